From an optimization exercise on the open Yosys and OpenROAD flow, aimed at a short achievable clock period and few clock cycles; shortcuts taken in it are not production practice. In this exercise RTL edits were held to simulation tests only and were not proved equivalent to the original. Runs are listed by start time; runs that overlapped did not see each other's results, and the first one shown may already differ from the original design. Not every run is shown, and edits may drop behaviour that the tests do not exercise. Power and IR drop assume default switching activity.

==> flow/design.v <==
module ControlUnit(
  input [5:0] opcode,
  input [5:0] funct,
  output reg [1:0] RegDst,
  output reg Branch,
  output reg MemRead,
  output reg [1:0] MemtoReg,
  output reg [1:0] ALUOp,
  output reg MemWrite,
  output reg ALUSrc,
  output reg RegWrite, 
  output reg Jump,
  output reg Jal,
  output reg print,
  output reg in, 
  output reg [1:0] bits_16_26,
  output reg pause
);
  always @(*)
    case (opcode)
      6'b000000:  
			begin
				RegDst    <= 2'b01;
				Branch    <= 0;
				MemRead   <= 0;
				MemtoReg  <= 2'b00;
				ALUOp     <= 2'b00;  
				MemWrite  <= 0;
				ALUSrc    <= 0;
				RegWrite  <= 1;
				Jump      <= 0;
				Jal       <= 0;
				print     <= 0;
				in		    <= 0;
				bits_16_26<= 0;
				pause	  <= 0;
			end
		6'b001000:  
			begin
				RegDst    <= 2'b00;
				Branch    <= 0;
				MemRead   <= 0;
				MemtoReg  <= 2'b00;
				ALUOp     <= 2'b00;  
				MemWrite  <= 0;
				ALUSrc    <= 1;
				RegWrite  <= 1;
				Jump      <= 0;
				Jal       <= 0;
				print     <= 0;
			   in		    <= 0;
				bits_16_26<= 2'b11;
				pause	  <= 0;
			end
		6'b000010:  
			begin
				RegDst    <= 2'b00; 
				Branch    <= 0;
				MemRead   <= 0;
				MemtoReg  <= 2'b00; 
				ALUOp     <= 2'b00;  
				MemWrite  <= 0;
				ALUSrc    <= 0;
				RegWrite  <= 0;
				Jump      <= 1;
				Jal       <= 0;
				print     <= 0;
				in		    <= 0;
				bits_16_26<= 2'b00;
				pause	  <= 0;
			end
		6'b000011:  
			begin
				RegDst    <= 2'b00; 
				Branch    <= 0;
				MemRead   <= 0;
				MemtoReg  <= 2'b00; 
				ALUOp     <= 2'b01;  
				MemWrite  <= 0;
				ALUSrc    <= 1;
				RegWrite  <= 0;
				Jump      <= 0;
				Jal       <= 1;
				print     <= 0;
				in		    <= 0;
				bits_16_26<= 2'b00;
				pause	  <= 0;
			end
      6'b100011:
        begin
          RegDst    <= 2'b00;
          Branch    <= 0;
          MemRead   <= 1;
          MemtoReg  <= 2'b01;  
          ALUOp     <= 2'b11;  
          MemWrite  <= 0;
          ALUSrc    <= 1;
          RegWrite  <= 1;
			 Jump      <= 0;
			 Jal       <= 0;
			 print     <= 0;
			 in		  <= 0;
			 bits_16_26<= 2'b11;
			 pause	  <= 0;
        end
      6'b101011:
        begin
          RegDst    <= 2'b00;  
          Branch    <= 0;
          MemRead   <= 0;
          MemtoReg  <= 2'b00;  
          ALUOp     <= 2'b11;
          MemWrite  <= 1;
          ALUSrc    <= 1;
          RegWrite  <= 0;
			 Jump      <= 0;
			 Jal       <= 0;
			 print     <= 0;
			 in		  <= 0;
			 bits_16_26<= 2'b11;
			 pause	  <= 0;
        end
		6'b000100:
		  begin
			 RegDst    <= 2'b00;  
			 Branch    <= 1;
			 MemRead   <= 0;
			 MemtoReg  <= 2'b00;  
			 ALUOp     <= 2'b10;  
			 MemWrite  <= 0;
			 ALUSrc    <= 0;
			 RegWrite  <= 0;
			 Jump      <= 0;
			 Jal       <= 0;
			 print     <= 0;
			 in		  <= 0;
			 bits_16_26<= 2'b11;
			 pause	  <= 0;
		  end
      6'b000101: 
		  begin
			 RegDst    <= 2'b00;  
			 Branch    <= 1;
			 MemRead   <= 0;
			 MemtoReg  <= 2'b00;  
			 ALUOp     <= 2'b00;  
			 MemWrite  <= 0;
			 ALUSrc    <= 0;
			 RegWrite  <= 0;
			 Jump      <= 0;
			 Jal       <= 0;
			 print     <= 0;
			 in        <= 0;
			 bits_16_26<= 2'b11;
			 pause	  <= 0;
		  end
		6'b001111:
		  begin
			  RegDst    <= 2'b00;  
			  Branch    <= 0;	 
			  MemRead   <= 0;	
			  MemtoReg  <= 2'b10;
			  ALUOp     <= 2'b00;
			  MemWrite  <= 0;
			  ALUSrc    <= 0;  
			  RegWrite  <= 1;
			  Jump      <= 0;
			  Jal       <= 0;
			  print     <= 0;
			  in		   <= 0;
			  bits_16_26<= 2'b11;
			  pause	  <= 0;
		  end
		6'b111111:
        begin
          RegDst    <= 2'b00;
          Branch    <= 0;
          MemRead   <= 0;
          MemtoReg  <= 2'b00;
          ALUOp     <= 2'b00;
          MemWrite  <= 0;
          ALUSrc    <= 0;
          RegWrite  <= 0;
			 Jump      <= 0;
			 Jal       <= 0;
			 print     <= 1;
			 in		  <= 0;
			 bits_16_26<= 2'b00;
			 pause	  <= 0;
        end
		6'b111000:
        begin
          RegDst    <= 2'b10;
          Branch    <= 0;
          MemRead   <= 0;
          MemtoReg  <= 2'b10;
          ALUOp     <= 2'b00;
          MemWrite  <= 0;
          ALUSrc    <= 0;
          RegWrite  <= 1;
			 Jump      <= 0;
			 Jal       <= 0;
			 print     <= 0;
			 in		  <= 1;
			 bits_16_26<= 2'b01;
			 pause	  <= 0;
        end
		6'b000111:
		 begin
          RegDst    <= 2'b00;
          Branch    <= 0;
          MemRead   <= 0;
          MemtoReg  <= 2'b00;
          ALUOp     <= 2'b00;
          MemWrite  <= 0;
          ALUSrc    <= 0;
          RegWrite  <= 0;
			 Jump      <= 0;
			 Jal       <= 0;
			 print     <= 0;
			 in		  <= 0;
			 bits_16_26<= 2'b00;
			 pause	  <= 1;
			end
      default:
        begin
          RegDst    <= 2'b00;
          Branch    <= 0;
          MemRead   <= 0;
          MemtoReg  <= 2'b00;
          ALUOp     <= 2'b00;
          MemWrite  <= 0;
          ALUSrc    <= 0;
          RegWrite  <= 0;
			 Jump      <= 0;
			 Jal       <= 0;
			 print     <= 0;
			 in		  <= 0;
			 bits_16_26<= 2'b00;
			 pause	  <= 0;
        end
    endcase
endmodule
module ALUControl(
  input[5:0] opcode,
  input [5:0] funct,
  input [4:0] shamt,
  output reg [3:0] ALUCtrl
);
always @(*) begin
	case (opcode)
		6'b001000:  
			ALUCtrl <= 4'b0010;
		6'b101011, 6'b100011:  
			ALUCtrl <= 4'b1010;
		6'b000011: 	 
			ALUCtrl <= 4'b1110;
		6'b000100:  
			ALUCtrl <= 4'b1100;
		 6'b000101:  
			ALUCtrl <= 4'b0100;
		6'b000000:  
			case (funct)
				6'b100000:  
					ALUCtrl <= 4'b0010;
				6'b100100:  
					ALUCtrl <= 4'b1011;
				6'b100111: 
					ALUCtrl <= 4'b1001;
				6'b000000:  
					ALUCtrl <= 4'b0101;
				6'b000010:  
					ALUCtrl <= 4'b1000;
				6'b100010:  
					ALUCtrl <= 4'b0110;
				6'b100101:  
					ALUCtrl <= 4'b0001;
				6'b101010:  
					ALUCtrl <= 4'b0111;
				6'b011000:  
					ALUCtrl <= 4'b1111;
				6'b011010:  
					ALUCtrl <= 4'b0011;
				6'b001000:  
					ALUCtrl <= 4'b0000;
				default:
					ALUCtrl <= 4'b0000;
			endcase
		default:
			ALUCtrl <= 4'b1111;
	endcase
end
endmodule
module signExtend
( input [1:0] bits_16_26,
  input [26:0] sign_to_extend_1,
  input [3:0] sign_to_extend_2,
  input [4:0] input_register,
  output [31:0] signal_extended
);
	assign signal_extended = (bits_16_26==0) ? {6'b0, sign_to_extend_1[25:0]}: ((bits_16_26 == 1) ? {28'b0, sign_to_extend_2[3:0]} : {16'b0, sign_to_extend_1[15:0]});
endmodule
module Mux_N #(parameter N=31, parameter M=0)
 (input [N:0] input_1, input [N:0] input_2, input [N:0] input_3, input [M:0] flag, output [N:0] mux_output);
	assign mux_output = (flag == 0) ? input_1 : ((flag == 1) ? input_2 : input_3);
endmodule
module Mux_Y #(parameter N=31, parameter M=0)
(input [M:0] flag, input [N:0] input_1, input [N:0] input_2, output [N:0] mux_output);
	  assign mux_output = (flag == 0) ? input_1 : input_2;
endmodule
module BankRegister
(
input clk, input reset, input RegWrite, input Jal,
input [4:0]source, input [4:0] target, input [4:0]target_or_destination,  input [4:0] print_adress,
output [31:0] read_register_1, output [31:0]read_register_2, output [31:0] print_register, input[31:0] write_data, input[31:0] pc
);
	integer i;
	reg [31:0]registers [31:0];
	assign read_register_1 = registers[source];
	assign read_register_2 = registers[target];
	assign print_register = registers[print_adress];
	always @(posedge clk)
	begin
		if (reset == 1)
		begin
			for (i = 0; i < 32; i=i+1)
			begin
				registers[i] <= 32'b0;
			end
		end
		else if (RegWrite) registers[target_or_destination] <= write_data;
		else if (Jal == 1) registers[31] <= pc + 1;
	end
endmodule
module ArithmeticLogicUnit
	(
	input [31:0] read_data_1,
	input [31:0] read_data_2,
	input [3:0] ALUCtrl,
	input [4:0] shamt,
	input [31:0] signal_extended,
	output reg [31:0] ALU_result
);
	always @(*)
	begin
		case (ALUCtrl)
			4'b0010: ALU_result = read_data_1 + read_data_2;
			4'b1010: ALU_result = read_data_1 + read_data_2;
			4'b0110: ALU_result = read_data_1 - read_data_2;
			4'b0001: ALU_result = read_data_1 | read_data_2;
			4'b1011: ALU_result = read_data_1 & read_data_2;
			4'b0111: ALU_result = (read_data_1 < read_data_2) ? 32'd1 : 32'd0;
			4'b0101: ALU_result = read_data_1 << shamt;
			4'b1000: ALU_result = read_data_1 >> shamt;
			4'b1001: ALU_result = ~read_data_1;
			4'b1111: ALU_result = read_data_1 * read_data_2;
			4'b0011:
				begin
					if (read_data_2 != 0)
						ALU_result = read_data_1 / read_data_2;
					else ALU_result = 32'd1;
				end
			4'b1100:  
				begin
					if (read_data_1 == read_data_2)
						ALU_result = signal_extended;
					else ALU_result = 32'hffffffff;
				end
			4'b0100:  
				begin
					if (read_data_1 != read_data_2)
						ALU_result = signal_extended;
					else ALU_result = 32'hffffffff;
				end
			default:
				ALU_result = 32'd0;
		endcase
	end
endmodule
module DataMemory
(
	input [31:0] write_data_ram,
	input [31:0] address,
	input MemWrite, reset, clk,
	output [31:0] read_data
);
	integer i;
	reg [31:0] ram[31:0];
	always @ (posedge clk)
	begin
		if (reset)
		begin
			for (i = 0; i < 32; i=i+1)
				ram[i] <= 32'b0;
		end
		else if (MemWrite)
			ram[address[4:0]] <= write_data_ram;
	end
	assign read_data = ram[address[4:0]];
endmodule
module mips_core
(
	input clk,
	input reset,
	output [31:0] imem_addr,
	input [31:0] imem_data,
	input [3:0] input_register,
	output retire,
	output [31:0] retire_pc,
	output wb_en,
	output [4:0] wb_addr,
	output [31:0] wb_data,
	output mem_we,
	output [4:0] mem_addr,
	output [31:0] mem_wdata,
	output print,
	output [31:0] print_a, print_b, print_c,
	output halted
);
	integer i;
	reg        rst_q;
	reg [31:0] pc_f;
	reg [31:0] regs [0:31];
	reg [31:0] dmem [0:31];
	reg [63:0] bp_v, bp_t;
	reg        x_valid;
	reg [31:0] x_ir, x_pc, x_pnext;
	reg        d_act;
	reg [2:0]  d_cnt;
	reg [31:0] d_rem, d_q;
	reg        h;
	reg        t_retire, t_wb_en, t_mem_we, t_print;
	reg [31:0] t_pc, t_wb_data, t_mem_wdata, t_pa, t_pb, t_pcc;
	reg [4:0]  t_wb_addr, t_mem_addr;
	wire [5:0]  x_op    = x_ir[31:26];
	wire [4:0]  x_rs    = x_ir[25:21];
	wire [4:0]  x_rt    = x_ir[20:16];
	wire [4:0]  x_rd    = x_ir[15:11];
	wire [4:0]  x_sh    = x_ir[10:6];
	wire [5:0]  x_fn    = x_ir[5:0];
	wire [31:0] x_imm   = {16'b0, x_ir[15:0]};
	wire [31:0] x_tgt   = {6'b0, x_ir[25:0]};
	wire x_rtype = x_op == 6'b000000;
	wire x_addi  = x_op == 6'b001000;
	wire x_li    = x_op == 6'b001111;
	wire x_lw    = x_op == 6'b100011;
	wire x_sw    = x_op == 6'b101011;
	wire x_beq   = x_op == 6'b000100;
	wire x_bne   = x_op == 6'b000101;
	wire x_j     = x_op == 6'b000010;
	wire x_jal   = x_op == 6'b000011;
	wire x_prn   = x_op == 6'b111111;
	wire x_in    = x_op == 6'b111000;
	wire x_jr    = x_rtype && x_fn == 6'b001000;
	wire x_div   = x_rtype && x_fn == 6'b011010;
	wire [31:0] a = regs[x_rs];
	wire [31:0] b = regs[x_rt];
	wire [31:0] c = regs[x_rd];
	localparam DK = 4;
	localparam DN = 32 / DK;
	wire [DK-1:0] dv_bits = a >> (32 - DK - DK * d_cnt);
	reg  [31:0]   dv_r;
	reg  [32:0]   dv_t;
	reg  [DK-1:0] dv_q;
	integer k;
	always @(*) begin
		dv_r = d_act ? d_rem : 32'b0;
		for (k = DK - 1; k >= 0; k = k - 1) begin
			dv_t = {dv_r, dv_bits[k]};
			if (dv_t >= {1'b0, b}) begin
				dv_t = dv_t - {1'b0, b};
				dv_q[k] = 1'b1;
			end else
				dv_q[k] = 1'b0;
			dv_r = dv_t[31:0];
		end
	end
	wire        dv_zero  = b == 32'b0;
	wire        dv_fast  = !d_act && (dv_zero || a < b);
	wire        dv_last  = d_act && d_cnt == DN - 1;
	wire        dv_done  = dv_fast || dv_last;
	wire [31:0] dv_res   = dv_fast ? {31'b0, dv_zero} : {d_q[31-DK:0], dv_q};
	reg [31:0] alu;
	always @(*) begin
		case (x_fn)
			6'b100000: alu = a + b;
			6'b100010: alu = a - b;
			6'b100100: alu = a & b;
			6'b100101: alu = a | b;
			6'b100111: alu = ~a;
			6'b000000: alu = a << x_sh;
			6'b000010: alu = a >> x_sh;
			6'b101010: alu = {31'b0, a < b};
			6'b011000: alu = a * b;
			6'b011010: alu = dv_res;
			default:   alu = 32'b0;
		endcase
	end
	wire [4:0]  maddr = a[4:0] + x_ir[4:0];
	wire [31:0] mrd   = dmem[maddr];
	wire        wen   = (x_rtype && !x_jr) || x_addi || x_li || x_lw || x_jal || x_in;
	wire [4:0]  waddr = x_rtype ? x_rd : x_jal ? 5'd31 : x_in ? x_rs : x_rt;
	wire [31:0] pc1   = x_pc + 32'd1;
	wire [31:0] wdata = x_rtype ? alu :
	                    x_addi  ? a + x_imm :
	                    x_li    ? x_imm :
	                    x_lw    ? mrd :
	                    x_jal   ? pc1 :
	                    {28'b0, input_register};
	wire        eq     = a == b;
	wire        taken  = (x_beq && eq) || (x_bne && !eq);
	wire [31:0] x_next = (x_j || x_jal) ? x_tgt : x_jr ? a : taken ? x_imm : pc1;
	wire x_busy = x_valid && !h;
	wire x_go   = x_busy && (!x_div || dv_done);
	wire stall  = x_busy && x_div && !dv_done;
	wire redir  = x_go && (x_next != x_pnext);
	wire x_wr   = x_go && wen;
	wire [5:0]  f_op    = imem_data[31:26];
	wire        f_j     = f_op[5:1] == 5'b00001;
	wire        f_br    = f_op[5:1] == 5'b00010;
	wire        f_jr    = f_op == 6'b000000 && imem_data[5:0] == 6'b001000;
	wire        f_pause = f_op == 6'b000111;
	wire        bpv     = bp_v[pc_f[5:0]] && !rst_q;
	wire        f_bt    = bpv ? bp_t[pc_f[5:0]] : f_op[0];
	wire [31:0] r31     = rst_q ? 32'b0 : (x_wr && waddr == 5'd31) ? wdata : regs[31];
	wire [31:0] f_seq   = pc_f + 32'd1;
	wire [31:0] f_pred  = f_j ? {6'b0, imem_data[25:0]} :
	                      (f_br && f_bt) ? {16'b0, imem_data[15:0]} :
	                      f_jr ? r31 : f_seq;
	wire        f_enter = !redir && !stall && !h;
	always @(posedge clk) begin
		rst_q <= reset;
		if (reset) begin
			pc_f    <= 32'b0;
			x_valid <= 1'b0;
			h       <= 1'b0;
			d_act   <= 1'b0;
			d_cnt   <= 3'b0;
		end else begin
			if (redir) begin
				pc_f    <= x_next;
				x_valid <= 1'b0;
			end else if (f_enter) begin
				pc_f    <= f_pred;
				x_valid <= 1'b1;
				h       <= f_pause;
			end else if (x_go) begin
				x_valid <= 1'b0;
			end
			d_act <= stall;
			d_cnt <= stall ? d_cnt + 3'd1 : 3'd0;
		end
		if (f_enter) begin
			x_ir    <= imem_data;
			x_pc    <= pc_f;
			x_pnext <= f_pred;
		end
		if (stall) begin
			d_rem <= dv_r;
			d_q   <= {d_q[31-DK:0], dv_q};
		end
	end
	always @(posedge clk) begin
		if (rst_q) begin
			for (i = 0; i < 32; i = i + 1)
				regs[i] <= 32'b0;
		end else if (x_wr)
			regs[waddr] <= wdata;
	end
	always @(posedge clk) begin
		if (rst_q) begin
			for (i = 0; i < 32; i = i + 1)
				dmem[i] <= 32'b0;
		end else if (x_go && x_sw)
			dmem[maddr] <= b;
	end
	always @(posedge clk) begin
		if (rst_q) begin
			bp_v <= 64'b0;
			bp_t <= 64'b0;
		end else if (x_go && (x_beq || x_bne)) begin
			bp_v[x_pc[5:0]] <= 1'b1;
			bp_t[x_pc[5:0]] <= taken;
		end
	end
	always @(posedge clk) begin
		t_retire <= !reset && x_go;
		t_wb_en  <= x_go && wen;
		t_mem_we <= x_go && x_sw;
		t_print  <= x_go && x_prn;
		t_pc        <= x_pc;
		t_wb_addr   <= waddr;
		t_wb_data   <= wdata;
		t_mem_addr  <= maddr;
		t_mem_wdata <= b;
		t_pa        <= a;
		t_pb        <= b;
		t_pcc       <= c;
	end
	assign imem_addr = pc_f;
	assign retire    = t_retire;
	assign retire_pc = t_pc;
	assign wb_en     = t_wb_en;
	assign wb_addr   = t_wb_addr;
	assign wb_data   = t_wb_data;
	assign mem_we    = t_mem_we;
	assign mem_addr  = t_mem_addr;
	assign mem_wdata = t_mem_wdata;
	assign print     = t_print;
	assign print_a   = t_pa;
	assign print_b   = t_pb;
	assign print_c   = t_pcc;
	assign halted    = h;
endmodule
==> flow/flow/run.sh <==
#!/bin/bash
set -euo pipefail
MARGIN=$(cat flow/margin.txt)
bash standard.sh SETUP_SLACK_MARGIN=$MARGIN finish > flow_make.log 2>&1
==> flow/flow/margin.txt <==
118.8
==> flow/standard.sh <==
#!/bin/bash
# synth_recipe.tcl (not shown) runs the flow's synth.tcl, then flattens the netlist and writes it again
# the make line also repeats each setting of config.mk as NAME=value (left out here)
make -C /OpenROAD-flow-scripts/flow DESIGN_CONFIG=/design/flow/config.mk WORK_HOME=/design/flow/orfs CLKGATE_MAP_FILE= SYNTH_SCRIPT=/design/flow/synth_recipe.tcl "${@:-finish}"
==> flow/config.mk <==
export PLATFORM = sky130hd
export DESIGN_NAME = mips_core
export DESIGN_NICKNAME = mips_core
export VERILOG_FILES = /design/flow/design.v
export SDC_FILE = /design/flow/constraint.sdc
export NUM_CORES = 4
export LEC_CHECK = 0
export ABC_CLOCK_PERIOD_IN_PS = 28000
export CAP_MARGIN = 20
export CORE_MARGIN = 2
export CORE_UTILIZATION = 40
export PLACE_DENSITY = 0.6
export SLEW_MARGIN = 20
==> flow/constraint.sdc <==
create_clock -name core_clock -period 150.0 [get_ports {clk}]
set_input_delay 30.0000 -clock core_clock [delete_from_list [all_inputs] [get_ports {clk}]]
set_output_delay 30.0000 -clock core_clock [all_outputs]
set_load 0.01 [all_outputs]
==> summary.md, run 1 <==
| Metric | Value |
|---|---|
| Vias in the first global route | 121000 |
| Period utilization | 21.1% |
| Row cnt | 231 |
| Post-synth top cells | nor2_1, edfxtp_1, mux4_2, nand2_1, clkbuf_1 |
| Clock latency on the worst-skew pair | 1010 ps |
| Distinct cells, synth | 103 |
| Synthesis-to-layout area growth | 12.9% |
| Syn_nets | 14300 |
| Initial detailed-routing violation count | 22900 |
| Outcome | finished clean |
| Area share of the largest cell type after synthesis | 41.8% |
| Final antenna-violating net count | 0 |
| DRT Pass-1 Iters | 9 |
| Cell taking the most area after synthesis | edfxtp_1 |
| Post-Syn Area per Cell | 11.7 um2 |
| Initial Util | 40.1% |
| Most common cell in the netlist | nor2_1 |
| Synth Instances | 13500 |
| Worst Hold Class | reg2reg |
| Setup TNS Final | 0 ps |
| Crit path launch type | register |
| Yosys warnings | 1 |
| Clk_skew | 78.8 ps |
| Bufs on Longest Clock Path | 4 |
| Final std cells w/o fill | 19100 |
| Global route overflow | 0 |
| Worst Setup End Kind | primary output |
| CTS Hold Bufs | 0 |
| Routed WL per cell | 39.4 um |
| Nets | 14400 |
| CTS tree | yes |
| # port buffers | 276 |
| Max incr delay on CP | 350 ps |
| Post-synth EDFFs | 2204 |
| Synth area leaders | edfxtp_1, mux4_2, nor2_1, fa_1, dfxtp_1 |
| Slew margin rel. | 6.89% |
| Die Span Y | 633 um |
| Die outline area | 0.401 mm2 |
| Clock buffer count from CTS | 297 |
| CP Data Arrival Time | 1590 ps |
| Via count | 128000 |
| CP Cell Sequence | buf_12 > buf_6 |
| Gp weighted congestion | 1.08 |
| CP top delay family | flip-flops |
| First-pass GRT wire length | 1020000 um |
| H-tree lvl count | 5 |
| Fin. Hold Viols | 0 |
| Register area share after synthesis | 46.3% |
| DP HPWL | 498000 um |
| CP bufs+invs | 2 |
| Max_cap viols | 0 |
| Placement Cell Area | 0.168 mm2 |
| Worst path slowest cell | dfxtp_4 |
| Clock transition at path regs | 60 ps |
| Finished Cell Area | 0.179 mm2 |
| CORE AREA | 0.395 mm2 |
| Largest net degree at the start of global routing | 97 |
| Detailed Route WL | 752000 um |
| Slew Limit Fails | 0 |
| Fin crit period | 31590 ps |
| Dpl cells | 18400 |
| Slew @ Worst Pin | 1380 ps |
| Initial antenna violation count | 94 |
| Avg Vias per Cell | 6.70 |
| Crit Path Max Fanout | 2 |
| Setup violations, final | 0 |
| Total GRT Usage | 36.9% |
| Drc violations | 0 |
| Kind of critical path | reg2out |
| Synth Flop Type | edfxtp_1 |
| RSZ-0062 raised after global routing | yes |
| Sink Count | 2555 |
| Clk root buf | clkbuf_16 |
| Post-synthesis async set-or-reset flop share | 0% |
| Hold_ws | 455 ps |
| Post-Syn Area | 0.158 mm2 |
| Max frequency | 31.7 MHz |
| Layout cells sized above 1 | 21.6% |
| Die Wd | 633 um |
| Ports | 277 |
| FF+latch count, synth | 2555 |
| CP required | 120000 ps |
-- sequential cells by signal, indices dropped and copies added, names as in the netlist, 3 cells and up, named ones only --
signal / count
bp_v: 64
bp_t: 64
x_ir: 32
d_rem: 32
t_pc: 32
t_wb_addr: 5
x_pc: 32
t_pb: 32
t_pcc: 32
d_q: 28
t_mem_addr: 5
regs: 1024
d_cnt: 3
pc_f: 32
t_wb_data: 32
t_pa: 32
x_pnext: 32
dmem: 1024
-- final timing paths --
path            start           end  slack [ps]  cells after the start
max           pc_f[1]  imem_addr[1]      118410                      2
min            d_q[0]        d_q[4]         460                      0
max reg2reg  register   regs[14][0]      127570                     65
min reg2reg    d_q[0]        d_q[4]         460                      0
-- logic make-up (layout without fill, tap and decap cells) --
group / Yosys count / in the layout / share of synthesized area, %
AND/OR/NAND/NOR: 4574 / 4575 / 12.0
flip-flops: 2555 / 2555 / 46.3
buffers and inverters: 1884 / 2168 / 4.86
AO/OA/AOI/OAI: 1725 / 1727 / 7.37
multiplexers: 1667 / 1667 / 19.6
adder cells (fa/ha/maj): 786 / 786 / 8.18
XOR/XNOR: 310 / 310 / 1.76
other: 0 / 78 / 0
-- stage by stage --
step           utilization, %  setup WS, ps
5_1_grt                  45.2        118420
3_5_place_dp             42.5        116910
6_report                 45.3        118410
3_3_place_gp             42.5        116900
2_1_floorplan               -        118430
4_1_cts                  45.0        118410
-- cell type report --
cell class | instances | area (um2)
fill | 36300 | 216000
sequential | 2555 | 73500
inverter | 745 | 2810
multi-input combinational | 9065 | 78600
tap | 5242 | 6560
clock buffer | 376 | 7990
clock inverter | 163 | 1730
antenna | 78 | 195
timing repair buffer | 884 | 7370
-- repair_timing --
item | in CTS | in global routing
pin swaps | 8 | 14
setup endpoints to repair | 399 | 301
cloned | 6 | 1
gates resized for setup | 1250 | 119
buffers inserted | 52 | 6
-- routing by layer --
metal  up-vias  wire length [um]  track usage [%]
met3      2774            118000             15.2
met2     11600            307000             51.2
met5         -               749            0.725
li1      49400                 -                -
met4        50             72200             28.2
met1     64200            255000             45.3
-- cell usage in the layout, fill, tap and decap left out, types with 48 or more instances in the layout --
master	synthesis	layout
o22ai_1	54	53
fa_1	415	414
dfxtp_2	0	86
o21a_1	59	58
clkbuf_16	0	307
ha_1	371	370
buf_4	69	576
nor4_1	57	48
edfxtp_1	2204	2204
nor2b_1	56	48
xnor2_1	215	212
and3_1	60	57
diode_2	0	78
nand3_1	181	175
inv_1	718	712
a31oi_1	97	95
mux4_2	1132	1131
nand2_1	1093	1023
xor2_1	90	90
mux2i_1	392	376
nand4_1	56	56
nor2_1	2694	2678
clkbuf_1	766	63
nand2b_1	49	48
nand2_2	0	66
clkinv_1	12	64
mux2_2	142	141
buf_2	151	94
o21ai_0	276	262
and2_1	76	74
a22oi_1	178	177
a21o_1	123	123
a21oi_1	414	412
buf_6	17	150
nor3_1	116	108
dfxtp_1	351	225
Testbench counts, summed over its fixed seeds: cycles 37,369.
Power of run 1 is not shown: the default activity estimate is doubtful for this run.
==> run 2: changes to the inputs <==
--- a/flow/design.v
+++ b/flow/design.v
@@ -425,5 +425,6 @@
 	reg [63:0] bp_v, bp_t;
 	reg        x_valid;
-	reg [31:0] x_ir, x_pc, x_pnext;
+	reg [31:0] x_ir, x_pc;
+	reg        x_bpv, x_bpt;
 	reg        d_act;
 	reg [2:0]  d_cnt;
@@ -510,9 +511,11 @@
 	wire        eq     = a == b;
 	wire        taken  = (x_beq && eq) || (x_bne && !eq);
-	wire [31:0] x_next = (x_j || x_jal) ? x_tgt : x_jr ? a : taken ? x_imm : pc1;
+	wire        x_pt   = x_bpv ? x_bpt : x_op[0];    
+	wire [31:0] x_next = x_jr ? a : taken ? x_imm : pc1;
+	wire        x_miss = ((x_beq || x_bne) && taken != x_pt) || (x_jr && a != regs[31]);
 	wire x_busy = x_valid && !h;
 	wire x_go   = x_busy && (!x_div || dv_done);
 	wire stall  = x_busy && x_div && !dv_done;
-	wire redir  = x_go && (x_next != x_pnext);
+	wire redir  = x_go && x_miss;
 	wire x_wr   = x_go && wen;
 	wire [5:0]  f_op    = imem_data[31:26];
@@ -525,8 +528,9 @@
 	wire [31:0] r31     = rst_q ? 32'b0 : (x_wr && waddr == 5'd31) ? wdata : regs[31];
 	wire [31:0] f_seq   = pc_f + 32'd1;
-	wire [31:0] f_pred  = f_j ? {6'b0, imem_data[25:0]} :
-	                      (f_br && f_bt) ? {16'b0, imem_data[15:0]} :
-	                      f_jr ? r31 : f_seq;
 	wire        f_enter = !redir && !stall && !h;
+	wire [31:0] f_early = redir ? x_next : f_enter ? f_seq : pc_f;
+	wire        f_tk    = f_enter && (f_j || (f_br && f_bt));
+	wire        f_rt    = f_enter && f_jr;
+	wire [31:0] f_tgt   = {6'b0, imem_data[25:16] & {10{!f_op[2]}}, imem_data[15:0]};
 	always @(posedge clk) begin
 		rst_q <= reset;
@@ -538,9 +542,8 @@
 			d_cnt   <= 3'b0;
 		end else begin
+			pc_f <= f_tk ? f_tgt : f_rt ? r31 : f_early;
 			if (redir) begin
-				pc_f    <= x_next;
 				x_valid <= 1'b0;
 			end else if (f_enter) begin
-				pc_f    <= f_pred;
 				x_valid <= 1'b1;
 				h       <= f_pause;
@@ -554,5 +557,6 @@
 			x_ir    <= imem_data;
 			x_pc    <= pc_f;
-			x_pnext <= f_pred;
+			x_bpv   <= bpv;
+			x_bpt   <= bp_t[pc_f[5:0]];
 		end
 		if (stall) begin
==> flow/flow/run.sh (replaced) <==
#!/bin/bash
# Standard ORFS layout (standard.sh, unchanged synthesis) with these
# changes to how the layout is made:
#  - port buffers are buf_4 cells rather than the default delay-type buffer;
#  - repair may resize cells to other footprints.
# The whole make output goes to flow_make.log here; ORFS keeps each step's own
# log under orfs/logs/.
set -euo pipefail
bash standard.sh \
  SETUP_SLACK_MARGIN=118.8 \
  "BUFFER_PORTS_ARGS=-buffer_cell sky130_fd_sc_hd__buf_4" \
  MATCH_CELL_FOOTPRINT=0 \
  finish > flow_make.log 2>&1
removed: flow/flow/margin.txt
==> run 2 against run 1 <==
Against the previous run:
- setup slack better by 63 ps
- die area fell by 1.3%
- register-to-register slack better by 1400 ps
- maximum frequency rose by 0.20%
- sequential cell count decreased by 30
- routed wire length decreased by 7.6%
==> summary.md, run 2 <==
| Metric | Value |
|---|---|
| PwrDens | 19.3 mW/mm2 |
| Bufs on Longest Clock Path | 4 (unchanged) |
| Dpl cells | 18400 (-0.011%) |
| Die Wd | 629 um (-0.65%) |
| Worst Hold Class | reg2reg |
| Clk_skew | 77.4 ps (-1.32 ps) |
| Design Power | 3.40 mW |
| Slew @ Worst Pin | 1370 ps (-18.4 ps) |
| Initial antenna violation count | 83 (-12%) |
| Slew Limit Fails | 0 (unchanged) |
| CTS tree | yes |
| Synth area leaders | edfxtp_1, mux4_2, nor2_1, fa_1, dfxtp_1 |
| Post-synth top cells | nor2_1, edfxtp_1, nand2_1, mux4_2, clkbuf_1 |
| Final antenna-violating net count | 0 (unchanged) |
| Post-synthesis async set-or-reset flop share | 0% (unchanged) |
| Avg Vias per Cell | 6.53 (-2.6%) |
| Most common cell after layout, fill and taps aside | nor2_1 |
| DRT Pass-1 Iters | 7 (-2) |
| Nets | 14400 (+0.18%) |
| H-tree lvl count | 5 (unchanged) |
| Crit Path Max Fanout | 2 (unchanged) |
| Global route overflow | 0 (unchanged) |
| Fin. Hold Viols | 0 (unchanged) |
| First-pass GRT wire length | 956000 um (-6.1%) |
| Sink Count | 2525 (-1.2%) |
| Worst Setup End Kind | primary output |
| FF+latch count, synth | 2525 (-1.2%) |
| Drc violations | 0 (unchanged) |
| Pleak | 66.1 nW |
| CP required | 120000 ps (about the same) |
| Cell taking the most area after synthesis | edfxtp_1 |
| Crit path launch type | register |
| Register area share after synthesis | 46.3% (about the same) |
| Layout cells sized above 1 | 20.2% (-1.4 points) |
| Via count | 124000 (-2.8%) |
| Detailed Route WL | 695000 um (-7.6%) |
| Area share of the largest cell type after synthesis | 41.8% (about the same) |
| Initial Util | 40.2% (+0.088 points) |
| Worst VDD drop | 0.0000838 V |
| Largest net degree at the start of global routing | 128 (+32%) |
| Yosys warnings | 1 (unchanged) |
| Setup TNS Final | 0 ps (unchanged) |
| CP Data Arrival Time | 1530 ps (-60 ps) |
| Gp weighted congestion | 1.04 (-3.3%) |
| Core Util, Final | 45.2% (about the same) |
| Syn_nets | 14500 (+1.3%) |
| Max frequency | 31.7 MHz (+0.20%) |
| Initial detailed-routing violation count | 19600 (-14%) |
| Outcome | finished clean |
| Row cnt | 229 (-0.87%) |
| Max_cap viols | 0 (unchanged) |
| Synthesis-to-layout area growth | 12.5% |
| Clock latency on the worst-skew pair | 990 ps (-20 ps) |
| Post-Syn Area | 0.156 mm2 (-1.3%) |
| Kind of critical path | reg2out |
| Final std cells w/o fill | 19100 (-0.24%) |
| Synth Flop Type | edfxtp_1 |
| DP HPWL | 450000 um (-9.7%) |
| # port buffers | 276 (unchanged) |
| Clock buffer count from CTS | 294 (-1.0%) |
| CORE AREA | 0.389 mm2 (-1.5%) |
| Most frequent cells in the layout | nor2_1, edfxtp_1, nand2_1, mux4_2, inv_1 |
| Post-synth EDFFs | 2174 (-1.4%) |
| Clk root buf | clkbuf_16 |
| Fin crit period | 31530 ps (-63.0 ps) |
| Min-Delay Startpoint | d_q[12] |
| CTS Hold Bufs | 0 (unchanged) |
| Setup violations, final | 0 (unchanged) |
| Ports | 277 (unchanged) |
| Distinct cells, synth | 109 (+5.8%) |
| Synth Instances | 13700 (+1.4%) |
| Largest regs | dmem x1024, regs x1024 |
| Post-Syn Area per Cell | 11.4 um2 (-2.6%) |
| Most common cell in the netlist | nor2_1 |
| Worst setup path start | pc_f[1] |
| Slew margin rel. | 8.00% (+1.1 points) |
| Total GRT Usage | 34.4% (-2.5 points) |
| Die Span Y | 629 um (-0.65%) |
| Routed WL per cell | 36.5 um (-7.4%) |
| Clock transition at path regs | 70 ps (about the same) |
| RSZ-0062 raised after global routing | yes |
| Die outline area | 0.396 mm2 (-1.3%) |
| Vias in the first global route | 119000 (-1.7%) |
| Period utilization | 21.0% (-0.042 points) |
-- run 2: worst paths after layout --
kind	slack (ps)	cells after the start	endpoint
max	118470	2	imem_addr[1]
min	440	0	d_q[16]
max reg2reg	128940	64	regs[18][0]
min reg2reg	440	0	d_q[16]
-- run 2: metal layers --
layer / wire, um / global-route usage (%)
met1: 241000 / 42.1
met5: 566 / 0.362
met2: 300000 / 51.2
met3: 93000 / 11.2
met4: 60700 / 24.4
-- run 2: timing repair --
item | in CTS | in global routing
gates resized for setup | 439 | 58
setup endpoints to repair | 265 | 292
hold endpoints to repair | 0 | 0
pin swaps | 3 | 8
gates cloned | 4 | 0
setup buffers | 47 | 2
-- run 2: cell families after synthesis --
group	count (synthesis)	synth area share (%)
buffers and inverters	1939	4.96
adder cells (fa/ha/maj)	786	8.29
multiplexers	1632	18.2
flip-flops	2525	46.3
AND/OR/NAND/NOR	4642	12.5
AO/OA/AOI/OAI	1851	8.02
XOR/XNOR	312	1.76
-- run 2: power breakdown --
part | switching (mW) | internal (mW)
logic | 1.27 | 0.599
registers | 0.0181 | 0.788
clock network | 0.309 | 0.409
-- run 2: cell type report --
| class | count | area, um2 |
|---|---|---|
| Fill cell | 35700 | 213000 |
| Multi-Input combinational cell | 9224 | 77200 |
| Sequential cell | 2525 | 72700 |
| Clock buffer | 389 | 8030 |
| Timing Repair Buffer | 807 | 7190 |
| Tap cell | 5197 | 6500 |
| Inverter | 722 | 2720 |
| Clock inverter | 142 | 1350 |
| Antenna cell | 57 | 143 |
-- run 2: worst max-delay path: stages (launching register included) --
cell and delay, ps:
dfxtp_4 350, buf_12 130, buf_6 110
-- run 2: metrics by stage --
| stage | hold WS [ps] | instance area (um2) | setup slack, ps |
|---|---|---|---|
| after floorplan | 346 | 156000 | 118140 |
| after global placement | 428 | 164000 | 117140 |
| after detailed placement | 436 | 164000 | 117110 |
| after CTS | 440 | 175000 | 118450 |
| after global routing | 447 | 176000 | 118450 |
| final | 439 | 176000 | 118470 |
Testbench counts for the RTL of run 2, summed over its fixed seeds: cycles 37,371.
==> run 3: changes to the inputs <==
--- a/flow/design.v
+++ b/flow/design.v
@@ -420,4 +420,5 @@
 	integer i;
 	reg        rst_q;
+	reg [3:0]  in_q;    
 	reg [31:0] pc_f;
 	reg [31:0] regs [0:31];
@@ -460,5 +461,15 @@
 	localparam DK = 4;
 	localparam DN = 32 / DK;
-	wire [DK-1:0] dv_bits = a >> (32 - DK - DK * d_cnt);
+	reg  [2:0]    dv_c0;
+	integer ci;
+	always @(*) begin
+		dv_c0 = DN - 1;
+		for (ci = DN - 1; ci >= 0; ci = ci - 1)
+			if ((a >> (32 - DK - DK * ci)) >= b)
+				dv_c0 = ci;
+	end
+	wire [2:0]    dv_cur  = d_act ? d_cnt : dv_c0;
+	wire [DK-1:0] dv_bits = a >> (32 - DK - DK * dv_cur);
+	wire [31:0]   dv_qin  = d_act ? d_q : 32'b0;
 	reg  [31:0]   dv_r;
 	reg  [32:0]   dv_t;
@@ -466,5 +477,5 @@
 	integer k;
 	always @(*) begin
-		dv_r = d_act ? d_rem : 32'b0;
+		dv_r = d_act ? d_rem : (a >> (32 - DK * dv_c0));
 		for (k = DK - 1; k >= 0; k = k - 1) begin
 			dv_t = {dv_r, dv_bits[k]};
@@ -479,7 +490,6 @@
 	wire        dv_zero  = b == 32'b0;
 	wire        dv_fast  = !d_act && (dv_zero || a < b);
-	wire        dv_last  = d_act && d_cnt == DN - 1;
-	wire        dv_done  = dv_fast || dv_last;
-	wire [31:0] dv_res   = dv_fast ? {31'b0, dv_zero} : {d_q[31-DK:0], dv_q};
+	wire        dv_done  = dv_fast || dv_cur == DN - 1;
+	wire [31:0] dv_res   = dv_fast ? {31'b0, dv_zero} : {dv_qin[31-DK:0], dv_q};
 	reg [31:0] alu;
 	always @(*) begin
@@ -508,5 +518,5 @@
 	                    x_lw    ? mrd :
 	                    x_jal   ? pc1 :
-	                    {28'b0, input_register};
+	                    {28'b0, in_q};
 	wire        eq     = a == b;
 	wire        taken  = (x_beq && eq) || (x_bne && !eq);
@@ -535,4 +545,5 @@
 	always @(posedge clk) begin
 		rst_q <= reset;
+		in_q  <= input_register;
 		if (reset) begin
 			pc_f    <= 32'b0;
@@ -552,5 +563,5 @@
 			end
 			d_act <= stall;
-			d_cnt <= stall ? d_cnt + 3'd1 : 3'd0;
+			d_cnt <= stall ? dv_cur + 3'd1 : 3'd0;
 		end
 		if (f_enter) begin
@@ -562,5 +573,5 @@
 		if (stall) begin
 			d_rem <= dv_r;
-			d_q   <= {d_q[31-DK:0], dv_q};
+			d_q   <= {dv_qin[31-DK:0], dv_q};
 		end
 	end
==> run 3 against run 2 <==
Against the previous run:
- clock power increased by 3.5%
- sequential cell count increased by 4
- critical path type unchanged
- critical path depth unchanged
- cell count up 2.3%
- total power increased by 24%
- still clean
- synthesized cell count rose by 2.4%
- core utilization is essentially flat
- combinational power is 41% higher
- global-route usage decreased by 0.26 points
- critical endpoint is now imem_addr[19]
- die area rose by 3.2%
==> summary.md, run 3 <==
| Metric | Value |
|---|---|
| DP HPWL | 455000 um (+1.2%) |
| Nets | 14900 (+3.6%) |
| Dpl ws | 116630 ps (-475 ps) |
| Max incr delay on CP | 350 ps (about the same) |
| CORE AREA | 0.402 mm2 (+3.4%) |
| Die Span Y | 639 um (+1.6%) |
| Detailed Route WL | 712000 um (+2.5%) |
| CTS Hold Bufs | 0 (unchanged) |
| Sink Count | 2529 (+0.16%) |
| Gp weighted congestion | 1.02 (-2.0%) |
| Yosys warnings | 1 (unchanged) |
| Post-synth EDFFs | 2174 (unchanged) |
| Area share of the largest cell type after synthesis | 40.5% (-1.3 points) |
| Period utilization | 21.1% (+0.041 points) |
| Post-synthesis adder-cell area fraction | 9.34% (+1.1 points) |
| Drc violations | 0 (unchanged) |
| Synthesis-to-layout area growth | 12.7% |
| Post-synthesis async set-or-reset flop share | 0% (unchanged) |
| Slew @ Worst Pin | 1290 ps (-71.2 ps) |
| Routed WL per cell | 36.5 um (+0.19%) |
| Global route overflow | 0 (unchanged) |
| Clock transition at path regs | 60 ps (about the same) |
| Largest net degree at the start of global routing | 157 (+23%) |
| Final std cells w/o fill | 19500 (+2.3%) |
| Worst path slowest cell | dfxtp_2 |
| Cell taking the most area after synthesis | edfxtp_1 |
| Slew margin rel. | 13.7% (+5.7 points) |
| Distinct cells, synth | 111 (+1.8%) |
| Most common cell after layout, fill and taps aside | nor2_1 |
| Worst Setup End Kind | primary output |
| Worst Hold Class | reg2reg |
| First-pass GRT wire length | 976000 um (+2.1%) |
| Most common cell in the netlist | nor2_1 |
| Final worst setup slack | 118410 ps (-61.0 ps) |
| Main combinational cell family by area after synthesis | multiplexers |
| Bufs on Longest Clock Path | 4 (unchanged) |
| CP Cell Sequence | buf_8 > buf_6 |
| GR Util met2 | 48.9% (-2.3 points) |
| Post-synthesis mux area share | 19.2% (+1.0 points) |
| Clock buffer count from CTS | 293 (-0.34%) |
| Via count | 128000 (+3.1%) |
| Die Wd | 639 um (+1.6%) |
| RSZ-0062 raised after global routing | yes |
| PwrDens | 23.2 mW/mm2 (+20%) |
| Routing usage on met1 | 42.5% (+0.35 points) |
| Slew Limit Fails | 0 (unchanged) |
| Worst VDD drop | 0.0000799 V (-4.7%) |
| Syn_nets | 15000 (+3.4%) |
| Initial Util | 40.1% (-0.076 points) |
| Post-synth top cells | nor2_1, edfxtp_1, mux4_2, nand2_1, clkbuf_1 |
| Crit Path Max Fanout | 2 (unchanged) |
| Ports | 277 (unchanged) |
| Synth Flop Type | edfxtp_1 |
| Register area share after synthesis | 44.9% (-1.4 points) |
| Synth Instances | 14000 (+2.4%) |
| Die outline area | 0.408 mm2 (+3.2%) |
| Most frequent cells in the layout | nor2_1, edfxtp_1, mux4_2, nand2_1, inv_1 |
| Setup violations, final | 0 (unchanged) |
| FF+latch count, synth | 2529 (+0.16%) |
| Synth Area in XOR/XNOR | 1.72% (-0.041 points) |
| Fillers | 36600 (+2.3%) |
| Setup TNS Final | 0 ps (unchanged) |
| Compound-gate portion of the synthesized area | 7.89% (-0.12 points) |
| Post-Syn Area | 0.161 mm2 (+3.2%) |
| CP Data Arrival Time | 1590 ps (+60 ps) |
| Kind of critical path | reg2out |
| H-tree lvl count | 5 (unchanged) |
| Max_cap viols | 0 (unchanged) |
| Outcome | finished clean |
| Total GRT Usage | 34.1% (-0.26 points) |
| CP required | 120000 ps (about the same) |
| Dpl cells | 18800 (+2.3%) |
| CTS tree | yes |
| Post-Syn Area per Cell | 11.5 um2 (+0.81%) |
| Clk root buf | clkbuf_16 |
| Crit path launch type | register |
| Simple-gate share of the synthesized area | 12.1% (-0.43 points) |
| Pleak | 68.2 nW (+3.3%) |
| Final antenna-violating net count | 0 (unchanged) |
| Largest regs | dmem x1024, regs x1024 |
| Row cnt | 233 (+1.7%) |
| Vias in the first global route | 122000 (+2.5%) |
| Clk_skew | 115 ps (+37.2 ps) |
| GRT Max-Usage Layer | met2 |
| Met3 Usage GRT | 11.6% (+0.42 points) |
| Avg Vias per Cell | 6.58 (+0.78%) |
| Max frequency | 31.7 MHz (-0.19%) |
| Fin. Hold Viols | 0 (unchanged) |
| Synth area leaders | edfxtp_1, mux4_2, nor2_1, fa_1, dfxtp_1 |
| Initial detailed-routing violation count | 21200 (+7.9%) |
| Fin crit period | 31590 ps (+61.0 ps) |
| Design Power | 4.22 mW (+24%) |
| DRT Pass-1 Iters | 7 (unchanged) |
| Layout cells sized above 1 | 20.8% (+0.59 points) |
| Initial antenna violation count | 68 (-18%) |
| Clock latency on the worst-skew pair | 1000 ps (about the same) |
| # port buffers | 276 (unchanged) |
-- run 3: final timing paths --
check	from	to	slack [ps]	cells past startpoint
max reg2reg	register	d_rem[6]	120880	84
min reg2reg	bp_v[14]	bp_v[14]	450	2
min	bp_v[14]	bp_v[14]	450	2
max	pc_f[19]	imem_addr[19]	118410	2
-- run 3: report_power, final --
| part | internal, mW | switching (mW) | leakage (nW) |
|---|---|---|---|
| Clock | 0.421 | 0.322 | 4.72 |
| Sequential | 0.821 | 0.0225 | 25.4 |
| Combinational | 0.996 | 1.63 | 38.1 |
-- run 3: cell type report --
cell class                 instances  area [um2]  share of cell area (%)
antenna                           52         130                  0.0716
clock buffer                     356        7790                    4.29
clock inverter                   177        1940                    1.07
inverter                         788        2970                    1.63
multi-input combinational       9513       82200                    45.3
sequential                      2529       72700                    40.0
tap                             5287        6620                    3.64
timing repair buffer             793        7250                    3.99
-- run 3: metrics by stage --
step	instance area (um2)	hold WS (ps)	utilization (%)
after detailed placement	170000	440	42.2
after global routing	182000	475	45.2
after floorplan	161000	346	-
after CTS	181000	450	45.0
final	182000	449	45.2
after global placement	170000	431	42.2
-- run 3: what timing repair did --
| item | CTS | global route |
|---|---|---|
| resized for setup | 461 | 81 |
| gates cloned | 1 | 0 |
| setup buffers | 35 | 28 |
| pin swaps | 1 | 6 |
| setup endpoints to repair | 271 | 259 |
-- run 3: logic make-up (layout without fill, tap and decap cells) --
kind of cell	after synthesis	in the layout
multiplexers	1699	1699
AND/OR/NAND/NOR	4621	4622
adder cells (fa/ha/maj)	955	955
buffers and inverters	1971	2114
flip-flops	2529	2529
other	0	52
AO/OA/AOI/OAI	1924	1924
XOR/XNOR	313	313
-- run 3: per-layer routing --
metal	vias up	wire, um	part of all wire (%)
li1	50800	-	-
met1	64600	247000	35
met2	10200	298000	42
met3	2521	101000	14
met4	36	65700	9.2
met5	-	412	0.058
-- run 3: critical path: cells and delay by family (launching register included) --
| kind | cells | cell delay (ps) |
|---|---|---|
| flip-flops | 1 | 350 |
| buffers and inverters | 2 | 280 |
Testbench counts for the RTL of run 3, summed over its fixed seeds: cycles 37,245.
==> run 4: changes to the inputs <==
--- a/flow/design.v
+++ b/flow/design.v
@@ -421,5 +421,7 @@
 	reg        rst_q;
 	reg [3:0]  in_q;    
-	reg [31:0] pc_f;
+	reg [31:0] fa;        
+	reg [31:0] pr_e;
+	reg        pr_tk, pr_rt;
 	reg [31:0] regs [0:31];
 	reg [31:0] dmem [0:31];
@@ -524,5 +526,6 @@
 	wire [31:0] x_next = x_jr ? a : taken ? x_imm : pc1;
 	wire        x_miss = ((x_beq || x_bne) && taken != x_pt) || (x_jr && a != regs[31]);
-	wire x_busy = x_valid && !h;
+	wire x_halt = x_valid && x_op == 6'b000111;    
+	wire x_busy = x_valid && !x_halt;
 	wire x_go   = x_busy && (!x_div || dv_done);
 	wire stall  = x_busy && x_div && !dv_done;
@@ -534,18 +537,25 @@
 	wire        f_jr    = f_op == 6'b000000 && imem_data[5:0] == 6'b001000;
 	wire        f_pause = f_op == 6'b000111;
+	wire [31:0] pc_f    = rst_q ? 32'b0 :
+	                      pr_tk ? {6'b0, x_ir[25:16] & {10{!x_ir[28]}}, x_ir[15:0]} :
+	                      pr_rt ? regs[31] : pr_e;
 	wire        bpv     = bp_v[pc_f[5:0]] && !rst_q;
 	wire        f_bt    = bpv ? bp_t[pc_f[5:0]] : f_op[0];
 	wire [31:0] r31     = rst_q ? 32'b0 : (x_wr && waddr == 5'd31) ? wdata : regs[31];
 	wire [31:0] f_seq   = pc_f + 32'd1;
-	wire        f_enter = !redir && !stall && !h;
+	wire        f_enter = !redir && !stall && !x_halt;
 	wire [31:0] f_early = redir ? x_next : f_enter ? f_seq : pc_f;
 	wire        f_tk    = f_enter && (f_j || (f_br && f_bt));
 	wire        f_rt    = f_enter && f_jr;
 	wire [31:0] f_tgt   = {6'b0, imem_data[25:16] & {10{!f_op[2]}}, imem_data[15:0]};
+	wire [31:0] f_next  = f_tk ? f_tgt : f_rt ? r31 : f_early;
 	always @(posedge clk) begin
 		rst_q <= reset;
 		in_q  <= input_register;
+		pr_e  <= f_early;
+		pr_tk <= f_tk;
+		pr_rt <= f_rt;
 		if (reset) begin
-			pc_f    <= 32'b0;
+			fa      <= 32'b0;
 			x_valid <= 1'b0;
 			h       <= 1'b0;
@@ -553,5 +563,5 @@
 			d_cnt   <= 3'b0;
 		end else begin
-			pc_f <= f_tk ? f_tgt : f_rt ? r31 : f_early;
+			fa <= f_next;
 			if (redir) begin
 				x_valid <= 1'b0;
@@ -613,5 +623,5 @@
 		t_pcc       <= c;
 	end
-	assign imem_addr = pc_f;
+	assign imem_addr = fa;
 	assign retire    = t_retire;
 	assign retire_pc = t_pc;
--- a/flow/config.mk
+++ b/flow/config.mk
@@ -9,5 +9,5 @@
 export CAP_MARGIN = 20
 export CORE_MARGIN = 2
-export CORE_UTILIZATION = 40
-export PLACE_DENSITY = 0.6
+export CORE_UTILIZATION = 60
+export PLACE_DENSITY = 0.72
 export SLEW_MARGIN = 20
==> run 4 against run 3 <==
Against the previous run:
- total power down 3.9%
- register-to-register slack better by 420 ps
- critical endpoint is now imem_addr[0]
- global-route usage up 21 points
==> summary.md, run 4 <==
| Metric | Value |
|---|---|
| Max incr delay on CP | 490 ps (+140 ps) |
| CTS tree | yes |
| Placement Cell Area | 0.170 mm2 (+0.45%) |
| Synth area leaders | edfxtp_1, mux4_2, nor2_1, fa_1, dfxtp_1 |
| Slew Limit Fails | 0 (unchanged) |
| Crit path launch type | register |
| Slew margin rel. | 9.84% (-3.9 points) |
| DRT Pass-1 Iters | 10 (+3) |
| Die outline area | 0.277 mm2 (-32%) |
| Nets | 15300 (+2.9%) |
| CP bufs+invs | 1 (-1) |
| Die Wd | 526 um (-18%) |
| CP top delay family | flip-flops |
| Synth Flop Type | edfxtp_1 |
| Outcome | finished clean |
| Detailed Route WL | 772000 um (+8.4%) |
| Worst path slowest cell | dfxtp_4 |
| Largest net degree at the start of global routing | 145 (-7.6%) |
| Area share of the largest cell type after synthesis | 39.9% (-0.55 points) |
| Post-synthesis adder-cell area fraction | 9.22% (-0.13 points) |
| Max_cap viols | 0 (unchanged) |
| Clock transition at path regs | 60 ps (about the same) |
| Synth Instances | 14400 (+2.9%) |
| CP Cell Sequence | buf_6 |
| Synth Area in XOR/XNOR | 1.71% (-0.0094 points) |
| Period utilization | 21.1% (about the same) |
| Max frequency | 31.7 MHz (about the same) |
| Main combinational cell family by area after synthesis | multiplexers |
| Sink Count | 2563 (+1.3%) |
| Most common cell in the netlist | nor2_1 |
| CP required | 120000 ps (about the same) |
| Synthesis-to-layout area growth | 11.2% |
| Initial antenna violation count | 106 (+56%) |
| Clock buffer count from CTS | 285 (-2.7%) |
| Simple-gate share of the synthesized area | 12.4% (+0.32 points) |
| Compound-gate portion of the synthesized area | 8.57% (+0.68 points) |
| Fin. Hold Viols | 0 (unchanged) |
| Kind of critical path | reg2out |
| Fillers | 19500 (-47%) |
| Post-Syn Area | 0.163 mm2 (+1.4%) |
| Global route overflow | 0 (unchanged) |
| PwrDens | 22.3 mW/mm2 (-3.9%) |
| DP HPWL | 508000 um (+12%) |
| Layout cells sized above 1 | 20.6% (-0.17 points) |
| First-pass GRT wire length | 1050000 um (+7.8%) |
| Register area share after synthesis | 44.7% (-0.19 points) |
| Critical Path Stages | 1 (-1) |
| Crit Path Max Fanout | 1 (-1) |
| Yosys warnings | 1 (unchanged) |
| Avg Vias per Cell | 7.65 (+16%) |
| Worst setup path start | fa[0] |
| Worst Setup End Kind | primary output |
| Clk_skew | 85.5 ps (-29.1 ps) |
| Routed WL per cell | 42.3 um (+16%) |
| Drc violations | 0 (unchanged) |
| Row cnt | 191 (-18%) |
| Worst VDD drop | 0.0000603 V (-24%) |
| FF+latch count, synth | 2563 (+1.3%) |
| CP endpoint | imem_addr[0] |
| Most common cell after layout, fill and taps aside | nor2_1 |
| CP Data Arrival Time | 1580 ps (about the same) |
| Initial Util | 60.4% (+20 points) |
| Distinct cells, synth | 109 (-1.8%) |
| Pleak | 68.8 nW (+0.90%) |
| Bufs on Longest Clock Path | 4 (unchanged) |
| Vias in the first global route | 133000 (+9.3%) |
| Setup violations, final | 0 (unchanged) |
| Fin crit period | 31580 ps (-10.0 ps) |
| Post-Syn Area per Cell | 11.3 um2 (-1.5%) |
| H-tree lvl count | 5 (unchanged) |
| Gp weighted congestion | 1.08 (+5.7%) |
| Die Span Y | 526 um (-18%) |
| Largest regs | dmem x1024, regs x1024 |
| Final antenna-violating net count | 0 (unchanged) |
| Worst Hold Class | reg2reg |
| Setup TNS Final | 0 ps (unchanged) |
| FF-to-FF path depth | 79 (-6.0%) |
| Clk root buf | clkbuf_16 |
| Cell taking the most area after synthesis | edfxtp_1 |
| Ports | 277 (unchanged) |
| Hold Path Depth | 2 (unchanged) |
| Total GRT Usage | 55.0% (+21 points) |
| Slew @ Worst Pin | 1350 ps (+53.1 ps) |
| # port buffers | 276 (unchanged) |
| Most frequent cells in the layout | nor2_1, edfxtp_1, mux4_2, nand2_1, inv_1 |
| Worst reg-to-reg setup slack | 121300 ps (+420 ps) |
| CORE AREA | 0.271 mm2 (-33%) |
| Finished Cell Area | 0.182 mm2 (about the same) |
| Post-synthesis async set-or-reset flop share | 0% (unchanged) |
| Via count | 140000 (+8.8%) |
| RSZ-0062 raised after global routing | yes |
| Clock latency on the worst-skew pair | 960 ps (-40 ps) |
| Post-synthesis mux area share | 18.5% (-0.68 points) |
| RR Endpoint | d_rem[11] |
| Initial detailed-routing violation count | 26400 (+25%) |
| Post-synth EDFFs | 2174 (unchanged) |
| Syn_nets | 15400 (+2.7%) |
| Post-synth top cells | nor2_1, edfxtp_1, nand2_1, mux4_2, clkbuf_1 |
==> run 4: cell count changes in the layout (fill, tap and decap cells not counted), sizes merged, moves of 47 or more <==
cell / before / now
nor2: 2713 / 2852
nand2: 987 / 1109
o21ai: 316 / 374
nor3: 145 / 197
a21oi: 536 / 470
nand3: 190 / 143
nand2b: 129 / 76
mux2i: 481 / 405
diode: 52 / 99
a22oi: 190 / 110
a211oi: 78 / 180
mux2: 123 / 203
==> run 4: power by group <==
group	internal (mW)	switching, mW
combinational	0.895	1.57
sequential	0.828	0.0226
clock	0.423	0.315
total	2.15	1.91
==> run 4: per-stage QoR <==
stage          util, %  cells  hold slack [ps]  total power, mW  setup slack, ps
3_3_place_gp      62.9  17600              442             3.14           117460
5_1_grt           67.0  18200              489             4.19           118460
4_1_cts           66.9  18100              468             3.92           118450
3_5_place_dp      62.9  17600              454             3.17           117420
2_1_floorplan        -  14400              360             2.40           118220
6_report          67.1  18200              468             4.05           118420
==> run 4: how the worst min path moves through the flow <==
stage	from	endpoint	slack [ps]
after global routing	bp_t[9]	bp_t[9]	490
final	bp_v[29]	bp_v[29]	470
after CTS	bp_v[29]	bp_v[29]	470
after global placement	bp_v[30]	bp_v[30]	440
after floorplan	x_pc[2]	t_pc[2]	360
after detailed placement	bp_v[34]	bp_v[34]	450
==> run 4: cells by family (layout without fill, tap and decap cells) <==
kind of cell,after synthesis,count (layout)
adders and majority gates,955,955
other,0,99
xor gates and xnor gates,314,314
AOI/OAI and AO/OA,2083,2083
and+or+nand+nor,4851,4851
DFF,2563,2563
muxes,1668,1668
buffers and inverters,1981,2142
==> run 4: layer usage <==
| metal | share of wire (%) | wire, um | up-vias | GRT usage (%) |
|---|---|---|---|---|
| met1 | 30 | 233000 | 67700 | 64.1 |
| met2 | 40 | 310000 | 15200 | 74.7 |
| li1 | - | - | 52500 | - |
| met5 | 0.11 | 864 | - | 0.329 |
| met3 | 18 | 140000 | 4183 | 26.6 |
| met4 | 11 | 88200 | 92 | 49.2 |
==> run 4: worst register-to-register path: cells and delay by family, from the launching register on <==
| family | cells | cell delay (ps) |
|---|---|---|
| AOI/OAI and AO/OA | 44 | 13900 |
| adders and majority gates | 6 | 2860 |
| buffers and inverters | 13 | 6410 |
| DFF | 1 | 680 |
| muxes | 4 | 2030 |
| and+or+nand+nor | 12 | 2610 |
==> run 4: final cells by class <==
type	count	area, um2	area share [%]
clock buffer	375	7980	4.39
tap	3570	4470	2.46
timing repair buffer	812	7240	3.99
sequential	2563	73400	40.4
antenna	99	248	0.136
multi-input combinational	9871	83800	46.1
clock inverter	144	1590	0.876
inverter	811	3050	1.68
==> run 4: repair_timing <==
action / in CTS / in global routing
hold buffers: 0 / 0
cloned: 1 / 1
gates resized for setup: 426 / 65
buffers inserted: 5 / 2
endpoints found under the setup margin: 265 / 265
pin swaps: 2 / 9
Testbench counts for the RTL of run 4, summed over its fixed seeds: cycles 37,245.
==> run 5: changes to the inputs <==
--- a/flow/flow/run.sh
+++ b/flow/flow/run.sh
@@ -3,8 +3,13 @@
 # changes to how the layout is made:
 #  - port buffers are buf_4 cells rather than the default delay-type buffer;
-#  - repair may resize cells to other footprints.
+#  - repair may resize cells to other footprints;
+#  - the program-memory pins are kept together on one edge (io_pins.tcl);
+#  - before detailed placement, flip-flops that drive only output buffers are
+#    moved next to those buffers (pull_out_flops.tcl).
 # The whole make output goes to flow_make.log here; ORFS keeps each step's own
 # log under orfs/logs/.
 set -euo pipefail
+export PRE_IO_PLACEMENT_TCL="$(pwd)/flow/io_pins.tcl"
+export PRE_DETAIL_PLACE_TCL="$(pwd)/flow/pull_out_flops.tcl"
 bash standard.sh \
   SETUP_SLACK_MARGIN=118.8 \
==> flow/flow/io_pins.tcl (new file) <==
# Keep the program-memory interface (imem_addr, imem_data) and reset together
# on the top edge: the fetch address register sits between the returning
# instruction word and the address it drives.
set names {reset}
for {set i 0} {$i < 32} {incr i} {
  lappend names "imem_addr\[$i\]" "imem_data\[$i\]"
}
set_io_pin_constraint -pin_names $names -region top:*
==> flow/flow/pull_out_flops.tcl (new file) <==
# Output paths: move each flip-flop whose output feeds nothing but output-port
# buffers onto the middle of those buffers; the detailed placement that
# follows makes the placement legal again.
set block [ord::get_db_block]
set moved 0
foreach bterm [$block getBTerms] {
  if {[$bterm getIoType] != "OUTPUT"} { continue }
  set net [$bterm getNet]
  if {$net == "NULL"} { continue }
  set drv ""
  foreach it [$net getITerms] { if {[$it isOutputSignal]} { set drv $it } }
  if {$drv == ""} { continue }
  set buf [$drv getInst]
  set n2 ""
  foreach it [$buf getITerms] { if {[$it isInputSignal]} { set n2 [$it getNet] } }
  if {$n2 == "" || $n2 == "NULL"} { continue }
  set fdrv ""
  set only_bufs 1
  set xs 0
  set ys 0
  set nb 0
  foreach it [$n2 getITerms] {
    if {[$it isOutputSignal]} { set fdrv $it; continue }
    set ld [$it getInst]
    # a load that is not an output-port buffer: leave this flip-flop alone
    set onet ""
    foreach o [$ld getITerms] { if {[$o isOutputSignal]} { set onet [$o getNet] } }
    if {$onet == "" || $onet == "NULL" || [llength [$onet getBTerms]] == 0} { set only_bufs 0; break }
    set l [$ld getLocation]
    set xs [expr {$xs + [lindex $l 0]}]
    set ys [expr {$ys + [lindex $l 1]}]
    incr nb
  }
  if {$fdrv == "" || !$only_bufs || $nb == 0} { continue }
  if {[llength [$n2 getBTerms]] != 0} { continue }
  set ff [$fdrv getInst]
  if {![[$ff getMaster] isSequential]} { continue }
  if {[info exists done([$ff getName])]} { continue }
  set done([$ff getName]) 1
  $ff setLocation [expr {$xs / $nb}] [expr {$ys / $nb}]
  incr moved
}
puts "pull_out_flops: moved $moved flip-flops next to their output buffers"
==> run 5 against run 4 <==
Against the previous run:
- via count fell by 2.0%
- clock skew rose by 8.9 ps
- sequential cell count did not move
- worst hold slack got worse by 7.3 ps
- clock power fell by 3%
- cell area fell by 0.44%
- cell count fell by 0.26%
- routed wire length fell by 3.3%
- critical path depth did not move
- setup slack improved by 50 ps
- sequential power barely moved
- first-iteration DRC count fell by 5.4%
- critical path type unchanged
- largest cell class unchanged
==> summary.md, run 5 <==
| Metric | Value |
|---|---|
| CP required | 120000 ps (about the same) |
| Gp weighted congestion | 1.08 (-0.22%) |
| Worst path slowest cell | dfxtp_4 |
| Ports | 277 (unchanged) |
| Yosys warnings | 1 (unchanged) |
| CP bufs+invs | 1 (unchanged) |
| FF+latch count, synth | 2563 (unchanged) |
| Clk root buf | clkbuf_16 |
| Sink Count | 2563 (unchanged) |
| Most common cell after layout, fill and taps aside | nor2_1 |
| Layout cells sized above 1 | 20.3% (-0.31 points) |
| Worst VDD drop | 0.0000857 V (+42%) |
| Max frequency | 31.7 MHz (+0.16%) |
| Largest regs | dmem x1024, regs x1024 |
| Kind of critical path | reg2out |
| Fin crit period | 31530 ps (-50.0 ps) |
| Slew Limit Fails | 0 (unchanged) |
| Clock buffer count from CTS | 281 (-1.4%) |
| Final antenna-violating net count | 0 (unchanged) |
| Distinct cells, synth | 109 (unchanged) |
| CP Data Arrival Time | 1530 ps (-50 ps) |
| Setup TNS Final | 0 ps (unchanged) |
| First-pass GRT wire length | 1020000 um (-2.7%) |
| Global route overflow | 0 (unchanged) |
| Setup violations, final | 0 (unchanged) |
| Switching pwr | 1.89 mW (-1.1%) |
| Vias in the first global route | 132000 (-1.2%) |
| Fillers | 19800 (+1.7%) |
| Synthesis-to-layout area growth | 10.7% |
| Pleak | 68.5 nW (-0.52%) |
| Row cnt | 191 (unchanged) |
| Power share of the clock group | 17.9% (-0.3 points) |
| Register area share after synthesis | 44.7% (unchanged) |
| Synth area leaders | edfxtp_1, mux4_2, nor2_1, fa_1, dfxtp_1 |
| Bufs on Longest Clock Path | 4 (unchanged) |
| CP Cell Sequence | buf_8 |
| Fin. Hold Viols | 0 (unchanged) |
| Pint | 2.12 mW (-1.0%) |
| Nets | 15300 (-0.24%) |
| CP top delay family | flip-flops |
| Detailed Route WL | 746000 um (-3.3%) |
| Initial Util | 60.4% (unchanged) |
| Max incr delay on CP | 410 ps (-80 ps) |
| RSZ-0062 raised after global routing | yes |
| Initial antenna violation count | 98 (-7.5%) |
| Total GRT Usage | 53.2% (-1.8 points) |
| Clock transition at path regs | 60 ps (about the same) |
| Most frequent cells in the layout | nor2_1, edfxtp_1, mux4_2, nand2_1, inv_1 |
| Die outline area | 0.277 mm2 (unchanged) |
| Synth Flop Type | edfxtp_1 |
| Largest net degree at the start of global routing | 140 (-3.4%) |
| Routed WL per cell | 41.0 um (-3.1%) |
| Crit Path Max Fanout | 2 (+1) |
| Area share of the largest cell type after synthesis | 39.9% (unchanged) |
| Post-Syn Area per Cell | 11.3 um2 (unchanged) |
| Crit path launch type | register |
| Post-Syn Area | 0.163 mm2 (unchanged) |
| Synth Instances | 14400 (unchanged) |
| Max_cap viols | 0 (unchanged) |
| Period utilization | 21.0% (-0.033 points) |
| Clock latency on the worst-skew pair | 1000 ps (+40 ps) |
| DP HPWL | 487000 um (-4.1%) |
| # port buffers | 276 (unchanged) |
| Via count | 137000 (-2.0%) |
| Post-synth top cells | nor2_1, edfxtp_1, nand2_1, mux4_2, clkbuf_1 |
| Post-synthesis async set-or-reset flop share | 0% (unchanged) |
| Drc violations | 0 (unchanged) |
| Clk_skew | 94.4 ps (+8.86 ps) |
| Avg Vias per Cell | 7.52 (-1.7%) |
| CTS tree | yes |
| Slew margin rel. | 10.8% (+0.97 points) |
| Logic pwr share | 60.9% (about the same) |
| Sw frac | 47.1% (about the same) |
| Slew @ Worst Pin | 1330 ps (-17.6 ps) |
| Sequential power share | 21.2% (+0.2 points) |
| CORE AREA | 0.271 mm2 (unchanged) |
| Outcome | finished clean |
| Worst Hold Class | reg2reg |
| Die Span Y | 526 um (unchanged) |
| PwrDens | 22.2 mW/mm2 (-0.63%) |
| Worst Setup End Kind | primary output |
| Cell taking the most area after synthesis | edfxtp_1 |
| Core Util, Final | 66.8% (-0.29 points) |
| Post-synth EDFFs | 2174 (unchanged) |
| H-tree lvl count | 5 (unchanged) |
| Syn_nets | 15400 (unchanged) |
| DRT Pass-1 Iters | 8 (-2) |
| Most common cell in the netlist | nor2_1 |
| Initial detailed-routing violation count | 25000 (-5.4%) |
| Die Wd | 526 um (unchanged) |
-- run 5: metrics by stage --
step / power (mW) / cell area, um2 / hold slack [ps] / cells / worst slack [ps]
global placement: 3.13 / 170000 / 443 / 17600 / 117280
detailed placement: 3.18 / 170000 / 447 / 17600 / 117210
finish: 4.01 / 181000 / 460 / 18200 / 118470
floorplan: 2.40 / 163000 / 360 / 14400 / 118220
global route: 4.16 / 181000 / 485 / 18100 / 118480
CTS: 3.90 / 181000 / 463 / 18100 / 118490
-- run 5: power by group through the flow --
stage / Combinational [mW] / Sequential, mW / Clock, mW
floorplan: 1.55 / 0.854 / 0
global placement: 2.27 / 0.859 / 0
detailed placement: 2.32 / 0.861 / 0
CTS: 2.34 / 0.848 / 0.712
global route: 2.57 / 0.851 / 0.740
finish: 2.44 / 0.851 / 0.719
-- run 5: final cells by class --
class,instances,area [um2],area share (%)
Clock inverter,144,1510,0.834
Clock buffer,367,7740,4.28
Timing Repair Buffer,779,6860,3.79
Tap cell,3570,4470,2.47
Multi-Input combinational cell,9871,83700,46.3
Antenna cell,92,230,0.127
Sequential cell,2563,73400,40.5
Inverter,811,3050,1.68
-- run 5: final timing paths --
path,startpoint,endpoint,slack [ps],cells after the start
setup / recovery,h,halted,118470,1
hold / removal,bp_v[14],bp_v[14],460,2
setup reg to reg,register,d_rem[28],121540,79
hold reg to reg,bp_v[14],bp_v[14],460,2
-- run 5: kinds of logic after synthesis --
family | synth area share (%)
XOR/XNOR | 1.71
adder cells (fa/ha/maj) | 9.22
flip-flops | 44.7
multiplexers | 18.5
AO/OA/AOI/OAI | 8.57
buffers and inverters | 4.88
AND/OR/NAND/NOR | 12.4
-- run 5: what timing repair did --
action / in CTS / in global routing
buffers inserted: 4 / 1
cloned: 0 / 0
hold buffers: 0 / 0
pin swaps: 1 / 2
resized for setup: 398 / 62
endpoints found under the setup margin: 266 / 267
-- run 5: metal layers --
metal,vias to the layer above,global-route usage [%],part of all wire (%)
met5,-,0.641,0.15
met4,91,46.9,11
met3,3955,24.4,17
met2,13900,73.3,41
met1,66500,62.3,31
li1,52400,-,-
==> run 6: changes to the inputs <==
--- a/flow/design.v
+++ b/flow/design.v
@@ -568,8 +568,8 @@
 			end else if (f_enter) begin
 				x_valid <= 1'b1;
-				h       <= f_pause;
 			end else if (x_go) begin
 				x_valid <= 1'b0;
 			end
+			h     <= f_enter ? f_pause : x_halt;
 			d_act <= stall;
 			d_cnt <= stall ? dv_cur + 3'd1 : 3'd0;
==> flow/flow/io_pins.tcl (replaced) <==
# Keep the program-memory interface (imem_addr, imem_data), reset and halted
# together on the top edge: the fetch address register and the halted register
# sit between the returning instruction word and the pins they drive.
set names {reset halted}
for {set i 0} {$i < 32} {incr i} {
  lappend names "imem_addr\[$i\]" "imem_data\[$i\]"
}
set_io_pin_constraint -pin_names $names -region top:*
# print_b and mem_wdata carry the same register value: keep each pair together.
for {set i 0} {$i < 32} {incr i} {
  set_io_pin_constraint -group -order -pin_names [list "mem_wdata\[$i\]" "print_b\[$i\]"]
}
--- a/flow/config.mk
+++ b/flow/config.mk
@@ -9,5 +9,5 @@
 export CAP_MARGIN = 20
 export CORE_MARGIN = 2
-export CORE_UTILIZATION = 60
-export PLACE_DENSITY = 0.72
+export CORE_UTILIZATION = 45
+export PLACE_DENSITY = 0.62
 export SLEW_MARGIN = 20
==> run 6 against run 5 <==
Against the previous run:
- still clean on timing, DRC and antenna
- core utilization down 17 points
- cell area up 0.53%
- sequential cell count stayed put
- non-clock buffer count down 29
- routed wire length is 5.3% lower
- register-to-register slack gained 2200 ps
- via count shrank 4.7%
- first-iteration DRC count decreased by 17%
- synthesized area is 0.13% lower
- clock skew fell by 22 ps
- sequential share of layout area shrank 0.22 points
==> summary.md, run 6 <==
| Metric | Value |
|---|---|
| Final antenna-violating net count | 0 (unchanged) |
| CTS tree | yes |
| DP HPWL | 463000 um (-5.0%) |
| Seq. cell area | 0.0734 mm2 (about the same) |
| RSZ-0062 raised after global routing | yes |
| Cell taking the most area after synthesis | edfxtp_1 |
| H-tree lvl count | 5 (unchanged) |
| Period utilization | 20.9% (-0.081 points) |
| CORE AREA | 0.362 mm2 (+34%) |
| Synth Flop Type | edfxtp_1 |
| Fin. Hold Viols | 0 (unchanged) |
| Crit path launch type | register |
| CP bufs+invs | 1 (unchanged) |
| Nets | 15100 (-1.4%) |
| Worst reg-to-reg setup slack | 123710 ps (+2170 ps) |
| Clock latency on the worst-skew pair | 980 ps (-20 ps) |
| CP top delay family | flip-flops |
| CP Data Arrival Time | 1410 ps (-120 ps) |
| Initial detailed-routing violation count | 20800 (-17%) |
| Worst Hold Class | reg2reg |
| Crit Path Max Fanout | 2 (unchanged) |
| First-pass GRT wire length | 980000 um (-4.3%) |
| Multi-input logic area | 0.0831 mm2 (-0.69%) |
| Core Util, Final | 50.3% (-17 points) |
| Post-synth top cells | nor2_1, edfxtp_1, mux4_2, nand2_1, clkbuf_1 |
| Largest regs | dmem x1024, regs x1024 |
| Area share of the largest cell type after synthesis | 40.0% (+0.053 points) |
| Avg Vias per Cell | 6.80 (-9.7%) |
| DRT Pass-1 Iters | 14 (+6) |
| Bufs on Longest Clock Path | 4 (unchanged) |
| Post-Syn Area per Cell | 11.5 um2 (+1.1%) |
| Most frequent cells in the layout | nor2_1, edfxtp_1, mux4_2, nand2_1, inv_1 |
| Max frequency | 31.8 MHz (+0.39%) |
| Post-synthesis async set-or-reset flop share | 0% (unchanged) |
| Layout cells sized above 1 | 20.3% (+0.031 points) |
| Max_cap viols | 0 (unchanged) |
| Post-Syn Area | 0.163 mm2 (-0.13%) |
| Synth area leaders | edfxtp_1, mux4_2, nor2_1, fa_1, dfxtp_1 |
| Clk_skew | 72.7 ps (-21.6 ps) |
| Via count | 130000 (-4.7%) |
| Syn_nets | 15200 (-1.1%) |
| Distinct cells, synth | 112 (+2.8%) |
| Die Span Y | 606 um (+15%) |
| Gp weighted congestion | 1.02 (-5.1%) |
| Post-synth EDFFs | 2174 (unchanged) |
| # port buffers | 276 (unchanged) |
| Synthesis-to-layout area growth | 11.4% |
| Kind of critical path | reg2out |
| Finished Cell Area | 0.182 mm2 (+0.53%) |
| Outcome | finished clean |
| CTS Hold Bufs | 0 (unchanged) |
| CP Cell Sequence | buf_6 |
| Vias in the first global route | 125000 (-4.8%) |
| Clock buffer count from CTS | 292 (+3.9%) |
| Placement Cell Area | 0.171 mm2 (+0.48%) |
| Slew @ Worst Pin | 1310 ps (-24.5 ps) |
| Fin crit period | 31410 ps (-121 ps) |
| Largest net degree at the start of global routing | 130 (-7.1%) |
| Routed WL per cell | 36.8 um (-10%) |
| Most common cell after layout, fill and taps aside | nor2_1 |
| Total GRT Usage | 38.0% (-15 points) |
| Setup TNS Final | 0 ps (unchanged) |
| Max incr delay on CP | 340 ps (-70 ps) |
| Yosys warnings | 1 (unchanged) |
| Global route overflow | 0 (unchanged) |
| Initial antenna violation count | 86 (-12%) |
| Clk root buf | clkbuf_16 |
| Worst Setup End Kind | primary output |
| Slew Limit Fails | 0 (unchanged) |
| Register area share after synthesis | 44.8% (+0.059 points) |
| Detailed Route WL | 707000 um (-5.3%) |
| CP required | 120000 ps (about the same) |
| Worst path slowest cell | dfxtp_2 |
| FF+latch count, synth | 2563 (unchanged) |
| Die outline area | 0.368 mm2 (+33%) |
| Initial Util | 45.1% (-15 points) |
| Most common cell in the netlist | nor2_1 |
| Fillers | 31700 (+60%) |
| Sink Count | 2563 (unchanged) |
| Ports | 277 (unchanged) |
| Setup violations, final | 0 (unchanged) |
| Clock transition at path regs | 60 ps (about the same) |
| Slew margin rel. | 13.0% (+2.2 points) |
| Die Wd | 606 um (+15%) |
| Hold_ws | 451 ps (-8.75 ps) |
| Drc violations | 0 (unchanged) |
| Synth Instances | 14200 (-1.2%) |
| Row cnt | 221 (+16%) |
## run 6: layer usage
layer | vias to the layer above | track usage [%] | share of wire (%)
met3 | 2988 | 13.4 | 14
met4 | 74 | 29.6 | 9.6
li1 | 51700 | - | -
met1 | 64800 | 46.0 | 34
met2 | 10900 | 55.2 | 42
met5 | - | 0.379 | 0.10
## run 6: cell type report
type / count / share of cell area, %
antenna: 58 / 0.0798
clock buffer: 377 / 4.38
clock inverter: 153 / 0.871
inverter: 808 / 1.67
multi-input combinational: 9685 / 45.7
sequential: 2563 / 40.3
tap: 4794 / 3.30
timing repair buffer: 750 / 3.66
## run 6: kinds of logic (layout without fill, tap and decap cells)
logic type               count (synthesis)  in the layout  share of synthesized area [%]
AO/OA/AOI/OAI                         1915           1915                           7.96
XOR/XNOR                               321            321                           1.73
adder cells (fa/ha/maj)                955            955                           9.23
buffers and inverters                 1991           2088                           4.95
flip-flops                            2563           2563                           44.8
multiplexers                          1681           1681                           18.8
other                                    0             58                              0
AND/OR/NAND/NOR                       4812           4813                           12.5
## run 6: worst paths after layout
kind,from,endpoint,cells past startpoint
max,t_pb[27],print_b[27],1
min,bp_t[36],bp_t[36],2
max reg2reg,register,d_rem[19],80
min reg2reg,bp_t[36],bp_t[36],2
## run 6: repair_timing
| action | CTS | global route |
|---|---|---|
| pin swaps | 0 | 1 |
| buffers inserted | 3 | 3 |
| gates cloned | 1 | 0 |
| resized for setup | 390 | 47 |
| setup endpoints to repair | 271 | 258 |
## run 6: metrics by stage
stage                     setup slack [ps]  std cells
after detailed placement            117390      18600
after global placement              117490      18600
final                               118590      19200
after CTS                           118530      19100
after floorplan                     118350      14200
after global routing                118560      19100
Testbench counts for the RTL of run 6, summed over its fixed seeds: cycles 37,245.
Power of run 6 is not shown: the default activity estimate is doubtful for this run.
==> run 7: changes to the inputs <==
--- a/flow/design.v
+++ b/flow/design.v
@@ -472,6 +472,8 @@
 	end
 	wire [2:0]    dv_cur  = d_act ? d_cnt : dv_c0;
-	wire [DK-1:0] dv_bits = a >> (32 - DK - DK * dv_cur);
 	wire [31:0]   dv_qin  = d_act ? d_q : 32'b0;
+	wire [31:0]   dv_rin  = d_act ? d_rem : (a >> (32 - DK * dv_c0));
+	wire          dv_nar  = b[31:8] == 24'b0;
+	wire [DK-1:0] dv_bits = a >> (32 - DK - DK * dv_cur);
 	reg  [31:0]   dv_r;
 	reg  [32:0]   dv_t;
@@ -479,5 +481,5 @@
 	integer k;
 	always @(*) begin
-		dv_r = d_act ? d_rem : (a >> (32 - DK * dv_c0));
+		dv_r = dv_rin;
 		for (k = DK - 1; k >= 0; k = k - 1) begin
 			dv_t = {dv_r, dv_bits[k]};
@@ -490,8 +492,30 @@
 		end
 	end
+	wire [35:0]     dv_ax   = {a, {DK{1'b0}}};
+	wire [2*DK-1:0] dvn_bits = dv_ax >> (32 - DK - DK * dv_cur);
+	reg  [7:0]      dvn_r;
+	reg  [8:0]      dvn_t;
+	reg  [2*DK-1:0] dvn_q;
+	integer kn;
+	always @(*) begin
+		dvn_r = dv_rin[7:0];
+		for (kn = 2 * DK - 1; kn >= 0; kn = kn - 1) begin
+			dvn_t = {dvn_r, dvn_bits[kn]};
+			if (dvn_t >= {1'b0, b[7:0]}) begin
+				dvn_t = dvn_t - {1'b0, b[7:0]};
+				dvn_q[kn] = 1'b1;
+			end else
+				dvn_q[kn] = 1'b0;
+			dvn_r = dvn_t[7:0];
+		end
+	end
 	wire        dv_zero  = b == 32'b0;
 	wire        dv_fast  = !d_act && (dv_zero || a < b);
-	wire        dv_done  = dv_fast || dv_cur == DN - 1;
-	wire [31:0] dv_res   = dv_fast ? {31'b0, dv_zero} : {dv_qin[31-DK:0], dv_q};
+	wire        dv_done  = dv_fast || dv_cur == DN - 1 || (dv_nar && dv_cur == DN - 2);
+	wire [31:0] dv_rnext = dv_nar ? {24'b0, dvn_r} : dv_r;
+	wire [31:0] dv_qnext = dv_nar ? {dv_qin[31-2*DK:0], dvn_q} : {dv_qin[31-DK:0], dv_q};
+	wire [31:0] dv_res   = dv_fast ? {31'b0, dv_zero} :
+	                       (dv_nar && dv_cur == DN - 1) ? {dv_qin[31-DK:0], dvn_q[2*DK-1:DK]} :
+	                       dv_qnext;
 	reg [31:0] alu;
 	always @(*) begin
@@ -573,5 +597,5 @@
 			h     <= f_enter ? f_pause : x_halt;
 			d_act <= stall;
-			d_cnt <= stall ? dv_cur + 3'd1 : 3'd0;
+			d_cnt <= stall ? dv_cur + (dv_nar ? 3'd2 : 3'd1) : 3'd0;
 		end
 		if (f_enter) begin
@@ -582,6 +606,6 @@
 		end
 		if (stall) begin
-			d_rem <= dv_r;
-			d_q   <= {dv_qin[31-DK:0], dv_q};
+			d_rem <= dv_rnext;
+			d_q   <= dv_qnext;
 		end
 	end
==> run 7 against run 6 <==
Against the previous run:
- register-to-register slack worse by 3200 ps
- critical path depth unchanged
- maximum frequency about the same
- global-route usage down 0.94 points
- sequential cell count unchanged
- clock-buffer cell count up 15
- clock skew up 3.9 ps
- via count up 1.8%
- synthesized cell count up 3.0%
- still clean
- synthesized area up 1.3%
==> summary.md, run 7 <==
| Metric | Value |
|---|---|
| Outcome | finished clean |
| Min-Delay Startpoint | bp_v[56] |
| Synth Flop Type | edfxtp_1 |
| Detailed Route WL | 715000 um (+1.2%) |
| Period utilization | 21.0% (about the same) |
| Post-synth top cells | nor2_1, edfxtp_1, mux4_2, nand2_1, clkbuf_1 |
| RR Endpoint | regs[18][0] |
| Worst Hold Class | reg2reg |
| Setup TNS Final | 0 ps (unchanged) |
| Max_cap viols | 0 (unchanged) |
| Setup violations, final | 0 (unchanged) |
| Crit Path Max Fanout | 2 (unchanged) |
| CP Data Arrival Time | 1430 ps (+20 ps) |
| Total GRT Usage | 37.0% (-0.94 points) |
| DRT Pass-1 Iters | 7 (-7) |
| Clk_skew | 76.6 ps (+3.93 ps) |
| Hold Path Depth | 2 (unchanged) |
| Gp weighted congestion | 1.03 (+0.94%) |
| Post-synthesis async set-or-reset flop share | 0% (unchanged) |
| Drc violations | 0 (unchanged) |
| Post-synth EDFFs | 2174 (unchanged) |
| Simple-gate share of the synthesized area | 12.5% (-0.048 points) |
| Syn_nets | 15700 (+3.2%) |
| Synth area leaders | edfxtp_1, mux4_2, nor2_1, fa_1, dfxtp_1 |
| Clock latency on the worst-skew pair | 980 ps (about the same) |
| Largest net degree at the start of global routing | 107 (-18%) |
| Worst Hold End | bp_v[56] |
| Max frequency | 31.8 MHz (about the same) |
| Main combinational cell family by area after synthesis | multiplexers |
| Fin crit period | 31430 ps (+20.0 ps) |
| # port buffers | 276 (unchanged) |
| Initial detailed-routing violation count | 22100 (+5.9%) |
| Nets | 15600 (+3.5%) |
| Synthesis-to-layout area growth | 12.5% |
| Initial Util | 45.2% (+0.079 points) |
| FF+latch count, synth | 2563 (unchanged) |
| Clock buffer count from CTS | 292 (unchanged) |
| CTS tree | yes |
| CP top delay family | flip-flops |
| Final antenna-violating net count | 0 (unchanged) |
| Routed WL per cell | 36.3 um (-1.4%) |
| Global route overflow | 0 (unchanged) |
| Post-Syn Area | 0.165 mm2 (+1.3%) |
| FF-to-FF path depth | 125 (+56%) |
| Synth Area in XOR/XNOR | 1.89% (+0.16 points) |
| Via count | 133000 (+1.8%) |
| Largest regs | dmem x1024, regs x1024 |
| Dpl cells | 19000 (+2.2%) |
| Slew Limit Fails | 0 (unchanged) |
| Distinct cells, synth | 112 (unchanged) |
| Worst Setup End Kind | primary output |
| Most common cell after layout, fill and taps aside | nor2_1 |
| Cell taking the most area after synthesis | edfxtp_1 |
| Bufs on Longest Clock Path | 4 (unchanged) |
| Compound-gate portion of the synthesized area | 8.10% (+0.14 points) |
| Post-synthesis adder-cell area fraction | 9.60% (+0.37 points) |
| Die Span Y | 610 um (+0.65%) |
| Kind of critical path | reg2out |
| Fin. Hold Viols | 0 (unchanged) |
| Area share of the largest cell type after synthesis | 39.5% (-0.52 points) |
| DP HPWL | 460000 um (-0.68%) |
| Die Wd | 610 um (+0.65%) |
| RSZ-0062 raised after global routing | yes |
| Worst reg-to-reg setup slack | 120520 ps (-3190 ps) |
| Max incr delay on CP | 320 ps (-20 ps) |
| Sink Count | 2563 (unchanged) |
| Row cnt | 222 (+0.45%) |
| CP bufs+invs | 1 (unchanged) |
| Initial antenna violation count | 101 (+17%) |
| Avg Vias per Cell | 6.73 (-0.89%) |
| Slew @ Worst Pin | 1330 ps (+28.5 ps) |
| Yosys warnings | 1 (unchanged) |
| Die outline area | 0.372 mm2 (+1.3%) |
| Layout cells sized above 1 | 20.9% (+0.52 points) |
| Worst path slowest cell | dfxtp_2 |
| Register area share after synthesis | 44.2% (-0.58 points) |
| Clk root buf | clkbuf_16 |
| CP Cell Sequence | buf_4 |
| Post-synthesis mux area share | 18.8% (about the same) |
| Most common cell in the netlist | nor2_1 |
| Vias in the first global route | 124000 (-0.94%) |
| First-pass GRT wire length | 971000 um (-0.82%) |
| Crit path launch type | register |
| Slew margin rel. | 11.1% (-1.9 points) |
| Synth Instances | 14700 (+3.0%) |
| Clock transition at path regs | 60 ps (about the same) |
| H-tree lvl count | 5 (unchanged) |
| Core Util, Final | 50.9% (+0.58 points) |
| CP required | 120000 ps (about the same) |
| Post-Syn Area per Cell | 11.3 um2 (-1.6%) |
| CORE AREA | 0.366 mm2 (+1.1%) |
| Most frequent cells in the layout | nor2_1, edfxtp_1, mux4_2, nand2_1, inv_1 |
| Ports | 277 (unchanged) |
| Final std cells w/o fill | 19700 (+2.7%) |
==> run 7: changes by cell type after synthesis, moves of 29 or more <==
cell / previous run / this run
a21oi_1: 441 / 538
o21ai_0: 309 / 414
ha_1: 540 / 592
and2_1: 76 / 26
nor2b_1: 68 / 106
inv_1: 776 / 823
clkbuf_1: 843 / 897
nand2_1: 1004 / 1085
nor2_1: 2810 / 2862
xor2_1: 79 / 109
mux2i_1: 439 / 483
a211oi_1: 130 / 98
buf_2: 136 / 107
==> run 7: how the worst max path moves through the flow <==
stage               slack, ps             to  cells past startpoint          start
CTS                    118530  mem_wdata[19]                      1       t_pb[19]
detailed placement     115670         fa[27]                      6  imem_data[29]
floorplan              118330         fa[24]                      8   imem_data[2]
finish                 118570  mem_wdata[25]                      1       t_pb[25]
global placement       116830         fa[27]                      8  imem_data[29]
global route           118570  mem_wdata[19]                      1       t_pb[19]
==> run 7: stage by stage <==
step	hold slack (ps)	setup slack, ps	cell area [um2]
after floorplan	346	118330	165000
after global placement	433	116830	173000
after detailed placement	443	115670	173000
after CTS	450	118530	185000
after global routing	472	118570	186000
final	453	118570	186000
==> run 7: kinds of logic (layout without fill, tap and decap cells) <==
group,count (synthesis),in the layout
compound gates,2051,2052
fa+ha+maj,1015,1015
other cells,0,82
mux,1705,1705
buf+inv,2052,2190
xor+xnor,357,357
simple gates,4916,4923
flops,2563,2563
==> run 7: cell type report <==
type                       instances  area [um2]
timing repair inverter             1        5.00
antenna                           82         205
clock buffer                     392        8030
inverter                         850        3210
sequential                      2563       73400
fill                           31700      180000
timing repair buffer             811        7490
tap                             4816        6030
clock inverter                   136        1490
multi-input combinational      10100       86300
==> run 7: layer usage <==
layer	vias to the layer above	part of all wire (%)	track usage, %
met5	-	0.058	0
met4	60	9.4	27.4
met3	2724	15	12.1
met2	11100	42	53.2
met1	65700	34	46.6
li1	53100	-	-
==> run 7: timing repair <==
item                                    in CTS  in global routing
setup buffers                               22                 67
endpoints found under the setup margin     305                313
pin swaps                                   23                 49
resized for setup                          497                150
gates cloned                                 3                  8
hold buffers                                 0                  0
Testbench counts for the RTL of run 7, summed over its fixed seeds: cycles 37,153.
Power of run 7 is not shown: default switching activity piles up to over one toggle a cycle in this logic, so the estimate is an artifact.
==> run 8: changes to the inputs <==
--- a/flow/design.v
+++ b/flow/design.v
@@ -644,5 +644,5 @@
 		t_mem_wdata <= b;
 		t_pa        <= a;
-		t_pb        <= b;
+		t_pb        <= x_prn ? b : 32'b0;
 		t_pcc       <= c;
 	end
--- a/flow/flow/io_pins.tcl
+++ b/flow/flow/io_pins.tcl
@@ -7,6 +7,2 @@
 }
 set_io_pin_constraint -pin_names $names -region top:*
-# print_b and mem_wdata carry the same register value: keep each pair together.
-for {set i 0} {$i < 32} {incr i} {
-  set_io_pin_constraint -group -order -pin_names [list "mem_wdata\[$i\]" "print_b\[$i\]"]
-}
==> run 8 against run 7 <==
Against the previous run:
- still clean on timing, DRC and antenna
- global-route usage is 1.7 points higher
- synthesized cell count is 1.1% higher
- synthesized area is 1.2% higher
- critical path type unchanged
- largest cell class unchanged
==> summary.md, run 8 <==
| Metric | Value |
|---|---|
| Outcome | finished clean |
| Cell taking the most area after synthesis | edfxtp_1 |
| Layout cells sized above 1 | 21.2% (+0.34 points) |
| Period utilization | 21.0% (about the same) |
| Synthesis-to-layout area growth | 12.7% |
| First-pass GRT wire length | 1020000 um (+5.0%) |
| Die outline area | 0.377 mm2 (+1.2%) |
| H-tree lvl count | 5 (unchanged) |
| Worst Setup End Kind | primary output |
| DRT Pass-1 Iters | 8 (+1) |
| Worst reg-to-reg setup slack | 120440 ps (-80 ps) |
| Routed WL per cell | 37.3 um (+2.7%) |
| Max incr delay on CP | 330 ps (about the same) |
| Synth area leaders | edfxtp_1, mux4_2, nor2_1, fa_1, dfxtp_1 |
| Detailed Route WL | 746000 um (+4.2%) |
| Main combinational cell family by area after synthesis | multiplexers |
| Post-synthesis adder-cell area fraction | 9.48% (-0.12 points) |
| FF+latch count, synth | 2595 (+1.2%) |
| Initial Util | 45.3% (+0.075 points) |
| Clock transition at path regs | 60 ps (about the same) |
| CTS tree | yes |
| Final antenna-violating net count | 0 (unchanged) |
| CP bufs+invs | 1 (unchanged) |
| Slew Limit Fails | 0 (unchanged) |
| Register area share after synthesis | 44.0% (-0.15 points) |
| Crit path launch type | register |
| CP Cell Sequence | buf_6 |
| Compound-gate portion of the synthesized area | 8.34% (+0.24 points) |
| Via count | 135000 (+1.9%) |
| # port buffers | 276 (unchanged) |
| Worst Hold Class | reg2reg |
| Post-synth EDFFs | 2174 (unchanged) |
| Synth Area in XOR/XNOR | 1.84% (-0.054 points) |
| Nets | 15800 (+1.1%) |
| Avg Vias per Cell | 6.76 (+0.43%) |
| Dpl ws | 116320 ps (+652 ps) |
| Initial antenna violation count | 86 (-15%) |
| Gp weighted congestion | 1.03 (-0.40%) |
| Global route overflow | 0 (unchanged) |
| Max_cap viols | 0 (unchanged) |
| Most common cell after layout, fill and taps aside | nor2_1 |
| Most common cell in the netlist | nor2_1 |
| Final worst setup slack | 118550 ps (-24.0 ps) |
| Clk root buf | clkbuf_16 |
| Worst path slowest cell | dfxtp_2 |
| Clock latency on the worst-skew pair | 1000 ps (+20 ps) |
| Total GRT Usage | 38.7% (+1.7 points) |
| Ports | 277 (unchanged) |
| CP Data Arrival Time | 1450 ps (+20 ps) |
| Vias in the first global route | 128000 (+3.4%) |
| Routed met3 length | 107000 um (+2.6%) |
| CP required | 120000 ps (about the same) |
| Bufs on Longest Clock Path | 4 (unchanged) |
| Distinct cells, synth | 122 (+8.9%) |
| Largest regs | dmem x1024, regs x1024 |
| Fin. Hold Viols | 0 (unchanged) |
| RR Endpoint | fa[0] |
| Post-synthesis async set-or-reset flop share | 0% (unchanged) |
| Initial detailed-routing violation count | 23500 (+6.3%) |
| Sink Count | 2595 (+1.2%) |
| Kind of critical path | reg2out |
| Largest net degree at the start of global routing | 181 (+69%) |
| Slew margin rel. | 11.2% (+0.16 points) |
| Hold Path Depth | 2 (unchanged) |
| Most frequent cells in the layout | nor2_1, edfxtp_1, mux4_2, nand2_1, inv_1 |
| RSZ-0062 raised after global routing | yes |
| Final std cells w/o fill | 20000 (+1.5%) |
| Placement Cell Area | 0.176 mm2 (+1.4%) |
| Fin crit period | 31460 ps (+24.0 ps) |
| Worst Hold End | bp_v[14] |
| Max frequency | 31.8 MHz (about the same) |
| Post-synth top cells | nor2_1, edfxtp_1, mux4_2, nand2_1, clkbuf_1 |
| CORE AREA | 0.370 mm2 (+1.1%) |
| Setup TNS Final | 0 ps (unchanged) |
| DP HPWL | 484000 um (+5.3%) |
| Synth Instances | 14800 (+1.1%) |
| Row cnt | 223 (+0.45%) |
| Syn_nets | 15900 (+1.0%) |
| FF-to-FF path depth | 134 (+7.2%) |
| Die Span Y | 614 um (+0.61%) |
| CP top delay family | flip-flops |
| Top routing layer used | met5 |
| Post-Syn Area | 0.167 mm2 (+1.2%) |
| Yosys warnings | 1 (unchanged) |
| Die Wd | 614 um (+0.61%) |
| Area share of the largest cell type after synthesis | 39.0% (-0.48 points) |
| Min-Delay Startpoint | bp_v[14] |
| Post-Syn Area per Cell | 11.3 um2 (+0.14%) |
| WL met1 | 254000 um (+4.0%) |
| Synth Flop Type | edfxtp_1 |
| Simple-gate share of the synthesized area | 12.6% (+0.15 points) |
| Post-synthesis mux area share | 18.9% (about the same) |
| Met2 wire len | 316000 um (+5.7%) |
| Drc violations | 0 (unchanged) |
| Crit Path Max Fanout | 1 (-1) |
| Setup violations, final | 0 (unchanged) |
| Clk_skew | 97.8 ps (+21.1 ps) |
| Dpl cells | 19300 (+1.7%) |
| Slew @ Worst Pin | 1330 ps (-8.55 ps) |
| Finished Cell Area | 0.189 mm2 (+1.4%) |
| Clock buffer count from CTS | 299 (+2.4%) |
run 8: cell count changes after synthesis, sizes merged, moves of 25 or more:
cell    before   now
nor2b      107    82
a221oi      43    77
buf        305   271
and2        30    61
mux2i      484   512
mux2       106   166
nor2      2863  2788
and3        59   164
dfxtp      389   421
xnor2      248   222
a22oi      209    99
mux4      1115  1090
o31ai       25    60
run 8: kinds of logic (layout without fill, tap and decap cells):
kind of cell / count (synthesis) / count (layout)
other cells: 0 / 65
compound gates: 2108 / 2108
xor+xnor: 351 / 351
mux: 1768 / 1768
fa+ha+maj: 1015 / 1015
simple gates: 4949 / 4951
flops: 2595 / 2595
buf+inv: 2032 / 2197
run 8: layout make-up:
class | instances | area, um2
antenna | 65 | 163
clock buffer | 387 | 8130
clock inverter | 159 | 1830
fill | 32400 | 181000
inverter | 849 | 3230
multi-input combinational | 10200 | 87400
sequential | 2595 | 74000
tap | 4950 | 6190
timing repair buffer | 802 | 7660
run 8: per-layer routing:
layer | vias up | track usage [%]
li1 | 53800 | -
met1 | 67600 | 47.9
met2 | 11100 | 56.4
met3 | 2705 | 13.1
met4 | 52 | 28.0
met5 | - | 0.0129
run 8: repair_timing:
item | in CTS | in global routing
setup buffers | 21 | 52
hold buffers | 0 | 0
cloned | 0 | 8
setup endpoints to repair | 313 | 340
gates resized for setup | 464 | 191
pin swaps | 4 | 14
run 8: how the worst max path moves through the flow:
stage | startpoint | endpoint | slack, ps | cells after the start
after floorplan | imem_data[2] | fa[16] | 118290 | 8
after global placement | imem_data[2] | fa[25] | 116910 | 9
after detailed placement | imem_data[2] | fa[0] | 116320 | 8
after CTS | t_pcc[2] | print_c[2] | 118530 | 1
after global routing | t_pcc[7] | print_c[7] | 118530 | 1
final | t_pcc[5] | print_c[5] | 118550 | 1
run 8: per-stage QoR:
step | util, % | hold WS (ps)
2_1_floorplan | - | 348
3_3_place_gp | 47.5 | 426
3_5_place_dp | 47.5 | 440
4_1_cts | 50.6 | 448
5_1_grt | 51.0 | 472
6_report | 51.0 | 446
Testbench counts for the RTL of run 8, summed over its fixed seeds: cycles 37,153.
Power of run 8 is left out for the same reason.
==> run 9: changes to the inputs <==
--- a/flow/flow/run.sh
+++ b/flow/flow/run.sh
@@ -13,5 +13,5 @@
 export PRE_DETAIL_PLACE_TCL="$(pwd)/flow/pull_out_flops.tcl"
 bash standard.sh \
-  SETUP_SLACK_MARGIN=118.8 \
+  SETUP_SLACK_MARGIN=119.2 \
   "BUFFER_PORTS_ARGS=-buffer_cell sky130_fd_sc_hd__buf_4" \
   MATCH_CELL_FOOTPRINT=0 \
==> run 9 against run 8 <==
Against the previous run:
- synthesized area did not move
- sequential share of layout area shrank 0.17 points
- cell count grew 0.20%
- setup slack better by 15 ps
- synthesized cell count did not move
- non-clock buffer count increased by 21
- first-iteration DRC count shrank 5.9%
- routed wire length down 0.79%
==> summary.md, run 9 <==
| Metric | Value |
|---|---|
| Die Wd | 614 um (unchanged) |
| CP top delay family | flip-flops |
| Post-synth EDFFs | 2174 (unchanged) |
| Worst setup path start | t_pcc[2] |
| Global route overflow | 0 (unchanged) |
| CORE AREA | 0.370 mm2 (unchanged) |
| Post-Syn Area | 0.167 mm2 (unchanged) |
| Distinct cells, synth | 122 (unchanged) |
| Kind of critical path | reg2out |
| Max incr delay on CP | 330 ps (about the same) |
| Cell taking the most area after synthesis | edfxtp_1 |
| Max_cap viols | 0 (unchanged) |
| Fin crit period | 31440 ps (-15.0 ps) |
| Worst Hold Class | reg2reg |
| Total GRT Usage | 38.1% (-0.55 points) |
| Via count | 135000 (+0.054%) |
| DRT Pass-1 Iters | 7 (-1) |
| Most frequent cells in the layout | nor2_1, edfxtp_1, mux4_2, nand2_1, inv_1 |
| Initial antenna violation count | 76 (-12%) |
| Post-Syn Area per Cell | 11.3 um2 (unchanged) |
| Bufs on Longest Clock Path | 4 (unchanged) |
| H-tree lvl count | 5 (unchanged) |
| First-pass GRT wire length | 1010000 um (-1.3%) |
| Worst Setup End Kind | primary output |
| Die Span Y | 614 um (unchanged) |
| Fin. Hold Viols | 0 (unchanged) |
| Most common cell after layout, fill and taps aside | nor2_1 |
| Met3 Usage GRT | 12.3% (-0.78 points) |
| Avg Vias per Cell | 6.75 (-0.15%) |
| CTS Hold Bufs | 0 (unchanged) |
| Detailed Route WL | 740000 um (-0.79%) |
| Row cnt | 223 (unchanged) |
| Die outline area | 0.377 mm2 (unchanged) |
| GR Util met2 | 56.2% (-0.24 points) |
| Ports | 277 (unchanged) |
| Yosys warnings | 1 (unchanged) |
| Core Util, Final | 51.2% (+0.22 points) |
| Slew Limit Fails | 0 (unchanged) |
| Outcome | finished clean |
| Nets | 15800 (+0.11%) |
| Gp weighted congestion | 1.03 (+0.46%) |
| Layout cells sized above 1 | 21.5% (+0.33 points) |
| CP bufs+invs | 1 (unchanged) |
| Clock transition at path regs | 60 ps (about the same) |
| Largest regs | dmem x1024, regs x1024 |
| Register area share after synthesis | 44.0% (unchanged) |
| Fillers | 32300 (-0.36%) |
| Setup TNS Final | 0 ps (unchanged) |
| Vias in the first global route | 129000 (+0.15%) |
| Initial detailed-routing violation count | 22100 (-5.9%) |
| Slew margin rel. | 8.44% (-2.8 points) |
| CTS tree | yes |
| Worst path slowest cell | dfxtp_2 |
| GRT Max-Usage Layer | met2 |
| Setup violations, final | 0 (unchanged) |
| Max frequency | 31.8 MHz (about the same) |
| Initial Util | 45.3% (unchanged) |
| Synth Instances | 14800 (unchanged) |
| Crit Path Max Fanout | 1 (unchanged) |
| Post-synthesis async set-or-reset flop share | 0% (unchanged) |
| CP required | 120000 ps (about the same) |
| Period utilization | 21.0% (about the same) |
| DP HPWL | 480000 um (-0.84%) |
| Clock latency on the worst-skew pair | 990 ps (about the same) |
| CP Data Arrival Time | 1440 ps (about the same) |
| Dpl ws | 116680 ps (+353 ps) |
| Clk root buf | clkbuf_16 |
| # port buffers | 276 (unchanged) |
| CP Cell Sequence | buf_6 |
| Syn_nets | 15900 (unchanged) |
| Routed WL per cell | 36.9 um (-0.99%) |
| Largest net degree at the start of global routing | 169 (-6.6%) |
| FF+latch count, synth | 2595 (unchanged) |
| Final worst setup slack | 118560 ps (+15.0 ps) |
| Synth Flop Type | edfxtp_1 |
| Area share of the largest cell type after synthesis | 39.0% (unchanged) |
| Slew @ Worst Pin | 1370 ps (+48.1 ps) |
| Sink Count | 2595 (unchanged) |
| Clock buffer count from CTS | 293 (-2.0%) |
| Final antenna-violating net count | 0 (unchanged) |
| Routing usage on met1 | 46.4% (-1.6 points) |
| RSZ-0062 raised after global routing | yes |
| Post-synth top cells | nor2_1, edfxtp_1, mux4_2, nand2_1, clkbuf_1 |
| Clk_skew | 93.2 ps (-4.53 ps) |
| Most common cell in the netlist | nor2_1 |
| Drc violations | 0 (unchanged) |
| Min-Delay Startpoint | bp_v[14] |
| Crit path launch type | register |
| Synth area leaders | edfxtp_1, mux4_2, nor2_1, fa_1, dfxtp_1 |
| Synthesis-to-layout area growth | 13.2% |
==> run 9: layout make-up <==
cell class	instances	area [um2]	area share, %
Clock inverter	163	2090	1.10
Timing Repair Buffer	823	8090	4.27
Antenna cell	93	233	0.123
Tap cell	4950	6190	3.27
Inverter	849	3220	1.70
Multi-Input combinational cell	10200	87600	46.2
Clock buffer	371	7990	4.22
Sequential cell	2595	74000	39.1
==> run 9: metal layers <==
layer,wire length [um],up-vias
met2,317000,11400
met3,103000,2906
met1,248000,67100
met4,71200,44
met5,522,-
li1,-,53900
==> run 9: kinds of logic (layout without fill, tap and decap cells) <==
| group | count (synthesis) | count (layout) | synth area share (%) |
|---|---|---|---|
| fa+ha+maj | 1015 | 1015 | 9.48 |
| xor+xnor | 351 | 351 | 1.84 |
| buf+inv | 2032 | 2206 | 4.83 |
| other cells | 0 | 93 | 0 |
| compound gates | 2108 | 2108 | 8.34 |
| flops | 2595 | 2595 | 44.0 |
| simple gates | 4949 | 4952 | 12.6 |
| mux | 1768 | 1770 | 18.9 |
==> run 9: per-stage QoR <==
stage               cell area, um2  std cells  hold slack (ps)
floorplan                   168000      14800              348
global placement            176000      19300              414
detailed placement          176000      19300              441
CTS                         188000      19900              449
global route                189000      20000              460
finish                      189000      20000              448
==> run 9: final timing paths <==
path,slack (ps),end,cells past startpoint
setup / recovery,118560,print_c[2],1
hold / removal,450,bp_v[14],2
setup reg to reg,120820,regs[26][0],135
hold reg to reg,450,bp_v[14],2
==> run 9: timing repair <==
action,4_1_cts,5_1_grt
cloned,4,13
endpoints found under the setup margin,313,346
pin swaps,14,16
setup buffers,26,58
gates resized for setup,530,211
Power of run 9 is left out for the same reason.

what the ideal ports hide:
In the flow no input, the clock included, has a driving cell. The finished layouts below were timed again as built, in two steps. Step 1 sets driving cells, clkbuf_16 on the clock port and buf_2 on the other inputs (assumed; they add their load-dependent delay and slew). Step 2 adds t to the input delays and takes it off the output delays; t is the mean of the earliest and latest rising clock arrival at the registers after step 1. Input paths then give back, and output paths get back, about the clock's delay inside the block. Three values: ideal, step 1, step 2; two values: the first two.
run | t (ns) | slack for setup (ns) | worst setup path at the end | cell pins on the clock port's net
run 1 | 1.098 | 118.406 / 118.276 / 117.697 | input to register | 1
run 2 | 1.067 | 118.469 / 118.353 / 117.837 | input to register | 1
run 3 | 1.062 | 118.408 / 118.289 / 117.736 | input to register | 1
run 4 | 1.034 | 118.418 / 118.302 / 117.670 | input to register | 1
run 5 | 1.071 | 118.468 / 118.345 / 117.822 | input to register | 1
run 6 | 1.058 | 118.589 / 118.474 / 117.871 | input to register | 1
run 7 | 1.070 | 118.569 / 118.444 / 117.478 | input to register | 1
run 8 | 1.078 | 118.545 / 118.422 / 117.622 | input to register | 1
run 9 | 1.061 | 118.560 / 118.440 / 117.598 | input to register | 1
After both steps setup and hold are still met in every run listed. The setup slack of run 7, which loses most, moves by -0.125 ns with the drivers and by -1.091 ns with both steps.
